From an optimization exercise on the open Yosys and OpenROAD flow, aimed at small area and a short achievable clock period; shortcuts taken in it are not production practice. RTL that was checked went through simulation tests only; none was proved equivalent to the original. Runs are listed by start time; runs that overlapped did not see each other's results, and the first one shown may already differ from the original design. The series may have gaps, and a smaller design here may also do less where the tests do not look. Function not checked in runs 2 to 4: the RTL went through the layout flow alone. Power is estimated from default activity; no workload was simulated.

==> flow/design.v <==
`default_nettype none
  module risc16b
    (
     input wire 	 clk,
     input wire 	 rst,
     output logic [15:0] i_addr,
     output logic 	 i_oe,
     input wire [15:0] 	 i_din,
     output logic [15:0] d_addr,
     output logic 	 d_oe,
     input wire [15:0] 	 d_din,
     output logic [15:0] d_dout,
     output logic [1:0]  d_we
     );
   logic [15:0] 	 alu_ain, alu_bin, alu_dout;
   logic [3:0] 		 alu_op;
   logic [2:0] 		 reg_file_rnum1, reg_file_rnum2, reg_file_wnum;
   logic [15:0] 	 reg_file_dout1, reg_file_dout2, reg_file_din;
   logic 		 reg_file_we;
   logic [15:0] 	 ex_result_in;
   logic 		 ex_reg_file_we_in, ex_reg_file_we_reg;
   logic [15:0] 	 ex_result_reg;  
   logic [15:0] 	 ex_ir;          
   alu16 alu16_inst(.ain(alu_ain), .bin(alu_bin), .op(alu_op), .dout(alu_dout));
   reg_file reg_file_inst
     (.clk(clk), .rst(rst), .we(reg_file_we),
      .rnum1(reg_file_rnum1), .rnum2(reg_file_rnum2), .wnum(reg_file_wnum),
      .dout1(reg_file_dout1), .dout2(reg_file_dout2), .din(reg_file_din));
   logic [15:0] 	 if_pc;  
   logic [15:0] 	 if_ir;  
   logic [15:0] 	 if_pc_bta;
   logic 		 if_pc_we;
   always_ff @(posedge clk) begin
      if(rst)
	if_pc <= 16'd0;
      else if (if_pc_we == 1)
        if_pc <= if_pc_bta;
      else
        if_pc <= if_pc + 16'd2;
   end
   always_ff @(posedge clk) begin
      if (rst)
        if_ir <= 16'd0;
      else
        if_ir <= i_din;
   end
   assign i_oe = 1'b1;
   assign i_addr = if_pc;
   logic [15:0]   id_operand_reg1, id_operand_reg2;  
   logic [15:0]   id_ir;  
   logic [15:0]   id_imm_reg;  
   logic [15:0]   id_pc;
   logic [15:0]   id_operand_in1, id_imm_in;
   assign reg_file_rnum1 = if_ir[10:8];
   assign reg_file_rnum2 = if_ir[7:5];
   assign if_pc_bta = (id_imm_in + if_pc);
   always_ff @(posedge clk) begin
      if (rst)
        id_pc <= 16'd0;
      else 
        id_pc <= if_pc;
   end   
   always_comb begin
      if (rst)
        id_operand_in1 = 16'd0;
      else if(if_ir[10:8]== id_ir[10:8] & ex_reg_file_we_in == 1)
	id_operand_in1 = ex_result_in;
      else if(if_ir[10:8]==ex_ir[10:8] & reg_file_we == 1)
	id_operand_in1 = ex_result_reg;
      else 
        id_operand_in1 = reg_file_dout1;
   end
   always_ff @(posedge clk) begin
      if(rst)
	id_operand_reg1 <= 16'b0;
      else
	id_operand_reg1 <= id_operand_in1;
   end
   always_comb begin
      if(if_ir[15:11] == 5'b10000 && id_operand_in1 == 0)
	if_pc_we = 1'b1;
      else if(if_ir[15:11] == 5'b10001 && id_operand_in1 != 0)
	if_pc_we = 1'b1;
      else if(if_ir[15:11] == 5'b10010 && id_operand_in1[15] == 1)
	if_pc_we = 1'b1;
      else if(if_ir[15:11] == 5'b10011 && id_operand_in1[15] == 0)
	if_pc_we = 1'b1;
      else if(if_ir[15:11] == 5'b11000)
	if_pc_we = 1'b1;
      else
	if_pc_we = 1'b0;
   end  
   always_ff @(posedge clk) begin
      if (rst)
        id_imm_reg <= 16'd0;
      else
	id_imm_reg <= id_imm_in;
   end
   always_ff @(posedge clk) begin
      if (rst) 
        id_ir <= 16'd0;
      else
        id_ir <= if_ir;
   end
   always_ff @(posedge clk) begin
      if (rst)
        id_operand_reg2 <= 16'd0;
      else if(if_ir[7:5]== id_ir[10:8] & ex_reg_file_we_in == 1)
	id_operand_reg2 <= ex_result_in;
      else if(if_ir[7:5]== ex_ir[10:8] & reg_file_we == 1)
	id_operand_reg2 <= ex_result_reg;
      else 
        id_operand_reg2 <= reg_file_dout2;
   end
   always_comb begin
      if(if_ir[15:11] == 5'b00100 || if_ir[15] == 1'b1)
	id_imm_in = {{8{if_ir[7]}}, if_ir[7:0]};
      else
	id_imm_in = {8'b0, if_ir[7:0]};      
   end  
   logic [15:0]       ex_operand_reg1;
   assign ex_reg_file_we_in = (id_ir == 16'h0 ||  id_ir[15] == 1'h1 || (id_ir[15:11]==5'b0 && id_ir[4]==1'b1 && id_ir[0] == 1'b0)) ? 1'b0 : 1'b1;
   always_ff @(posedge clk) begin
      if (rst)
	ex_reg_file_we_reg <= 16'd0;
      else
	ex_reg_file_we_reg <= ex_reg_file_we_in;
   end
   assign d_addr = id_operand_reg2;
   always_comb begin
      if(id_ir[15:11]==5'b0 && (id_ir[4] == 1'b1 && id_ir[0] == 1'b1))
	d_oe = 1'd1;
      else
	d_oe = 1'd0;
   end
   always_comb begin
      if(id_ir[4:0] == 5'b10000 && id_ir[15:11] == 5'b0)
	d_dout = id_operand_reg1;
      else if(id_ir[4:0] == 5'b10010 && id_operand_reg2[0] == 1'b0) begin
	 d_dout[7:0] = 0;
	 d_dout[15:8] = id_operand_reg1[7:0];
      end
      else if(id_ir[4:0] == 5'b10010 && id_operand_reg2[0] == 1'b1) begin
	 d_dout[7:0] = id_operand_reg1[7:0];
	 d_dout[15:8] = 0;
      end
      else
	d_dout = 16'b0;
   end  
   always_comb begin
      if(id_ir[15:11]==5'b0 && id_ir[4:0] == 5'b10000)
	d_we = 2'b11;
      else if(id_ir[15:11]==5'b0 && id_ir[4:0] == 5'b10010)begin
	 if(id_operand_reg2[0] == 1'b0)
	   d_we = 2'b01;
	 else
	   d_we = 2'b10;
      end
      else
	d_we = 2'b00;
   end
   always_ff @(posedge clk) begin
      if(rst)
	ex_result_reg <= 16'd0;
      else
	ex_result_reg <= ex_result_in;
   end
   always_comb begin
      if( id_ir[15:11] == 5'b00000 && id_ir[4:0]== 5'b10011   )begin
	 if(id_operand_reg2[0]==1'b0)begin
	    ex_result_in[7:0] = d_din[15:8]  ;
	    ex_result_in[15:8] = 8'b0;
	 end
	 else begin
	    ex_result_in[15:8]= 8'b0;
	    ex_result_in[7:0]=d_din[7:0];
	 end
      end
      else if (id_ir[15:11]==5'd0 && id_ir[4:0]==5'b10001)begin
	 ex_result_in = d_din;
      end
      else
	ex_result_in = alu_dout;
   end  
   always_comb begin
      if(id_ir[15] == 1'b1)
	alu_ain = id_pc;
      else
	alu_ain = id_operand_reg1;
   end
   always_ff @(posedge clk) begin
      if (rst)
	ex_ir <= 16'd0;
      else
	ex_ir <= id_ir;
   end
   always_comb begin
      if(id_ir[15] == 1'b1)
	alu_op <= 4'b0100;
      else
	if (id_ir[14:11] == 4'b0000 )
	  alu_op <= id_ir[3:0];
	else
	  alu_op <= id_ir[14:11];
   end
   always_comb begin
      if (id_ir[15:11] == 5'b00000)
	alu_bin = id_operand_reg2;
      else
	alu_bin = id_imm_reg;
   end
   assign reg_file_wnum = ex_ir[10:8];
   assign reg_file_din = ex_result_reg;
   assign reg_file_we = ex_reg_file_we_reg;
endmodule
module reg_file
  (
   input wire 	       clk, rst,
   input wire [2:0]    rnum1, rnum2,
   output logic [15:0] dout1, dout2,
   input wire [2:0]    wnum,
   input wire [15:0]   din,
   input wire 	       we
   );
   logic [15:0]        registers[8];
   assign dout1 = registers[rnum1];
   assign dout2 = registers[rnum2];
   always_ff @(posedge clk) begin
      if (rst)
	for (int i = 0; i < 8; i++) registers[i] <= 16'h0000;
      else if (we)
	registers[wnum] <= din;
   end
endmodule
module alu16
  (
   input wire [15:0]   ain, bin,
   input wire [3:0]    op,
   output logic [15:0] dout
   );
   always_comb begin
      case(op)
	4'b0000 : dout = ain;
	4'b0001 : dout = bin;
	4'b0010 : dout = ~bin;
	4'b0011 : dout = ain ^ bin;
	4'b0100 : dout = ain + bin;
	4'b0101 : dout = ain - bin;
	4'b0110 : dout = bin << 8;
	4'b0111 : dout = bin >> 8;
	4'b1000 : dout = bin << 1;
	4'b1001 : dout = bin >> 1;
	4'b1010 : dout = ain & bin;
	4'b1011 : dout = ain|bin;
	4'b1100 : begin
	   if(ain - bin > 0)
	     dout = 255 - ain + bin;
	   else
	     dout = 255 - bin + ain;
	end
	default : dout = 16'h0000;
      endcase  
   end
endmodule
`default_nettype wire
==> flow/run.sh <==
#!/bin/bash
# synth_recipe.tcl (not shown) runs the flow's synth.tcl, then flattens the netlist and writes it again
# the make line also repeats each setting of config.mk as NAME=value (left out here)
make -C /OpenROAD-flow-scripts/flow DESIGN_CONFIG=/design/flow/config.mk WORK_HOME=/design/flow/orfs CLKGATE_MAP_FILE= SYNTH_SCRIPT=/design/flow/synth_recipe.tcl finish
==> flow/config.mk <==
export PLATFORM = sky130hd
export DESIGN_NAME = risc16b
export DESIGN_NICKNAME = risc16b
export VERILOG_FILES = /design/flow/design.v
export SDC_FILE = /design/flow/constraint.sdc
export NUM_CORES = 4
export LEC_CHECK = 0
export CAP_MARGIN = 20
export CORE_MARGIN = 2
export CORE_UTILIZATION = 40
export PLACE_DENSITY = 0.6
export SLEW_MARGIN = 20
==> flow/constraint.sdc <==
create_clock -name core_clock -period 7.0 [get_ports {clk}]
set_input_delay 1.4000 -clock core_clock [delete_from_list [all_inputs] [get_ports {clk}]]
set_output_delay 1.4000 -clock core_clock [all_outputs]
set_load 0.01 [all_outputs]
==> run summary, run 1 <==
run status=no timing/DRC/antenna violations; post-placement setup slack=-0.335 ns; number of buffers on the longest clock path=3; remaining global-route overflow=0; root buffer cell=sky130_fd_sc_hd__clkbuf_16; vias in the first global route=approximately 16000; average wire length per cell after detail routing=between 20 and 30 um; routed via count divided by cell count=6.01; area added between synthesis and finish=19.5%; number of I/O pins=86; clock network latency to the later pin of the worst-skew pair=0.54 ns; count of filler cells inserted in the layout=4313; total number of nets in the final design=2211; highest ir drop seen on vdd=0.245 mV; number of enable-type register cells in the synthesized netlist=128; Min Hold Slack=0.466 ns; Synthesized Nets=2034; number of cells on the worst hold path=1; placed wire-length estimate after detailed placement=54600 um; final clock skew=between 0.02 and 0.025 ns; transition time at the pin with the least slew margin=1.10 ns; vias post-DR=16193; TritonCTS clock tree=built; area occupied by multi-input gates=roughly 0.011 mm^2; arrival time of the worst setup path=7.19 ns; global-route wire length before repair=104000 um; Die Area=~0.047 mm^2; largest area contributor in the synthesized netlist=sky130_fd_sc_hd__edfxtp_1; Initial Util=40.2%; largest reg by FF count=reg_file_inst.registers; list of cells traversed by the critical path=or4_4, nor2_8, mux2i_1, inv_1, buf_4, ha_1, ha_1, nor2b_1, o31a_1, o211ai_1, a21oi_1, nor4_1, o22ai_1, maj3_1, mux2i_1, nor4b_2, o41ai_2, o22ai_2, o21ba_1, a21oi_1, o311a_1, buf_4, o22a_1, a311oi_1; worst max-slew margin expressed relative to the limit=26.1%; DRT iter0 DRCs=1555; final setup violating endpoints=0; clock-pin slew on the worst setup and hold paths=0.07 ns; Max-Cap Viols=0; synthesized instance count=1902; antenna cells=0; register bit total from synthesis=245; critical path's slowest cell=sky130_fd_sc_hd__or4_4; Total Routing Usage GR=29.5%; final RePlAce weighted congestion=1.03; number of warnings issued by yosys=3; number of placement rows=78; sequential fraction of the synthesis area=34.1%; cell types with the largest area share after synthesis=sky130_fd_sc_hd__edfxtp_1 21%, sky130_fd_sc_hd__dfxtp_1 13%, sky130_fd_sc_hd__mux4_2 7.9%; clock sink total=245; number of detailed-routing iterations run before antenna repair=7; chip width=217 um; CP Max Fanout=8; category of the worst setup path launch point=flop; cells on worst reg2reg path=24; proportion of layout cells with a drive suffix above 1=roughly 18%; Core Box Area=0.0451 mm^2; Final Hold Vio Count=0; number of buffers created by CTS=24; slowest cell delay on critical path=0.62 ns; area share of the leading cell type in the synthesized netlist=21.2%; number of buffers inserted by port buffering=84; total leakage power=0.00845 uW; Largest register FFs=128; startpoint-to-endpoint class of the critical path=flop to flop; number of unique standard cell types used by synthesis=100; max-slew violation count=0; H-tree level count=1; Post-route DRC=0; Tmin final=6.75 ns; P per Cell Area=around 260 mW/mm^2; aggregate routed wire length=70500 um; final period utilization=between 90% and 100%; die height=217 um; antenna violations before repair=0; Main synth FF type=sky130_fd_sc_hd__edfxtp_1; area used by sequential logic in the layout=0.00619 mm^2; ys async rst share=0%; Synth Cell Area=0.0181 mm^2; Setup crit end kind=flop; mean instance size in the synthesized netlist=9.54 um^2; aggregate negative setup slack=0 ns; largest net degree at the start of global routing=89; required time of the worst setup path=7.44 ns; post-route ant nets=0; slack of the critical path=about 0.25 ns; Hold Crit Class=flop to flop; timing-limited maximum frequency=0.148 GHz
-- layout make-up --
cell class                      instances  share of cell area [%]
Timing Repair Buffer                  257                    9.93
Clock buffer                           33                    3.41
Clock inverter                         10                   0.606
Inverter                               75                    1.30
Tap cell                              600                    3.46
Sequential cell                       245                    28.5
Multi-Input combinational cell       1476                    52.8
-- per-layer routing --
metal	part of all wire, %	global-route usage, %	up-vias
li1	-	-	7387
met1	40	37.0	7934
met2	47	49.6	689
met3	6.4	3.83	183
met4	6.1	16.0	0
met5	0	0	-
-- Yosys cell counts, drive strengths merged (9+ instances only) --
library cell  instances
o21ai               101
nand3                37
a221oi               11
xnor2                67
inv                  75
or3                  14
nor2                152
a211oi               31
a21boi                9
o221ai               14
a31oi                17
nor2b                63
fa                    9
o211ai               24
dfxtp               117
o21a                 11
a21o                 10
or2                   9
mux2i                72
xor2                 22
mux2                 22
a2111oi              12
and2                146
nand2b               21
nor4                 15
o22ai                23
ha                   89
a21oi               101
a22o                  9
clkbuf               73
nand2               116
buf                  33
mux4                 64
edfxtp              128
nand4                12
nor3                 48
and3                 13
-- what timing repair did --
action / CTS / global route
hold buffers: 0 / 0
pin swaps: 2 / 6
setup buffers: 4 / 6
gates resized for setup: 6 / 35
endpoints found under the setup margin: 16 / 16
-- per-stage QoR --
step	power [uW]	cells	utilization, %	cell area (um^2)
2_1_floorplan	3210	1902	-	18100
3_3_place_gp	4180	2641	45.5	20500
3_5_place_dp	4170	2642	45.5	20500
4_1_cts	5610	2689	47.6	21500
5_1_grt	5970	2696	48.1	21700
6_report	5720	2696	48.1	21700
-- layout by cell type, fill, tap and decap left out, drive strengths merged, types with 67 or more instances in the layout --
cell type	n
nand2	116
clkdlybuf4s50	83
xnor2	67
ha	89
a21oi	101
dfxtp	117
and2	146
mux2i	72
o21ai	101
inv	76
edfxtp	128
nor2	152
buf	174
-- final timing paths --
check / from / to / slack (ns)
max: id_ir[11] / if_pc[13] / 0.25
max reg2reg: id_ir[11] / if_pc[13] / 0.25
min: if_ir[3] / id_ir[3] / 0.47
min reg2reg: if_ir[3] / id_ir[3] / 0.47
-- worst max-delay path: cells and delay by family (launching register included) --
family / cells / cell delay, ns
compound gates: 11 / 2.95
simple gates: 5 / 1.38
fa+ha+maj: 3 / 1.13
mux: 2 / 0.47
buf+inv: 3 / 0.40
flops: 1 / 0.31
-- power breakdown --
part | internal [uW] | total, uW | switching, uW
logic | 1060 | 2530 | 1470
clock network | 851 | 1420 | 566
registers | 1610 | 1770 | 160
total | 3520 | 5720 | 2200
-- cell families after synthesis --
kind of cell,synth area share [%]
buffers and inverters,4.06
other,0.0207
multiplexers,13.3
adder cells (fa/ha/maj),7.25
flip-flops,34.1
XOR/XNOR,4.30
AO/OA/AOI/OAI,17.4
AND/OR/NAND/NOR,19.6
==> run 2: changes to the inputs <==
==> flow/design.v (replaced) <==
`default_nettype none
module risc16b
  (
   input wire          clk,
   input wire          rst,
   output logic [15:0] i_addr,
   output logic        i_oe,
   input wire [15:0]   i_din,
   output logic [15:0] d_addr,
   output logic        d_oe,
   input wire [15:0]   d_din,
   output logic [15:0] d_dout,
   output logic [1:0]  d_we
   );
   logic [15:0] pc;         
   logic [15:0] ir1;        
   logic        v1;         
   logic [15:0] ir2;        
   logic        v2;         
   logic [7:0]  sa, sb;     
   logic [15:0] rf [8];     
   logic [7:0]  zf;         
   wire [4:0]  op2   = ir2[15:11];
   wire [4:0]  fn2   = ir2[4:0];
   wire        rform = (op2 == 5'b00000);
   wire [3:0]  aop   = rform ? fn2[3:0] : op2[3:0];
   wire        is_lw  = rform & (fn2 == 5'b10001);
   wire        is_lbu = rform & (fn2 == 5'b10011);
   wire        is_ld  = is_lw | is_lbu;
   logic [15:0] af;
   always_comb
     for (int i = 0; i < 16; i++)
       af[i] = ~is_ld & (aop == i);
   logic [15:0] ra, rb;
   always_comb begin
      ra = 16'd0;
      rb = 16'd0;
      for (int i = 0; i < 8; i++) begin
         ra = ra | (rf[i] & {16{sa[i]}});
         rb = rb | (rf[i] & {16{sb[i]}});
      end
   end
   wire [15:0] b = rform ? rb : {{8{ir2[7] & (op2 == 5'b00100)}}, ir2[7:0]};
   wire a_add = af[4];
   wire a_sub = af[5];
   wire a_rsb = af[12];           
   wire arith = a_add | a_sub | a_rsb;
   wire inv_b = a_sub | af[2];
   wire c_x   = af[0];                            
   wire c_y   = af[1] | af[2];            
   wire c_p   = arith | af[3] | af[11];   
   wire c_g   = af[10] | af[11];          
   wire s_l8  = af[6];
   wire s_r8  = af[7];
   wire s_l1  = af[8];
   wire s_r1  = af[9];
   logic [15:0] binc;                     
   always_comb begin
      logic t;
      binc[7:0] = b[7:0];
      t = a_rsb;
      for (int i = 8; i < 16; i++) begin
         binc[i] = b[i] ^ t;
         t = t & b[i];
      end
   end
   wire [15:0] x = ra ^ {16{a_rsb}};
   wire [15:0] y = binc ^ {16{inv_b}};
   wire        cin = a_sub;
   wire [15:0] p = x ^ y;
   wire [15:0] g = x & y;
   logic [15:0] cg, cp;    
   always_comb begin
      logic [15:0] gg, pp;
      gg = g;
      pp = p;
      gg[0] = g[0] | (p[0] & cin);
      for (int l = 0; l < 4; l++)
        for (int i = 0; i < 16; i++)
          if ((i >> l) & 1) begin
             gg[i] = gg[i] | (pp[i] & gg[((i >> l) << l) - 1]);
             pp[i] = pp[i] & pp[((i >> l) << l) - 1];
          end
      cg = gg;
      cp = pp;
   end
   wire [15:0] c = {cg[14:0], cin};       
   wire [15:0] lu = (p & {16{c_p}}) | (g & {16{c_g}}) | (x & {16{c_x}}) | (y & {16{c_y}});
   wire [15:0] sh = ({b[7:0], 8'd0} & {16{s_l8}}) | ({8'd0, b[15:8]} & {16{s_r8}}) |
                    ({b[14:0], 1'b0} & {16{s_l1}}) | ({1'b0, b[15:1]} & {16{s_r1}});
   wire [7:0]  lbyte = rb[0] ? d_din[7:0] : d_din[15:8];
   wire [15:0] ld = is_lw ? d_din : {8'd0, lbyte & {8{is_lbu}}};
   wire [15:0] res = (lu ^ (c & {16{arith}})) | sh | ld;
   wire [15:0] kz = {x[14:0] | y[14:0], cin};
   wire        z_arith = ((p ^ kz) == 16'd0);
   wire        z_ls    = ((lu | sh) == 16'd0);
   wire        zlo     = (d_din[7:0] == 8'd0);
   wire        zhi     = (d_din[15:8] == 8'd0);
   wire        z_ld    = is_lw ? (zlo & zhi) : (rb[0] ? zlo : zhi);
   wire        res_zero = arith ? z_arith : is_ld ? z_ld : z_ls;
   wire we = v2 & ~ir2[15] & ~(rform & fn2[4] & ~fn2[0]);
   assign d_addr = rb;
   assign d_oe   = v2 & rform & fn2[4] & fn2[0];
   assign d_dout = {fn2[1] ? ra[7:0] : ra[15:8], ra[7:0]};
   wire   st_w   = v2 & rform & (fn2 == 5'b10000);
   wire   st_b   = v2 & rform & (fn2 == 5'b10010);
   assign d_we   = {st_w | (st_b & rb[0]), st_w | (st_b & ~rb[0])};
   wire [15:0] wdata = res & {16{~rst}};
   wire        wzero = res_zero | rst;
   always_ff @(posedge clk)
     for (int i = 0; i < 8; i++)
       if (rst | (we & sa[i])) begin
          rf[i] <= wdata;
          zf[i] <= wzero;
       end
   wire [4:0] op1 = ir1[15:11];
   logic [7:0] da, db;
   always_comb
     for (int i = 0; i < 8; i++) begin
        da[i] = (ir1[10:8] == i);
        db[i] = (ir1[7:5] == i);
     end
   logic z_rd, n_rd;
   always_comb begin
      z_rd = 1'b0;
      n_rd = 1'b0;
      for (int i = 0; i < 8; i++) begin
         z_rd = z_rd | (da[i] & zf[i]);
         n_rd = n_rd | (da[i] & rf[i][15]);
      end
   end
   wire fwd = we & ((da & sa) != 8'd0);
   wire z   = fwd ? res_zero : z_rd;
   wire n   = fwd ? res[15] : n_rd;
   wire taken = v1 & ((op1 == 5'b10000 &  z) | (op1 == 5'b10001 & ~z) |
                      (op1 == 5'b10010 &  n) | (op1 == 5'b10011 & ~n) |
                      (op1 == 5'b11000));
   wire [7:0]  lo_t;
   wire        c8;
   assign {c8, lo_t} = {1'b0, pc[7:0]} + {1'b0, ir1[7:0]};
   wire [7:0]  hi_inc = pc[15:8] + 8'd1;
   wire [7:0]  hi_dec = pc[15:8] - 8'd1;
   wire [6:0]  lo_inc;
   wire        c8i;
   assign {c8i, lo_inc} = {1'b0, pc[7:1]} + 8'd1;
   wire        s8 = ir1[7];
   wire [15:0] target = {(c8 & ~s8) ? hi_inc : (~c8 & s8) ? hi_dec : pc[15:8], lo_t};
   wire [15:0] pc2    = {c8i ? hi_inc : pc[15:8], lo_inc, pc[0]};
   always_ff @(posedge clk) begin
      pc  <= (taken ? target : pc2) & {16{~rst}};
      v1  <= ~rst;
      v2  <= v1 & ~rst;
      ir1 <= i_din;
      ir2 <= ir1;
      sa  <= da;
      sb  <= db;
   end
   assign i_addr = pc;
   assign i_oe   = 1'b1;
endmodule
`default_nettype wire
--- a/flow/config.mk
+++ b/flow/config.mk
@@ -10,3 +10,4 @@
 export CORE_UTILIZATION = 40
 export PLACE_DENSITY = 0.6
+export SETUP_SLACK_MARGIN = 4
 export SLEW_MARGIN = 20
==> run 2 against run 1 <==
Against the previous run: synthesized cell count decreased by 43%; sequential cell count decreased by 46; first-iteration DRC count decreased by 0.90%; via count is 34% lower; clock-buffer cell count decreased by 15; combinational power shrank about 60%; sequential share of layout area increased by 5.5 points; synthesized area shrank 38%; power fell by 39%; sequential power decreased by 17%; cell count decreased by 37%.
==> run summary, run 2 <==
Tmin final=5.19 ns; Setup crit end kind=flop; Initial Util=40.6%; transition time at the pin with the least slew margin=1.18 ns; category of the worst setup path launch point=flop; max-slew violation count=0; reg-to-reg critical path endpoint=pc[9]; Final Hold Vio Count=0; number of hold-repair buffers added at the cts stage=0; Max-Cap Viols=0; total power draw=approximately 3500 uW; final core utilization=57.3%; area added between synthesis and finish=41.2%; TritonCTS clock tree=built; Die Area=0.0296 mm^2; highest ir drop seen on vdd=0.179 mV; register bit total from synthesis=between 150 and 200; slowest cell delay on critical path=approximately 0.55 ns; clock network latency to the later pin of the worst-skew pair=0.44 ns; fraction of met2 tracks used by global routing=between 40% and 50%; Post-route DRC=0; critical path's slowest cell=sky130_fd_sc_hd__a2111oi_1; synthesized instance count=1081; highest-count cells in the layout ignoring fill and taps=136 x sky130_fd_sc_hd__edfxtp_1, 97 x sky130_fd_sc_hd__buf_4, 92 x sky130_fd_sc_hd__buf_6; number of cells on the worst hold path=0; routed via count divided by cell count=6.27; worst max-slew margin expressed relative to the limit=20.9%; timing-limited maximum frequency=0.193 GHz; Worst Path Buf+Inv=1; aggregate routed wire length=43500 um; chip width=172 um; most common cell in the netlist=sky130_fd_sc_hd__a22oi_1; Hold Crit Class=flop to flop; final period utilization=between 70% and 80%; startpoint-to-endpoint class of the critical path=flop to flop; Synth Cell Area=0.0113 mm^2; largest net degree at the start of global routing=39; post-route ant nets=0; number of placement rows=about 60; number of I/O pins=86; number of enable-type register cells in the synthesized netlist=136; Core Box Area=roughly 0.028 mm^2; worst hold endpoint=ir2[13]; cells on worst reg2reg path=19; arrival time of the worst setup path=5.56 ns; Worst R2R Setup Slack=approximately 1.8 ns; vias post-DR=roughly 11000; met3 Resource Use GR=~5.0%; antenna violations before repair=1; sequential fraction of the synthesis area=47.4%; final clock skew=~0.018 ns; CP Max Fanout=7; cell types with the largest area share after synthesis=sky130_fd_sc_hd__edfxtp_1 36%, sky130_fd_sc_hd__dfxtp_1 11%, sky130_fd_sc_hd__a22oi_1 9.7%; area share of the leading cell type in the synthesized netlist=36.2%; remaining global-route overflow=0; root buffer cell=sky130_fd_sc_hd__clkbuf_16; Largest register FFs=128; required time of the worst setup path=7.37 ns; fraction of the mapped netlist area in compound gates=21.9%; area occupied by multi-input gates=0.00664 mm^2; number of detailed-routing iterations run before antenna repair=9; final setup violating endpoints=0; number of buffers on the longest clock path=2; P per Cell Area=218 mW/mm^2; list of cells traversed by the critical path=buf_6, nor4_2, o21ai_1, o21ba_2, ha_4, ha_4, ha_4, xor2_2, ha_1, a2111oi_1, nor3_2, a21oi_2, xnor2_2, or3_1, a31o_1, a22o_4, or3_4, o311a_1, a211oi_2; cell type group with the largest total delay on the critical path=compound AO/OA/AOI/OAI gates; Regs by FF count=rf (128), ir1 (16), pc (16); Main synth FF type=sky130_fd_sc_hd__edfxtp_1; DRT iter0 DRCs=1541; proportion of layout cells with a drive suffix above 1=36.2%; cell seen most often among critical-path stages=sky130_fd_sc_hd__ha_4; aggregate negative setup slack=0 ns; setup repair after global routing missed its margin=yes; total number of nets in the final design=1387; die height=~170 um; Min Hold Slack=0.368 ns; multiplexer fraction of the synthesized cell area=approximately 2.4%; met1 layer usage reported by global route=between 30% and 40%; H-tree level count=4; post-route insts no fill=1693; cell count after placement=1504; final RePlAce weighted congestion=0.923; R2R Path Start=ir2[15]; number of buffers inserted by port buffering=between 80 and 90; largest area contributor in the synthesized netlist=sky130_fd_sc_hd__edfxtp_1; xor and xnor area share after synthesis=5.28%; number of buffers created by CTS=17; run status=no timing/DRC/antenna violations; main combinational cell family by area after synthesis=compound AO/OA/AOI/OAI gates; largest reg by FF count=rf; GRT Max-Usage Layer=met2; global-route wire length before repair=62600 um; mean instance size in the synthesized netlist=between 10 and 15 um^2; placed wire-length estimate after detailed placement=27900 um; clock-pin slew on the worst setup and hold paths=0.08 ns; number of unique standard cell types used by synthesis=67; total leakage power=0.00613 uW; number of warnings issued by yosys=2; basic-gate share of the synthesized area counting and, or, nand and nor cells=13.2%; top post-synthesis cells by count=145 x sky130_fd_sc_hd__a22oi_1, 136 x sky130_fd_sc_hd__edfxtp_1, 64 x sky130_fd_sc_hd__nand2_1; Synthesized Nets=about 1200; count of filler cells inserted in the layout=about 2300; clock sink total=199; Adder-Cell Fraction of Synth Area=5.79%; antenna cells=0; hold path startpoint=ir1[13]; average wire length per cell after detail routing=25.7 um; ys async rst share=0%; Total Routing Usage GR=28.8%; most common cell after layout, fill and taps aside=sky130_fd_sc_hd__edfxtp_1; area used by sequential logic in the layout=about 0.0054 mm^2; vias in the first global route=10103
[run 2: changes by cell type after synthesis, sizes merged, moves of 62 or more]
cell,delta
and2,-143
mux4,-64
mux2i,-62
nor2,-91
a21oi,-63
a22oi,+139
[run 2: area by class of cell]
type                            count  area share (%)
Tap cell                          378            2.97
Sequential cell                   199            34.1
Inverter                           49            1.18
Timing Repair Buffer              267            16.3
Clock buffer                       18            2.83
Multi-Input combinational cell    768            41.7
Clock inverter                     14           0.927
[run 2: stage by stage]
step,cell area (um^2),setup WS [ns]
3_3_place_gp,12800,1.01
3_5_place_dp,12800,0.913
5_1_grt,15900,1.50
6_report,15900,1.81
4_1_cts,15000,1.76
2_1_floorplan,11600,1.73
[run 2: logic make-up (layout without fill, tap and decap cells)]
| group | after synthesis | in the layout |
|---|---|---|
| AO/OA/AOI/OAI | 334 | 334 |
| XOR/XNOR | 68 | 68 |
| adder cells (fa/ha/maj) | 51 | 51 |
| buffers and inverters | 115 | 348 |
| flip-flops | 199 | 199 |
| multiplexers | 25 | 25 |
| other | 1 | 1 |
| AND/OR/NAND/NOR | 288 | 289 |
[run 2: timing repair]
action                                  4_1_cts  5_1_grt
gates resized for setup                     344      137
endpoints found under the setup margin      323      273
pin swaps                                    67       67
cloned                                        1        0
buffers inserted                            114       41
[run 2: where the power goes]
group | switching, uW | internal (uW) | leakage (uW)
Combinational | 544 | 463 | 0.00390
Clock | 487 | 498 | 0.000296
Sequential | 93.7 | 1380 | 0.00193
[run 2: worst register-to-register path: stages, from the launching register on]
cell,delay (ns)
sky130_fd_sc_hd__dfxtp_4,0.37
sky130_fd_sc_hd__buf_6,0.12
sky130_fd_sc_hd__nor4_2,0.36
sky130_fd_sc_hd__o21ai_1,0.28
sky130_fd_sc_hd__o21ba_2,0.40
sky130_fd_sc_hd__ha_4,0.16
sky130_fd_sc_hd__ha_4,0.13
sky130_fd_sc_hd__ha_4,0.20
sky130_fd_sc_hd__xor2_2,0.25
sky130_fd_sc_hd__ha_1,0.36
sky130_fd_sc_hd__a2111oi_1,0.55
sky130_fd_sc_hd__nor3_2,0.09
sky130_fd_sc_hd__a21oi_2,0.23
sky130_fd_sc_hd__xnor2_2,0.15
sky130_fd_sc_hd__or3_1,0.33
sky130_fd_sc_hd__a31o_1,0.19
sky130_fd_sc_hd__a22o_4,0.28
sky130_fd_sc_hd__or3_4,0.42
sky130_fd_sc_hd__o311a_1,0.15
sky130_fd_sc_hd__a211oi_2,0.13
[run 2: layer usage]
layer | wire [um] | part of all wire, %
met1 | 17700 | 41
met2 | 20000 | 46
met3 | 4100 | 9.4
met4 | 1680 | 3.9
met5 | 0 | 0
[run 2: worst max path at each step]
| stage | end | slack, ns | startpoint | cells after the start |
|---|---|---|---|---|
| after floorplan | pc[13] | 1.73 | ir2[14] | 28 |
| after global placement | pc[11] | 1.01 | ir2[15] | 18 |
| after detailed placement | pc[11] | 0.91 | ir2[15] | 18 |
| after CTS | pc[9] | 1.76 | ir2[15] | 24 |
| after global routing | pc[9] | 1.50 | ir2[14] | 20 |
| final | pc[9] | 1.81 | ir2[15] | 19 |
==> run 3: changes to the inputs <==
==> flow/design.v (replaced) <==
`default_nettype none
module risc16b
  (
   input wire          clk,
   input wire          rst,
   output logic [15:0] i_addr,
   output logic        i_oe,
   input wire [15:0]   i_din,
   output logic [15:0] d_addr,
   output logic        d_oe,
   input wire [15:0]   d_din,
   output logic [15:0] d_dout,
   output logic [1:0]  d_we
   );
   logic [15:0] pc;         
   logic [15:0] ir1;        
   logic        v1;         
   logic [15:0] rf [8];     
   logic [7:0]  zf;         
   logic [7:0]  sa, sb;     
   logic [7:0]  imm;        
   logic        imm_sx;     
   logic        a_rsb;      
   logic        inv_b;      
   logic        a_sub;      
   logic        arith;      
   logic        c_p, c_g, c_x, c_y;         
   logic        s_l8, s_r8, s_l1, s_r1;     
   logic        is_lw, is_lbu;
   logic        we;         
   logic        st_w, st_b, ld_oe;
   logic        dsel;       
   logic [15:0] ra, rb;
   always_comb begin
      ra = 16'd0;
      rb = 16'd0;
      for (int i = 0; i < 8; i++) begin
         ra = ra | (rf[i] & {16{sa[i]}});
         rb = rb | (rf[i] & {16{sb[i]}});
      end
   end
   wire [15:0] b = rb | {{8{imm_sx}}, imm};
   logic [15:0] y;
   always_comb begin
      y[7:0] = b[7:0] ^ {8{inv_b}};
      for (int i = 8; i < 16; i++)
        y[i] = b[i] ^ (inv_b | (a_rsb & (&(b[15:8] | (8'hff << (i - 8))))));
   end
   wire [15:0] x = ra ^ {16{a_rsb}};
   wire        cin = a_sub;
   wire [15:0] p = x ^ y;
   wire [16:0] s17 = {x, 1'b1} + {y, cin};
   wire [15:0] sum = s17[16:1];
   wire        nr = ~rst;
   wire [15:0] g  = x & y;
   wire [15:0] lu = (p & {16{c_p & nr}}) | (g & {16{c_g & nr}}) |
                    (x & {16{c_x & nr}}) | (y & {16{c_y & nr}});
   wire [15:0] sh = ({b[7:0], 8'd0} & {16{s_l8 & nr}}) | ({8'd0, b[15:8]} & {16{s_r8 & nr}}) |
                    ({b[14:0], 1'b0} & {16{s_l1 & nr}}) | ({1'b0, b[15:1]} & {16{s_r1 & nr}});
   wire [7:0]  lbyte = rb[0] ? d_din[7:0] : d_din[15:8];
   wire [15:0] ld = ({16{is_lw & nr}} & d_din) | {8'd0, lbyte & {8{is_lbu & nr}}};
   wire [15:0] res = lu | sh | ld | (sum & {16{arith & nr}});
   wire [15:0] kz = {x[14:0] | y[14:0], cin};
   wire        z_arith = ((p ^ kz) == 16'd0);
   wire        z_ls    = ((lu | sh) == 16'd0);   
   wire        zlo     = (d_din[7:0] == 8'd0);
   wire        zhi     = (d_din[15:8] == 8'd0);
   wire        z_ld    = is_lw ? (zlo & zhi) : (rb[0] ? zlo : zhi);
   wire        res_zero = arith ? z_arith : (is_lw | is_lbu) ? z_ld : z_ls;
   assign d_addr = rb;
   assign d_oe   = ld_oe;
   assign d_dout = {dsel ? ra[7:0] : ra[15:8], ra[7:0]};
   assign d_we   = {st_w | (st_b & rb[0]), st_w | (st_b & ~rb[0])};
   wire [15:0] wdata = res;
   wire        wzero = res_zero | rst;
   always_ff @(posedge clk)
     for (int i = 0; i < 8; i++)
       if (rst | (we & sa[i])) begin
          rf[i] <= wdata;
          zf[i] <= wzero;
       end
   wire [4:0] op1 = ir1[15:11];
   wire [4:0] fn1 = ir1[4:0];
   logic [7:0] da, db;
   always_comb
     for (int i = 0; i < 8; i++) begin
        da[i] = (ir1[10:8] == i);
        db[i] = (ir1[7:5] == i);
     end
   logic z_rd, n_rd;
   always_comb begin
      z_rd = 1'b0;
      n_rd = 1'b0;
      for (int i = 0; i < 8; i++) begin
         z_rd = z_rd | (da[i] & zf[i]);
         n_rd = n_rd | (da[i] & rf[i][15]);
      end
   end
   wire fwd = we & ((da & sa) != 8'd0);
   wire z   = fwd ? res_zero : z_rd;
   wire n   = fwd ? res[15] : n_rd;
   wire taken = v1 & ((op1 == 5'b10000 &  z) | (op1 == 5'b10001 & ~z) |
                      (op1 == 5'b10010 &  n) | (op1 == 5'b10011 & ~n) |
                      (op1 == 5'b11000));
   wire [7:0]  lo_t;
   wire        c8;
   assign {c8, lo_t} = {1'b0, pc[7:0]} + {1'b0, ir1[7:0]};
   wire [7:0]  hi_inc = pc[15:8] + 8'd1;
   wire [7:0]  hi_dec = pc[15:8] - 8'd1;
   wire [6:0]  lo_inc;
   wire        c8i;
   assign {c8i, lo_inc} = {1'b0, pc[7:1]} + 8'd1;
   wire        s8 = ir1[7];
   wire [15:0] target = {(c8 & ~s8) ? hi_inc : (~c8 & s8) ? hi_dec : pc[15:8], lo_t};
   wire [15:0] pc2    = {c8i ? hi_inc : pc[15:8], lo_inc, pc[0]};
   wire        rform1 = (op1 == 5'b00000);
   wire [3:0]  aop1   = rform1 ? fn1[3:0] : op1[3:0];
   wire        ld1    = rform1 & fn1[4] & fn1[0];           
   wire        lw1    = rform1 & (fn1 == 5'b10001);
   wire        lbu1   = rform1 & (fn1 == 5'b10011);
   logic [15:0] af;                        
   always_comb
     for (int i = 0; i < 16; i++)
       af[i] = ~op1[4] & ~lw1 & ~lbu1 & (aop1 == i);
   wire        ok1    = v1 & ~rst;
   always_ff @(posedge clk) begin
      pc     <= (taken ? target : pc2) & {16{~rst}};
      v1     <= ~rst;
      ir1    <= i_din;
      sa     <= da;
      sb     <= db & {8{rform1}};
      imm    <= ir1[7:0] & {8{~rform1}};
      imm_sx <= (op1 == 5'b00100) & ir1[7];
      a_rsb  <= af[12];
      inv_b  <= af[5] | af[2];
      a_sub  <= af[5];
      arith  <= af[4] | af[5] | af[12];
      c_p    <= af[3] | af[11];
      c_g    <= af[10] | af[11];
      c_x    <= af[0];
      c_y    <= af[1] | af[2];
      s_l8   <= af[6];
      s_r8   <= af[7];
      s_l1   <= af[8];
      s_r1   <= af[9];
      is_lw  <= lw1;
      is_lbu <= lbu1;
      we     <= ok1 & ~op1[4] & ~(rform1 & fn1[4] & ~fn1[0]);
      st_w   <= ok1 & rform1 & (fn1 == 5'b10000);
      st_b   <= ok1 & rform1 & (fn1 == 5'b10010);
      ld_oe  <= ok1 & ld1;
      dsel   <= fn1[1];
   end
   assign i_addr = pc;
   assign i_oe   = 1'b1;
endmodule
`default_nettype wire
--- a/flow/config.mk
+++ b/flow/config.mk
@@ -6,8 +6,10 @@
 export NUM_CORES = 4
 export LEC_CHECK = 0
+export ABC_AREA = 1
 export CAP_MARGIN = 20
 export CORE_MARGIN = 2
 export CORE_UTILIZATION = 40
 export PLACE_DENSITY = 0.6
-export SETUP_SLACK_MARGIN = 4
+export SETUP_SLACK_MARGIN = 3.8
 export SLEW_MARGIN = 20
+export TNS_END_PERCENT = 0
==> run 3 against run 2 <==
Against the previous run: highest routed layer unchanged; critical path type unchanged; utilization is 4.4 points lower; cell count is 36% higher; synthesized cell count is 56% higher; sequential share of layout area is 0.38 points lower; worst setup slack better by 1.3 ns; global-route usage is 0.95 points lower.
==> run summary, run 3 <==
number of warnings issued by yosys=2; clock-pin slew on the worst setup and hold paths=roughly 0.060 ns; Synth Cell Area=between 0.01 and 0.015 mm^2; worst max-slew margin expressed relative to the limit=roughly 22%; required time of the worst setup path=7.48 ns; area share of the leading cell type in the synthesized netlist=between 30% and 40%; routed via count divided by cell count=5.43; CP Max Fanout=8; Regs by FF count=rf (128), ir1 (16), pc (16); global-route wire length before repair=70100 um; final setup violating endpoints=0; GRT Max-Usage Layer=met2; final period utilization=~56%; number of hold-repair buffers added at the cts stage=0; number of unique standard cell types used by synthesis=56; antenna cells=0; transition time at the pin with the least slew margin=roughly 1.2 ns; Max-Cap Viols=0; cell types with the largest area share after synthesis=sky130_fd_sc_hd__edfxtp_1 31%, sky130_fd_sc_hd__nand2_1 18%, sky130_fd_sc_hd__dfxtp_1 12%; count of filler cells inserted in the layout=slightly below 3000; area added between synthesis and finish=29.4%; Die Area=0.0339 mm^2; largest area contributor in the synthesized netlist=sky130_fd_sc_hd__edfxtp_1; DRT iter0 DRCs=1425; sequential fraction of the synthesis area=43.3%; post-detailed-placement cell area=0.0143 mm^2; Initial Util=40.9%; number of enable-type register cells in the synthesized netlist=roughly 140; final clock skew=0.0312 ns; register bit total from synthesis=213; chip width=184 um; setup repair after global routing missed its margin=yes; critical path's slowest cell=sky130_fd_sc_hd__dfxtp_4; aggregate negative setup slack=0 ns; Final Hold Vio Count=0; largest net degree at the start of global routing=34; slowest cell delay on critical path=roughly 0.41 ns; R2R Path Start=sb[3]; Total Routing Usage GR=27.8%; H-tree level count=1; worst setup path start=sb[3]; post-route insts no fill=between 2000 and 2500; highest ir drop seen on vdd=0.224 mV; max-slew violation count=0; number of I/O pins=between 80 and 90; met1 layer usage reported by global route=36.6%; Synthesized Nets=1766; total number of nets in the final design=about 1900; antenna violations before repair=0; total non-filler cell area in the finished layout=0.0168 mm^2; die height=184 um; Main synth FF type=sky130_fd_sc_hd__edfxtp_1; aggregate routed wire length=roughly 48000 um; Worst Path Buf+Inv=6; vias post-DR=12525; P per Cell Area=between 200 and 250 mW/mm^2; total leakage power=0.00771 uW; Largest register FFs=128; number of buffers inserted by port buffering=84; TritonCTS clock tree=built; most common cell after layout, fill and taps aside=sky130_fd_sc_hd__nand2_1; run status=no timing/DRC/antenna violations; Hold Crit Class=flop to flop; remaining global-route overflow=0; Tmin final=3.93 ns; met3 Resource Use GR=4.21%; placed wire-length estimate after detailed placement=approximately 33000 um; number of buffers created by CTS=25; Min Hold Slack=0.497 ns; Setup crit end kind=flop; clock sink total=213; most common cell in the netlist=sky130_fd_sc_hd__nand2_1; hold path startpoint=ir1[6]; final RePlAce weighted congestion=0.962; clock network latency to the later pin of the worst-skew pair=approximately 0.54 ns; highest-count cells in the layout ignoring fill and taps=560 x sky130_fd_sc_hd__nand2_1, 137 x sky130_fd_sc_hd__inv_1, 136 x sky130_fd_sc_hd__edfxtp_1; cell count after placement=2175; Core Box Area=~0.032 mm^2; ys async rst share=0%; number of placement rows=between 60 and 70; root buffer cell=sky130_fd_sc_hd__clkbuf_16; synthesized instance count=1688; proportion of layout cells with a drive suffix above 1=20.8%; vias in the first global route=11839; arrival time of the worst setup path=4.41 ns; fraction of met2 tracks used by global routing=46.7%; cell type group with the largest total delay on the critical path=simple AND/OR/NAND/NOR gates; post-route ant nets=0; number of detailed-routing iterations run before antenna repair=5; timing-limited maximum frequency=0.254 GHz; Post-route DRC=0; mean instance size in the synthesized netlist=7.70 um^2; largest reg by FF count=rf; cell seen most often among critical-path stages=sky130_fd_sc_hd__nand2_1; category of the worst setup path launch point=flop; average wire length per cell after detail routing=around 21 um; number of buffers on the longest clock path=3; top post-synthesis cells by count=613 x sky130_fd_sc_hd__nand2_1, 153 x sky130_fd_sc_hd__inv_1, 136 x sky130_fd_sc_hd__edfxtp_1; startpoint-to-endpoint class of the critical path=flop to flop
## run 3: cell count changes after synthesis, moves of 41 or more
cell                       change
sky130_fd_sc_hd__nand3_1      +88
sky130_fd_sc_hd__a22oi_1     -144
sky130_fd_sc_hd__clkbuf_1     -41
sky130_fd_sc_hd__inv_1       +104
sky130_fd_sc_hd__nand2_1     +549
sky130_fd_sc_hd__nor2_1       +74
## run 3: per-stage QoR
step | utilization [%] | total power (uW) | setup WS [ns]
floorplan | - | 1840 | 3.62
global placement | 44.7 | 2050 | 1.52
detailed placement | 44.8 | 2050 | 1.46
CTS | 51.5 | 3400 | 3.24
global route | 52.9 | 3560 | 2.85
finish | 52.9 | 3430 | 3.07
## run 3: what timing repair did
item                                    CTS  global route
endpoints found under the setup margin  230           178
pin swaps                                51            46
buffers inserted                         63            19
gates cloned                              2             2
resized for setup                       192            70
## run 3: final cells by class
class / instances / area (um^2) / share of cell area (%)
multi-input cells: 1250 / 7120 / 42.3
flip-flops and latches: 213 / 5660 / 33.7
repair buffers: 193 / 1990 / 11.9
inverters: 170 / 673 / 4.00
clock buffers: 30 / 666 / 3.96
well taps: 435 / 544 / 3.24
clock inverters: 16 / 158 / 0.938
## run 3: path summary, 6_finish.rpt
kind / cells past startpoint / slack (ns) / to
worst max-delay path: 30 / 3.07 / pc[0]
worst min-delay path: 2 / 0.50 / imm[6]
worst max register to register: 30 / 3.07 / pc[0]
worst min register to register: 2 / 0.50 / imm[6]
## run 3: power breakdown
| part | switching, uW | internal, uW |
|---|---|---|
| clock | 546 | 734 |
| combinational | 404 | 261 |
| sequential | 61.5 | 1420 |
## run 3: worst min-delay path: stages (launching register included)
cell and delay (ns):
sky130_fd_sc_hd__dfxtp_1 0.34, sky130_fd_sc_hd__nand2_1 0.08, sky130_fd_sc_hd__inv_1 0.03
## run 3: cells by family after synthesis
kind of cell             Yosys count  share of synthesized area (%)
other                              1                         0.0289
AND/OR/NAND/NOR                  976                           32.8
buffers and inverters            226                           8.28
AO/OA/AOI/OAI                    191                           8.70
adder cells (fa/ha/maj)           44                           4.35
flip-flops                       213                           43.3
XOR/XNOR                          37                           2.49
## run 3: per-layer routing
metal / share of wire, % / wire [um] / vias to the layer above
met5: 0 / 0 / -
met4: 4.2 / 1990 / 0
met3: 8.1 / 3870 / 126
met2: 46 / 21900 / 611
met1: 42 / 19800 / 5926
li1: - / - / 5862
==> run 4: changes to the inputs <==
--- a/flow/config.mk
+++ b/flow/config.mk
@@ -6,5 +6,4 @@
 export NUM_CORES = 4
 export LEC_CHECK = 0
-export ABC_AREA = 1
 export CAP_MARGIN = 20
 export CORE_MARGIN = 2
==> run 4 against run 3 <==
Against the previous run: still clean; sequential share of layout area up 3.0 points; first-iteration DRC count up 6.7%; fmax down 21%; global-route usage up 0.26 points; combinational power down 4.5%; sequential cell count unchanged; clock skew down 0.014 ns; register-to-register slack worse by 1.0 ns; power up 0.28%; utilization down 0.35 points; highest routed layer unchanged.
==> run summary, run 4 <==
clock sink total=213; Largest register FFs=128; final core utilization=52.5%; largest net degree at the start of global routing=20; aggregate routed wire length=44400 um; antenna violations before repair=0; vias in the first global route=10404; uppermost signal routing layer after detailed routing=met4; startpoint-to-endpoint class of the critical path=flop to flop; required time of the worst setup path=7.42 ns; Post-route DRC=0; number of I/O pins=86; placed wire-length estimate after detailed placement=28900 um; Initial Util=40.4%; mean instance size in the synthesized netlist=around 10 um^2; chip width=roughly 180 um; root buffer cell=sky130_fd_sc_hd__clkbuf_16; number of unique standard cell types used by synthesis=roughly 80; post-route ant nets=0; Min Hold Slack=0.526 ns; wire length on met1=17900 um; vias post-DR=10663; Regs by FF count=rf (128), ir1 (16), pc (16); cell count after placement=approximately 1600; cell type group with the largest total delay on the critical path=compound AO/OA/AOI/OAI gates; largest area contributor in the synthesized netlist=sky130_fd_sc_hd__edfxtp_1; number of detailed-routing iterations run before antenna repair=9; Core Box Area=around 0.029 mm^2; most common cell in the netlist=sky130_fd_sc_hd__edfxtp_1; antenna cells=0; average wire length per cell after detail routing=25.8 um; Synth Cell Area=0.0119 mm^2; number of buffers created by CTS=24; Synthesized Nets=1214; largest reg by FF count=rf; met3 WL=3980 um; number of hold-repair buffers added at the cts stage=0; Main synth FF type=sky130_fd_sc_hd__edfxtp_1; number of buffers inserted by port buffering=84; WL met2=a little over 20000 um; proportion of layout cells with a drive suffix above 1=around a quarter; arrival time of the worst setup path=5.36 ns; number of buffers on the longest clock path=3; CP Max Fanout=7; cell seen most often among critical-path stages=sky130_fd_sc_hd__buf_4; list of cells traversed by the critical path=buf_6, buf_4, a22oi_1, nand4_1, buf_4, nor2_4, nor4b_2, or2_4, xnor2_2, ha_4, buf_4, a222oi_1, o221ai_1, nand3b_1, o211a_1, a211oi_4, mux2i_2, a41oi_2, mux2_4; Hold Crit Class=flop to flop; final clock skew=approximately 0.017 ns; die height=about 180 um; P per Cell Area=roughly 220 mW/mm^2; TritonCTS clock tree=built; routed via count divided by cell count=about 6.2; post-detailed-placement cell area=around 0.013 mm^2; total number of nets in the final design=1392; global-route wire length before repair=around 65000 um; remaining global-route overflow=0; number of warnings issued by yosys=2; worst max-slew margin expressed relative to the limit=22.1%; DRT iter0 DRCs=1521; critical path's slowest cell=sky130_fd_sc_hd__dfxtp_4; H-tree level count=1; highest-count cells in the layout ignoring fill and taps=136 x sky130_fd_sc_hd__edfxtp_1, 115 x sky130_fd_sc_hd__buf_4, 108 x sky130_fd_sc_hd__a22oi_1; slowest cell delay on critical path=0.40 ns; Total Routing Usage GR=28.1%; final period utilization=between 70 and 80%; Die Area=0.0311 mm^2; setup repair after global routing missed its margin=yes; total leakage power=roughly 0.006 uW; final RePlAce weighted congestion=1.00; highest ir drop seen on vdd=0.166 mV; Final Hold Vio Count=0; clock network latency to the later pin of the worst-skew pair=0.53 ns; most common cell after layout, fill and taps aside=sky130_fd_sc_hd__edfxtp_1; ys async rst share=0%; number of placement rows=63; final setup violating endpoints=0; synthesized instance count=1136; run status=no timing/DRC/antenna violations; category of the worst setup path launch point=flop; top post-synthesis cells by count=136 x sky130_fd_sc_hd__edfxtp_1, 131 x sky130_fd_sc_hd__a22oi_1, 105 x sky130_fd_sc_hd__nor2_1; total non-filler cell area in the finished layout=0.0154 mm^2; aggregate negative setup slack=0 ns; cell types with the largest area share after synthesis=sky130_fd_sc_hd__edfxtp_1 34%, sky130_fd_sc_hd__dfxtp_1 13%, sky130_fd_sc_hd__a22oi_1 8.3%; Max-Cap Viols=0; clock-pin slew on the worst setup and hold paths=0.06 ns; number of enable-type register cells in the synthesized netlist=136; Worst Path Buf+Inv=4; register bit total from synthesis=213; timing-limited maximum frequency=slightly above 0.2 GHz; area added between synthesis and finish=30.1%; transition time at the pin with the least slew margin=1.16 ns; Tmin final=around 4.9 ns; sequential fraction of the synthesis area=47.4%; max-slew violation count=0; post-route insts no fill=1722; area share of the leading cell type in the synthesized netlist=about a third; Setup crit end kind=flop
## run 4: cell count changes in the layout (fill, tap and decap cells not counted), sizes merged, moves of 20 or more
cell   change
a21oi     -20
a22oi    +140
buf       +25
inv      -114
nand2    -565
nand3    -107
nor2      -51
o21ai     -27
xnor2     +34
## run 4: cell families after synthesis
family          after synthesis  share of synthesized area (%)
compound gates              337                           21.3
xor+xnor                     75                           5.60
fa+ha+maj                    44                           4.76
buf+inv                     119                           4.91
flops                       213                           47.4
mux                          21                           1.83
other cells                   1                         0.0316
simple gates                326                           14.2
## run 4: area by class of cell
| type | instances | area, um^2 |
|---|---|---|
| inverter | 54 | 210 |
| timing repair buffer | 217 | 1970 |
| clock buffer | 35 | 662 |
| clock inverter | 9 | 158 |
| fill | 2593 | 14000 |
| sequential | 213 | 5670 |
| tap | 390 | 488 |
| multi-input combinational | 804 | 6290 |
## run 4: report_power, final
group / internal, uW / switching (uW) / leakage (uW)
Sequential: 1420 / 74.8 / 0.00204
Clock: 804 / 503 / 0.000394
Combinational: 273 / 362 / 0.00352
Total: 2500 / 939 / 0.00595
## run 4: worst paths after layout
| kind | start | slack (ns) | depth (start not counted) | to |
|---|---|---|---|---|
| hold / removal | pc[15] | 0.53 | 2 | pc[15] |
| setup / recovery | sb[0] | 2.05 | 19 | pc[14] |
| setup reg to reg | sb[0] | 2.05 | 19 | pc[14] |
| hold reg to reg | pc[15] | 0.53 | 2 | pc[15] |
## run 4: tightest hold or removal path, cell delays in order (launching register included)
cell                      delay, ns
sky130_fd_sc_hd__dfxtp_1       0.34
sky130_fd_sc_hd__xor2_1        0.07
sky130_fd_sc_hd__nor2_1        0.08
## run 4: metrics by stage
stage / setup WS, ns / power (uW)
finish: 2.05 / 3440
floorplan: 2.32 / 1830
detailed placement: 0.878 / 2040
global placement: 0.937 / 2040
global route: 1.89 / 3550
CTS: 2.10 / 3420
## run 4: repair_timing
action | in CTS | in global routing
setup endpoints to repair | 322 | 322
gates cloned | 0 | 0
buffers inserted | 103 | 15
resized for setup | 121 | 34
pin swaps | 60 | 34
## run 4: routing by layer
metal  up-vias  global-route usage [%]
met5         -                       0
met3       154                    4.80
met2       692                    45.0
met4         0                    12.1
met1      5120                    37.5
li1       4697                       -
==> run 5: changes to the inputs <==
==> flow/design.v (replaced) <==
`default_nettype none
module risc16b
  (
   input wire          clk,
   input wire          rst,
   output logic [15:0] i_addr,
   output logic        i_oe,
   input wire [15:0]   i_din,
   output logic [15:0] d_addr,
   output logic        d_oe,
   input wire [15:0]   d_din,
   output logic [15:0] d_dout,
   output logic [1:0]  d_we
   );
   logic [15:0] pc;         
   logic [15:0] ir1;        
   logic        v1;         
   logic [15:0] rf [8];     
   logic [15:0] opa;        
   logic [15:0] opb;        
   logic [2:0]  dst;        
   logic        inv_r;      
   logic        a_rsb;      
   logic        arith;      
   logic        c_p, c_g, c_x, c_y, c_ny;   
   logic        s_l8, s_r8, s_l1, s_r1;     
   logic        is_lw, is_lbu;
   logic        we;         
   logic        st_w, st_b, ld_oe;
   logic        dsel;       
   wire [15:0] x = opa;
   wire [15:0] y = opb;
   wire [15:0] p   = x ^ y;
   wire [15:0] g   = x & y;
   wire [15:0] u   = {p[15:9], p[8] ^ a_rsb, x[7:0]};
   wire [15:0] v   = {g[14:9], (x[8] & y[8]) | (a_rsb & p[8]), 1'b0, y[7:0]};
   wire [15:0] sum = u + v;
   wire [15:0] lu = (p & {16{c_p}}) | (g & {16{c_g}}) |
                    (x & {16{c_x}}) | (y & {16{c_y}}) | (~y & {16{c_ny}});
   wire [15:0] sh = ({y[7:0], 8'd0} & {16{s_l8}}) | ({8'd0, y[15:8]} & {16{s_r8}}) |
                    ({y[14:0], 1'b0} & {16{s_l1}}) | ({1'b0, y[15:1]} & {16{s_r1}});
   wire [7:0]  lbyte = y[0] ? d_din[7:0] : d_din[15:8];
   wire [15:0] ld = ({16{is_lw}} & d_din) | {8'd0, lbyte & {8{is_lbu}}};
   wire [15:0] res = lu | sh | ld | ((sum ^ {16{inv_r}}) & {16{arith}});
   wire [15:0] kz = inv_r ? {u[14:0] & v[14:0], 1'b0} : {u[14:0] | v[14:0], 1'b0};
   wire        z_arith = ((u ^ v ^ {16{inv_r}} ^ kz) == 16'd0);
   wire        z_ls    = ((lu | sh) == 16'd0);
   wire        zlo     = (d_din[7:0] == 8'd0);
   wire        zhi     = (d_din[15:8] == 8'd0);
   wire        z_ld    = is_lw ? (zlo & zhi) : (y[0] ? zlo : zhi);
   wire        res_zero = arith ? z_arith : (is_lw | is_lbu) ? z_ld : z_ls;
   assign d_addr = y;
   assign d_oe   = ld_oe;
   assign d_dout = {dsel ? x[7:0] : x[15:8], x[7:0]};
   assign d_we   = {st_w | (st_b & y[0]), st_w | (st_b & ~y[0])};
   wire [15:0] wdata = res & {16{~rst}};
   always_ff @(posedge clk)
     for (int i = 0; i < 8; i++)
       if (rst | (we & (dst == i)))
         rf[i] <= wdata;
   wire [4:0] op1 = ir1[15:11];
   wire [4:0] fn1 = ir1[4:0];
   wire [2:0] d1  = ir1[10:8];
   wire [2:0] s1  = ir1[7:5];
   wire [15:0] rfa = rf[d1];
   wire [15:0] rfb = rf[s1];
   wire        fwd_a = we & (d1 == dst);
   wire        fwd_b = we & (s1 == dst);
   wire z = fwd_a ? res_zero : (rfa == 16'd0);
   wire n = fwd_a ? res[15] : rfa[15];
   wire taken = v1 & ((op1 == 5'b10000 &  z) | (op1 == 5'b10001 & ~z) |
                      (op1 == 5'b10010 &  n) | (op1 == 5'b10011 & ~n) |
                      (op1 == 5'b11000));
   wire [7:0]  lo_t;
   wire        c8;
   assign {c8, lo_t} = {1'b0, pc[7:0]} + {1'b0, ir1[7:0]};
   wire [7:0]  hi_inc = pc[15:8] + 8'd1;
   wire [7:0]  hi_dec = pc[15:8] - 8'd1;
   wire [6:0]  lo_inc;
   wire        c8i;
   assign {c8i, lo_inc} = {1'b0, pc[7:1]} + 8'd1;
   wire        s8 = ir1[7];
   wire [15:0] target = {(c8 & ~s8) ? hi_inc : (~c8 & s8) ? hi_dec : pc[15:8], lo_t};
   wire [15:0] pc2    = {c8i ? hi_inc : pc[15:8], lo_inc, pc[0]};
   wire        rform1 = (op1 == 5'b00000);
   wire [3:0]  aop1   = rform1 ? fn1[3:0] : op1[3:0];
   wire        lw1    = rform1 & (fn1 == 5'b10001);
   wire        lbu1   = rform1 & (fn1 == 5'b10011);
   wire        wr1    = ~op1[4] & ~(rform1 & fn1[4] & ~fn1[0]);
   logic [15:0] af;                        
   always_comb
     for (int i = 0; i < 16; i++)
       af[i] = wr1 & ~lw1 & ~lbu1 & (aop1 == i);
   wire        ok1    = v1 & ~rst;
   wire [15:0] imm1   = {{8{(op1 == 5'b00100) & ir1[7]}}, ir1[7:0]};
   wire [15:0] asel1  = fwd_a ? res : rfa;
   wire [15:0] bsel1  = ~rform1 ? imm1 : fwd_b ? res : rfb;
   always_ff @(posedge clk) begin
      pc     <= (taken ? target : pc2) & {16{~rst}};
      v1     <= ~rst;
      ir1    <= i_din;
      opa    <= asel1 ^ {16{af[5] | af[12]}};
      opb    <= bsel1;
      a_rsb  <= af[12];
      dst    <= d1;
      inv_r  <= af[5];
      arith  <= af[4] | af[5] | af[12];
      c_p    <= af[3] | af[11];
      c_g    <= af[10] | af[11];
      c_x    <= af[0];
      c_y    <= af[1];
      c_ny   <= af[2];
      s_l8   <= af[6];
      s_r8   <= af[7];
      s_l1   <= af[8];
      s_r1   <= af[9];
      is_lw  <= lw1;
      is_lbu <= lbu1;
      we     <= ok1 & wr1;
      st_w   <= ok1 & rform1 & (fn1 == 5'b10000);
      st_b   <= ok1 & rform1 & (fn1 == 5'b10010);
      ld_oe  <= ok1 & rform1 & fn1[4] & fn1[0];
      dsel   <= fn1[1];
   end
   assign i_addr = pc;
   assign i_oe   = 1'b1;
endmodule
`default_nettype wire
--- a/flow/config.mk
+++ b/flow/config.mk
@@ -6,9 +6,10 @@
 export NUM_CORES = 4
 export LEC_CHECK = 0
+export ABC_AREA = 1
 export CAP_MARGIN = 20
 export CORE_MARGIN = 2
-export CORE_UTILIZATION = 40
-export PLACE_DENSITY = 0.6
-export SETUP_SLACK_MARGIN = 3.8
+export CORE_UTILIZATION = 65
+export PLACE_DENSITY = 0.75
+export SETUP_SLACK_MARGIN = 4.5
 export SLEW_MARGIN = 20
 export TNS_END_PERCENT = 0
==> run 5 against run 4 <==
Against the previous run: power rose by 0.97%; die area fell by 31%; still clean on timing, DRC and antenna; sequential power rose by 3%; largest power group unchanged; worst hold slack got worse by 0.060 ns; global-route usage rose by 12 points.
==> run summary, run 5 <==
clock network latency to the later pin of the worst-skew pair=around 0.5 ns; Die Area=0.0213 mm^2; area occupied by multi-input gates=0.00686 mm^2; R2R Path Start=s_l1; area added between synthesis and finish=19.6%; top post-synthesis cells by count=411 x sky130_fd_sc_hd__nand2_1, 199 x sky130_fd_sc_hd__inv_1, 194 x sky130_fd_sc_hd__nor2_1; total power draw=3470 uW; met1 layer usage reported by global route=around 51%; Post-route DRC=0; mean instance size in the synthesized netlist=7.81 um^2; final period utilization=between 40% and 50%; synthesized instance count=1679; number of detailed-routing iterations run before antenna repair=6; number of warnings issued by yosys=2; clock sink total=approximately 220; Min Hold Slack=0.466 ns; routed via count divided by cell count=6.19; startpoint-to-endpoint class of the critical path=flop to flop; CP Max Fanout=13; number of unique standard cell types used by synthesis=62; fraction of met2 tracks used by global routing=about two thirds; area share of the leading cell type in the synthesized netlist=29.3%; reg-to-reg critical path endpoint=pc[4]; hold path startpoint=ir1[8]; timing-limited maximum frequency=0.331 GHz; Core Box Area=just under 0.02 mm^2; final clock skew=0.0151 ns; Setup crit end kind=flop; most common cell after layout, fill and taps aside=sky130_fd_sc_hd__nand2_1; category of the worst setup path launch point=flop; number of placement rows=51; number of buffers created by CTS=22; clock-pin slew on the worst setup and hold paths=0.07 ns; Initial Util=66.7%; vias post-DR=around 13000; highest-count cells in the layout ignoring fill and taps=400 x sky130_fd_sc_hd__nand2_1, 193 x sky130_fd_sc_hd__inv_1, 185 x sky130_fd_sc_hd__nor2_1; Main synth FF type=sky130_fd_sc_hd__edfxtp_1; Tmin final=3.02 ns; final setup violating endpoints=0; transition time at the pin with the least slew margin=approximately 1.0 ns; proportion of layout cells with a drive suffix above 1=15.5%; setup repair after global routing missed its margin=yes; post-route ant nets=0; total leakage power=0.00672 uW; vias in the first global route=~12000; run status=no timing/DRC/antenna violations; P per Cell Area=roughly 220 mW/mm^2; highest ir drop seen on vdd=0.212 mV; ys async rst share=0%; aggregate routed wire length=44500 um; area used by sequential logic in the layout=0.00568 mm^2; sequential fraction of the synthesis area=42.6%; root buffer cell=sky130_fd_sc_hd__clkbuf_16; global-route wire length before repair=66600 um; TritonCTS clock tree=built; Max-Cap Viols=0; arrival time of the worst setup path=roughly 3.4 ns; number of buffers inserted by port buffering=84; number of buffers on the longest clock path=3; largest area contributor in the synthesized netlist=sky130_fd_sc_hd__edfxtp_1; GRT Max-Usage Layer=met2; cells on worst reg2reg path=19; chip width=146 um; remaining global-route overflow=0; DRT iter0 DRCs=1616; largest reg by FF count=rf; required time of the worst setup path=7.37 ns; aggregate negative setup slack=0 ns; number of cells on the worst hold path=0; largest net degree at the start of global routing=40; most common cell in the netlist=sky130_fd_sc_hd__nand2_1; number of enable-type register cells in the synthesized netlist=128; H-tree level count=1; max-slew violation count=0; worst max-slew margin expressed relative to the limit=between 30% and 40%; average wire length per cell after detail routing=around 22 um; worst hold endpoint=dst[0]; Total Routing Usage GR=40.0%; Worst R2R Setup Slack=3.98 ns; antenna violations before repair=0; met3 Resource Use GR=7.63%; Hold Crit Class=flop to flop; register bit total from synthesis=215; die height=146 um; Largest register FFs=128; antenna cells=0; Synth Cell Area=0.0131 mm^2; total number of nets in the final design=1868; Synthesized Nets=approximately 1800; cell types with the largest area share after synthesis=sky130_fd_sc_hd__edfxtp_1 29%, sky130_fd_sc_hd__dfxtp_1 13%, sky130_fd_sc_hd__nand2_1 12%; Final Hold Vio Count=0; count of filler cells inserted in the layout=~1300; final RePlAce weighted congestion=1.00; number of I/O pins=86; placed wire-length estimate after detailed placement=31000 um
[run 5: cell count changes in the layout (fill, tap and decap cells not counted), sizes merged, moves of 75 or more]
cell	delta
inv	+155
nand2	+352
nor2	+88
a22oi	-139
buf	-75
o21ai	+78
[run 5: how the worst max path moves through the flow]
stage                     startpoint   endpoint  slack (ns)  cells past startpoint
after floorplan            d_din[10]      pc[4]        4.26                     17
after global placement           rst  rf[5][10]        3.06                      4
after detailed placement         rst  rf[5][14]        2.98                      4
after CTS                     opa[8]      pc[7]        4.14                     16
after global routing            s_l1      pc[4]        3.91                     19
final                           s_l1      pc[4]        3.98                     19
[run 5: cell type report]
cell class              instances  share of cell area [%]
clock buffers                  24                    3.69
clock inverters                15                   0.901
inverters                     213                    5.26
multi-input cells            1191                    43.7
flip-flops and latches        215                    36.2
well taps                     265                    2.11
repair buffers                139                    8.09
repair inverters                1                  0.0319
[run 5: power breakdown]
part | switching [uW] | total [uW] | internal, uW
combinational | 471 | 766 | 295
sequential | 95.9 | 1540 | 1440
clock | 497 | 1170 | 674
total | 1060 | 3470 | 2410
[run 5: critical path, cell delays in order (launching register included)]
cell,delay [ns]
sky130_fd_sc_hd__dfxtp_1,0.74
sky130_fd_sc_hd__inv_1,0.29
sky130_fd_sc_hd__o21ai_0,0.29
sky130_fd_sc_hd__nor2_1,0.06
sky130_fd_sc_hd__nand2_1,0.12
sky130_fd_sc_hd__nor2_1,0.06
sky130_fd_sc_hd__nand2_1,0.06
sky130_fd_sc_hd__nor2_1,0.04
sky130_fd_sc_hd__nand2_1,0.05
sky130_fd_sc_hd__nand2_1,0.06
sky130_fd_sc_hd__nand2_1,0.07
sky130_fd_sc_hd__nand2_2,0.08
sky130_fd_sc_hd__nand2_4,0.09
sky130_fd_sc_hd__nand2_2,0.09
sky130_fd_sc_hd__a21oi_4,0.21
sky130_fd_sc_hd__nand3_4,0.19
sky130_fd_sc_hd__nand2_4,0.16
sky130_fd_sc_hd__nand2_2,0.08
sky130_fd_sc_hd__nand2_2,0.08
sky130_fd_sc_hd__nor2_1,0.04
[run 5: cell families after synthesis]
group / synth area share, %
compound gates: 12.9
simple gates: 25.9
buf+inv: 9.30
mux: 0.0858
fa+ha+maj: 5.04
flops: 42.6
xor+xnor: 4.20
other cells: 0.0286
[run 5: timing repair]
action	CTS	global route
hold buffers	0	0
resized for setup	183	56
setup endpoints to repair	359	354
endpoints found under the hold margin	0	0
gates cloned	5	0
pin swaps	26	18
buffers inserted	18	20
[run 5: layer usage]
| metal | up-vias | wire (um) |
|---|---|---|
| li1 | 5770 | - |
| met1 | 5821 | 15700 |
| met2 | 991 | 20600 |
| met3 | 194 | 5360 |
| met4 | 0 | 2820 |
| met5 | - | 0 |
[run 5: per-stage QoR]
| stage | setup WS (ns) | util [%] | std cells | instance area, um^2 |
|---|---|---|---|---|
| floorplan | 4.26 | - | 1679 | 13200 |
| finish | 3.98 | 79.8 | 2063 | 15700 |
| detailed placement | 2.98 | 71.4 | 1981 | 14000 |
| CTS | 4.14 | 77.9 | 2043 | 15300 |
| global placement | 3.06 | 71.4 | 1981 | 14000 |
| global route | 3.91 | 79.8 | 2063 | 15700 |
==> run 6: changes to the inputs <==
--- a/flow/config.mk
+++ b/flow/config.mk
@@ -9,6 +9,6 @@
 export CAP_MARGIN = 20
 export CORE_MARGIN = 2
-export CORE_UTILIZATION = 65
-export PLACE_DENSITY = 0.75
+export CORE_UTILIZATION = 80
+export PLACE_DENSITY = 0.85
 export SETUP_SLACK_MARGIN = 4.5
 export SLEW_MARGIN = 20
==> run 6 against run 5 <==
Against the previous run: the flow now stops in 5_1_grt; synthesized area unchanged; synthesized cell count is the same.
==> run summary, run 6 <==
run status=stopped before the end; step where the flow halted=5_1_grt; Stop Error=[ERROR GRT-0116] Global routing finished with congestion. Check the congestion regions in the DRC Viewer.; root buffer cell=sky130_fd_sc_hd__clkbuf_16; ys async rst share=0%; register bit total from synthesis=215; number of hold-repair buffers added at the cts stage=0; top post-synthesis cells by count=411 x sky130_fd_sc_hd__nand2_1, 199 x sky130_fd_sc_hd__inv_1, 194 x sky130_fd_sc_hd__nor2_1; most common cell in the netlist=sky130_fd_sc_hd__nand2_1; sequential fraction of the synthesis area=42.6%; final RePlAce weighted congestion=~1.1; vias in the first global route=18132; number of buffers on the longest clock path=3; placed wire-length estimate after detailed placement=31100 um; clock sink total=215; synthesized instance count=1679; area share of the leading cell type in the synthesized netlist=29.3%; H-tree level count=1; number of buffers created by CTS=22; number of buffers inserted by port buffering=84; number of enable-type register cells in the synthesized netlist=around 130; number of unique standard cell types used by synthesis=62; mean instance size in the synthesized netlist=7.81 um^2; die height=132 um; cell count after placement=1928; Total Routing Usage GR=89.9%; chip width=132 um; number of placement rows=46; number of I/O pins=86; Synth Cell Area=0.0131 mm^2; largest net degree at the start of global routing=40; largest area contributor in the synthesized netlist=sky130_fd_sc_hd__edfxtp_1; Synthesized Nets=around 1800; cell types with the largest area share after synthesis=sky130_fd_sc_hd__edfxtp_1 29%, sky130_fd_sc_hd__dfxtp_1 13%, sky130_fd_sc_hd__nand2_1 12%; post-detailed-placement cell area=approximately 0.014 mm^2; Main synth FF type=sky130_fd_sc_hd__edfxtp_1; number of warnings issued by yosys=2; remaining global-route overflow=956; global-route wire length before repair=~120000 um; Initial Util=between 80 and 90%
run 6: cell counts after synthesis:
Identical to the previous run, type by type.
run 6: repair_timing:
action | CTS
setup endpoints to repair | 371
gates cloned | 3
pin swaps | 28
resized for setup | 208
setup buffers | 29
run 6: routing by layer:
metal  GRT usage [%]  GRT overflow
met5            57.5            11
met4            86.9           279
met3            78.0            89
met2             104           447
met1            89.5           130
run 6: worst min-delay path by stage:
stage / endpoint / cells past startpoint
after CTS: dst[1] / 0
after floorplan: dst[2] / 0
after detailed placement: dsel / 0
after global placement: dsel / 0
run 6: power by group through the flow:
stage / clock network [uW] / logic (uW) / registers (uW)
after CTS: 1260 / 742 / 1540
after detailed placement: 0 / 639 / 1560
after global placement: 0 / 611 / 1550
after floorplan: 0 / 445 / 1510
run 6: stage by stage:
stage,setup WS (ns),utilization (%)
2_1_floorplan,4.26,-
3_3_place_gp,2.81,87.4
3_5_place_dp,2.84,87.5
4_1_cts,4.13,96.9
run 6: logic make-up after synthesis:
| logic type | Yosys count | share of synthesized area [%] |
|---|---|---|
| simple gates | 779 | 25.9 |
| compound gates | 293 | 12.9 |
| buf+inv | 277 | 9.30 |
| flops | 215 | 42.6 |
| xor+xnor | 62 | 4.20 |
| fa+ha+maj | 51 | 5.04 |
| other cells | 1 | 0.0286 |
| mux | 1 | 0.0858 |
==> run 7: changes to the inputs <==
--- a/flow/design.v
+++ b/flow/design.v
@@ -63,6 +63,13 @@
    wire [2:0] d1  = ir1[10:8];
    wire [2:0] s1  = ir1[7:5];
-   wire [15:0] rfa = rf[d1];
-   wire [15:0] rfb = rf[s1];
+   logic [15:0] rfa, rfb;
+   always_comb begin
+      rfa = 16'd0;
+      rfb = 16'd0;
+      for (int i = 0; i < 8; i++) begin
+         rfa = rfa | (rf[i] & {16{d1 == i}});
+         rfb = rfb | (rf[i] & {16{s1 == i}});
+      end
+   end
    wire        fwd_a = we & (d1 == dst);
    wire        fwd_b = we & (s1 == dst);
@@ -75,9 +82,24 @@
    wire        c8;
    assign {c8, lo_t} = {1'b0, pc[7:0]} + {1'b0, ir1[7:0]};
-   wire [7:0]  hi_inc = pc[15:8] + 8'd1;
-   wire [7:0]  hi_dec = pc[15:8] - 8'd1;
-   wire [6:0]  lo_inc;
-   wire        c8i;
-   assign {c8i, lo_inc} = {1'b0, pc[7:1]} + 8'd1;
+   logic [7:0] hi_inc, hi_dec;            
+   logic [6:0] lo_inc;                    
+   logic       c8i;
+   always_comb begin
+      logic ci, cd;
+      ci = 1'b1;
+      cd = 1'b1;
+      for (int i = 0; i < 8; i++) begin
+         hi_inc[i] = pc[8+i] ^ ci;
+         hi_dec[i] = pc[8+i] ^ cd;
+         ci = ci & pc[8+i];
+         cd = cd & ~pc[8+i];
+      end
+      ci = 1'b1;
+      for (int i = 0; i < 7; i++) begin
+         lo_inc[i] = pc[1+i] ^ ci;
+         ci = ci & pc[1+i];
+      end
+      c8i = ci;
+   end
    wire        s8 = ir1[7];
    wire [15:0] target = {(c8 & ~s8) ? hi_inc : (~c8 & s8) ? hi_dec : pc[15:8], lo_t};
--- a/flow/config.mk
+++ b/flow/config.mk
@@ -9,7 +9,7 @@
 export CAP_MARGIN = 20
 export CORE_MARGIN = 2
-export CORE_UTILIZATION = 80
-export PLACE_DENSITY = 0.85
-export SETUP_SLACK_MARGIN = 4.5
+export CORE_UTILIZATION = 65
+export PLACE_DENSITY = 0.75
+export SETUP_SLACK_MARGIN = 4.0
 export SLEW_MARGIN = 20
 export TNS_END_PERCENT = 0
==> run 7 against run 6 <==
Against the previous run: the run now finishes clean; synthesized area is 1.7% lower; synthesized cell count down 1.8%.
==> run summary, run 7 <==
run status=no timing/DRC/antenna violations; number of cells on the worst hold path=0; final RePlAce weighted congestion=1.01; number of unique standard cell types used by synthesis=between 50 and 60; mean instance size in the synthesized netlist=7.82 um^2; global-route wire length before repair=63900 um; vias in the first global route=11427; total power draw=between 3000 and 4000 uW; Post-route DRC=0; H-tree level count=1; antenna cells=0; Hold Crit Class=flop to flop; Final Hold Vio Count=0; worst max-slew margin expressed relative to the limit=41.3%; number of warnings issued by yosys=2; startpoint-to-endpoint class of the critical path=flop to primary output; top post-synthesis cells by count=446 x sky130_fd_sc_hd__nand2_1, 196 x sky130_fd_sc_hd__inv_1, 171 x sky130_fd_sc_hd__nor2_1; final clock skew=0.0153 ns; CP Max Fanout=4; cell count after placement=1949; Die Area=0.0210 mm^2; Synth Cell Area=0.0129 mm^2; timing-limited maximum frequency=0.308 GHz; post-route insts no fill=between 1500 and 2000; number of hold-repair buffers added at the cts stage=0; root buffer cell=sky130_fd_sc_hd__clkbuf_16; vias post-DR=approximately 12000; number of placement rows=51; transition time at the pin with the least slew margin=0.877 ns; Initial Util=about two thirds; P per Cell Area=between 200 and 250 mW/mm^2; number of buffers created by CTS=23; Tmin final=around 3.2 ns; required time of the worst setup path=5.60 ns; average wire length per cell after detail routing=21.0 um; largest net degree at the start of global routing=43; area share of the leading cell type in the synthesized netlist=29.8%; Adder-Cell Fraction of Synth Area=between 6 and 7%; proportion of layout cells with a drive suffix above 1=7.11%; die height=145 um; xor and xnor area share after synthesis=3.33%; chip width=145 um; register bit total from synthesis=215; total number of nets in the final design=1814; most common cell in the netlist=sky130_fd_sc_hd__nand2_1; final setup violating endpoints=0; aggregate negative setup slack=0 ns; most common cell after layout, fill and taps aside=sky130_fd_sc_hd__nand2_1; Synthesized Nets=1748; cell types with the largest area share after synthesis=sky130_fd_sc_hd__edfxtp_1 30%, sky130_fd_sc_hd__dfxtp_1 14%, sky130_fd_sc_hd__nand2_1 13%; largest area contributor in the synthesized netlist=sky130_fd_sc_hd__edfxtp_1; number of buffers inserted by port buffering=84; sequential fraction of the synthesis area=43.3%; highest ir drop seen on vdd=roughly 0.25 mV; placed wire-length estimate after detailed placement=~30000 um; clock sink total=215; post-route ant nets=0; number of enable-type register cells in the synthesized netlist=128; aggregate routed wire length=41900 um; area added between synthesis and finish=15.0%; Total Routing Usage GR=40.1%; clock network latency to the later pin of the worst-skew pair=about 0.52 ns; clock-pin slew on the worst setup and hold paths=0.06 ns; highest-count cells in the layout ignoring fill and taps=445 x sky130_fd_sc_hd__nand2_1, 196 x sky130_fd_sc_hd__inv_1, 167 x sky130_fd_sc_hd__nor2_1; TritonCTS clock tree=built; synthesized instance count=approximately 1600; remaining global-route overflow=0; ys async rst share=0%; Setup crit end kind=primary output; multiplexer fraction of the synthesized cell area=less than 1%; cells on worst reg2reg path=13; post-detailed-placement cell area=0.0138 mm^2; arrival time of the worst setup path=1.85 ns; number of I/O pins=86; routed via count divided by cell count=~6.2; final period utilization=46.4%; max-slew violation count=0; count of filler cells inserted in the layout=approximately 1400; post-placement setup slack=3.13 ns; total non-filler cell area in the finished layout=roughly 0.015 mm^2; category of the worst setup path launch point=flop; Main synth FF type=sky130_fd_sc_hd__edfxtp_1; main combinational cell family by area after synthesis=simple AND/OR/NAND/NOR gates; DRT iter0 DRCs=1523; Max-Cap Viols=0; fraction of the mapped netlist area in compound gates=14.0%; setup repair after global routing missed its margin=yes; slack of the critical path=3.75 ns; number of buffers on the longest clock path=3; antenna violations before repair=0; Core Box Area=0.0195 mm^2; number of detailed-routing iterations run before antenna repair=8; basic-gate share of the synthesized area counting and, or, nand and nor cells=23.8%; total leakage power=0.00643 uW; Largest register FFs=between 100 and 150; largest reg by FF count=rf
[run 7: changes by cell type after synthesis, sizes merged, moves of 13 or more]
cell,before,now
a21oi,89,76
nor3,31,15
ha,48,63
nand2,415,447
nor2,200,174
[run 7: power by group]
| group | switching (uW) | internal, uW | leakage, uW |
|---|---|---|---|
| clock network | 506 | 781 | 0.000401 |
| registers | 94.6 | 1440 | 0.00205 |
| logic | 422 | 252 | 0.00398 |
[run 7: per-stage QoR]
step / util [%] / hold slack (ns)
after CTS: 75.7 / 0.488
after global placement: 71.1 / 0.466
after global routing: 76.2 / 0.498
after floorplan: - / 0.332
after detailed placement: 71.1 / 0.487
final: 76.2 / 0.498
[run 7: cells by family (layout without fill, tap and decap cells)]
family / count (synthesis) / after routing
AND/OR/NAND/NOR: 742 / 742
XOR/XNOR: 49 / 49
other: 1 / 1
multiplexers: 1 / 1
buffers and inverters: 275 / 358
adder cells (fa/ha/maj): 66 / 66
flip-flops: 215 / 215
AO/OA/AOI/OAI: 299 / 299
[run 7: area by class of cell]
cell class / count / area [um^2] / share of cell area [%]
clock buffers: 32 / 704 / 4.75
clock inverters: 10 / 109 / 0.734
inverters: 213 / 805 / 5.43
multi-input cells: 1158 / 6260 / 42.2
flip-flops and latches: 215 / 5610 / 37.8
well taps: 265 / 332 / 2.24
repair buffers: 103 / 1010 / 6.84
[run 7: per-layer routing]
metal  routed length (um)  track usage [%]
met2                18400             61.4
met5                    0                0
met4                 2280             19.5
met1                15800             53.7
met3                 5400             9.74
[run 7: path summary, 6_finish.rpt]
path | start | endpoint | slack (ns)
max reg2reg | opb[4] | rf[1][13] | 3.80
max | opa[3] | d_dout[11] | 3.75
min reg2reg | ir1[1] | dsel | 0.50
min | ir1[1] | dsel | 0.50
[run 7: timing repair]
item | 4_1_cts | 5_1_grt
endpoints found under the setup margin | 222 | 283
buffers inserted | 3 | 2
pin swaps | 3 | 2
resized for setup | 27 | 17
[run 7: worst max-delay path: stages (launching register included)]
cell                              delay (ns)
sky130_fd_sc_hd__dfxtp_1                0.49
sky130_fd_sc_hd__inv_1                  0.10
sky130_fd_sc_hd__a21oi_1                0.15
sky130_fd_sc_hd__clkdlybuf4s50_1        0.59
==> run 8: changes to the inputs <==
--- a/flow/config.mk
+++ b/flow/config.mk
@@ -9,7 +9,7 @@
 export CAP_MARGIN = 20
 export CORE_MARGIN = 2
-export CORE_UTILIZATION = 65
-export PLACE_DENSITY = 0.75
-export SETUP_SLACK_MARGIN = 4.0
+export CORE_UTILIZATION = 70
+export PLACE_DENSITY = 0.8
+export SETUP_SLACK_MARGIN = 5
 export SLEW_MARGIN = 20
 export TNS_END_PERCENT = 0
==> run 8 against run 7 <==
Against the previous run: clock skew is 0.017 ns higher; die area down 6.9%; combinational power is 9.2% higher; sequential share of layout area decreased by 0.47 points; register-to-register slack gained 0.22 ns; clock power down 6%; via count up 5.1%; critical path depth is 17 higher; synthesized area did not move; power is 0.48% lower; sequential cell count is the same; synthesized cell count did not move; critical endpoint is now pc[3]; largest cell class unchanged; highest routed layer unchanged.
==> run summary, run 8 <==
post-route ant nets=0; number of placement rows=49; Synthesized Nets=approximately 1700; required time of the worst setup path=roughly 7.4 ns; multiplexer fraction of the synthesized cell area=0.0776%; root buffer cell=sky130_fd_sc_hd__clkbuf_16; final period utilization=42.5%; GRT Max-Usage Layer=met2; final clock skew=roughly 0.033 ns; cells on worst reg2reg path=20; TritonCTS clock tree=built; number of hold-repair buffers added at the cts stage=0; top post-synthesis cells by count=446 x sky130_fd_sc_hd__nand2_1, 196 x sky130_fd_sc_hd__inv_1, 171 x sky130_fd_sc_hd__nor2_1; reg-to-reg critical path endpoint=pc[3]; arrival time of the worst setup path=3.41 ns; final setup violating endpoints=0; ys async rst share=0%; total number of nets in the final design=1818; clock-pin slew on the worst setup and hold paths=0.07 ns; Synth Cell Area=~0.013 mm^2; total non-filler cell area in the finished layout=0.0152 mm^2; Final Hold Vio Count=0; number of cells on the worst hold path=0; aggregate negative setup slack=0 ns; Adder-Cell Fraction of Synth Area=~6.6%; fraction of the mapped netlist area in compound gates=14.0%; Setup crit end kind=flop; highest ir drop seen on vdd=0.295 mV; total leakage power=between 0.006 and 0.007 uW; cell types with the largest area share after synthesis=sky130_fd_sc_hd__edfxtp_1 30%, sky130_fd_sc_hd__dfxtp_1 14%, sky130_fd_sc_hd__nand2_1 13%; startpoint-to-endpoint class of the critical path=flop to flop; clock network latency to the later pin of the worst-skew pair=0.54 ns; Min Hold Slack=0.442 ns; global-route wire length before repair=67800 um; antenna cells=0; number of detailed-routing iterations run before antenna repair=6; R2R Path Start=a_rsb; die height=140 um; number of buffers inserted by port buffering=84; category of the worst setup path launch point=flop; vias in the first global route=12311; H-tree level count=1; number of unique standard cell types used by synthesis=56; largest net degree at the start of global routing=43; transition time at the pin with the least slew margin=0.938 ns; antenna violations before repair=0; hold path startpoint=ir1[10]; aggregate routed wire length=44700 um; largest reg by FF count=rf; worst max-slew margin expressed relative to the limit=37.4%; most common cell in the netlist=sky130_fd_sc_hd__nand2_1; number of warnings issued by yosys=2; vias post-DR=12974; basic-gate share of the synthesized area counting and, or, nand and nor cells=about a quarter; largest area contributor in the synthesized netlist=sky130_fd_sc_hd__edfxtp_1; most common cell after layout, fill and taps aside=sky130_fd_sc_hd__nand2_1; area share of the leading cell type in the synthesized netlist=between 20% and 30%; run status=no timing/DRC/antenna violations; DRT iter0 DRCs=1939; number of enable-type register cells in the synthesized netlist=128; Initial Util=71.5%; mean instance size in the synthesized netlist=7.82 um^2; clock sink total=215; fraction of met2 tracks used by global routing=71.1%; Largest register FFs=128; average wire length per cell after detail routing=approximately 23 um; register bit total from synthesis=215; main combinational cell family by area after synthesis=simple AND/OR/NAND/NOR gates; worst hold endpoint=dst[2]; max-slew violation count=0; timing-limited maximum frequency=roughly 0.34 GHz; sequential fraction of the synthesis area=43.3%; met3 Resource Use GR=11.1%; number of buffers on the longest clock path=3; remaining global-route overflow=0; Main synth FF type=sky130_fd_sc_hd__edfxtp_1; area added between synthesis and finish=17.8%; synthesized instance count=1648; placed wire-length estimate after detailed placement=30700 um; Total Routing Usage GR=44.4%; proportion of layout cells with a drive suffix above 1=11.9%; Die Area=0.0195 mm^2; post-detailed-placement cell area=0.0138 mm^2; P per Cell Area=229 mW/mm^2; met1 layer usage reported by global route=55.6%; Hold Crit Class=flop to flop; number of buffers created by CTS=22; setup repair after global routing missed its margin=yes; Core Box Area=between 0.015 and 0.02 mm^2; CP Max Fanout=8; xor and xnor area share after synthesis=3.33%; Worst R2R Setup Slack=4.02 ns; final RePlAce weighted congestion=1.02; chip width=140 um; Max-Cap Viols=0; number of I/O pins=86; highest-count cells in the layout ignoring fill and taps=432 x sky130_fd_sc_hd__nand2_1, 193 x sky130_fd_sc_hd__inv_1, 164 x sky130_fd_sc_hd__nor2_1; routed via count divided by cell count=6.61; Post-route DRC=0; Tmin final=a little under 3 ns
## run 8: cell counts after synthesis
Identical to the previous run, type by type.
## run 8: logic make-up (layout without fill, tap and decap cells)
logic type	Yosys count	in the layout
buf+inv	275	359
flops	215	215
xor+xnor	49	49
mux	1	1
compound gates	299	299
fa+ha+maj	66	66
other cells	1	1
simple gates	742	744
## run 8: area by class of cell
cell class | instances | area (um^2)
Multi-Input combinational cell | 1160 | 6620
Sequential cell | 215 | 5670
Fill cell | 1069 | 2830
Timing Repair Buffer | 106 | 1070
Inverter | 213 | 805
Clock buffer | 28 | 593
Tap cell | 229 | 287
Clock inverter | 12 | 151
## run 8: worst max path at each step
stage                 to     start
6_report           pc[3]     a_rsb
5_1_grt            pc[3]  d_din[9]
4_1_cts        rf[7][13]    opb[1]
3_5_place_dp   rf[0][12]    opb[0]
3_3_place_gp    rf[4][9]       rst
2_1_floorplan      pc[5]  d_din[3]
## run 8: power breakdown
part	internal [uW]	switching (uW)	total, uW
Sequential	1440	96.2	1540
Clock	685	522	1210
Combinational	275	461	736
## run 8: timing repair
action | 4_1_cts | 5_1_grt
resized for setup | 118 | 61
cloned | 2 | 1
setup buffers | 11 | 5
pin swaps | 14 | 20
endpoints found under the setup margin | 374 | 374
## run 8: per-stage QoR
step	instances	total power (uW)	setup slack [ns]	utilization (%)
after floorplan	1648	1950	4.23	-
after global placement	1904	2170	3.41	76.4
after detailed placement	1904	2190	3.35	76.4
after CTS	1957	3400	4.07	83.1
after global routing	1963	3560	3.95	84.3
final	1963	3480	4.02	84.3
## run 8: metal layers
| layer | routed length [um] | up-vias |
|---|---|---|
| met1 | 15600 | 5857 |
| met4 | 3010 | 0 |
| met3 | 6100 | 265 |
| met5 | 0 | - |
| met2 | 20000 | 1237 |
| li1 | - | 5615 |
## run 8: critical path: stages (launching register included)
cell and delay (ns):
sky130_fd_sc_hd__dfxtp_4 0.38, sky130_fd_sc_hd__fa_2 0.49, sky130_fd_sc_hd__ha_4 0.29, sky130_fd_sc_hd__inv_2 0.03, sky130_fd_sc_hd__o211ai_1 0.08, sky130_fd_sc_hd__nand3_1 0.11
sky130_fd_sc_hd__nor2_1 0.12, sky130_fd_sc_hd__nand3_1 0.11, sky130_fd_sc_hd__nor2_2 0.19, sky130_fd_sc_hd__nand3_2 0.11, sky130_fd_sc_hd__nand2_2 0.10, sky130_fd_sc_hd__nand2_2 0.07
sky130_fd_sc_hd__nand3_2 0.08, sky130_fd_sc_hd__nand2_2 0.05, sky130_fd_sc_hd__inv_2 0.07, sky130_fd_sc_hd__nand3_4 0.14, sky130_fd_sc_hd__buf_6 0.18, sky130_fd_sc_hd__nand2_8 0.09
sky130_fd_sc_hd__nand2_1 0.08, sky130_fd_sc_hd__nand2_1 0.08, sky130_fd_sc_hd__nor2_1 0.05
==> run 9: changes to the inputs <==
--- a/flow/config.mk
+++ b/flow/config.mk
@@ -10,6 +10,7 @@
 export CORE_MARGIN = 2
 export CORE_UTILIZATION = 70
+export CTS_BUF_LIST = sky130_fd_sc_hd__clkbuf_4 sky130_fd_sc_hd__clkbuf_8
 export PLACE_DENSITY = 0.8
-export SETUP_SLACK_MARGIN = 5
+export SETUP_SLACK_MARGIN = 4.5
 export SLEW_MARGIN = 20
 export TNS_END_PERCENT = 0
==> run 9 against run 8 <==
Against the previous run: via count grew 0.78%; worst setup slack lost 0.018 ns; cell count grew 1.1%; sequential cell count is the same; first-iteration DRC count shrank 1.5%; non-clock buffer count is the same; worst hold slack gained 0.024 ns; critical path type is now flop to primary output; largest cell class unchanged; highest routed layer unchanged.
==> run summary, run 9 <==
highest ir drop seen on vdd=0.284 mV; Core Box Area=0.0180 mm^2; worst max-slew margin expressed relative to the limit=36.5%; sequential fraction of the synthesis area=roughly 43%; Largest register FFs=approximately 130; aggregate negative setup slack=0 ns; area added between synthesis and finish=17.2%; category of the worst setup path launch point=flop; number of warnings issued by yosys=2; number of detailed-routing iterations run before antenna repair=7; fraction of the mapped netlist area in compound gates=14.0%; total leakage power=approximately 0.0065 uW; Setup crit end kind=primary output; vias post-DR=13075; run status=no timing/DRC/antenna violations; main combinational cell family by area after synthesis=simple AND/OR/NAND/NOR gates; most common cell in the netlist=sky130_fd_sc_hd__nand2_1; cell type group with the largest total delay on the critical path=buffers and inverters; required time of the worst setup path=5.60 ns; max-slew violation count=0; mean instance size in the synthesized netlist=7.82 um^2; placed wire-length estimate after detailed placement=30700 um; area share of the leading cell type in the synthesized netlist=between 20% and 30%; final setup violating endpoints=0; Max-Cap Viols=0; multiplexer fraction of the synthesized cell area=0.0776%; global-route wire length before repair=68400 um; Synth Cell Area=0.0129 mm^2; ys async rst share=0%; vias in the first global route=between 10000 and 15000; most common cell after layout, fill and taps aside=sky130_fd_sc_hd__nand2_1; list of cells traversed by the critical path=buf_4, a21oi_1, clkdlybuf4s15_2; transition time at the pin with the least slew margin=between 0.9 and 1 ns; post-placement setup slack=3.35 ns; aggregate routed wire length=44800 um; largest reg by FF count=rf; routed via count divided by cell count=between 6 and 7; critical path's slowest cell=sky130_fd_sc_hd__dfxtp_4; Die Area=0.0195 mm^2; die height=around 140 um; setup repair after global routing missed its margin=yes; DRT iter0 DRCs=1909; Final Hold Vio Count=0; Total Routing Usage GR=44.9%; average wire length per cell after detail routing=22.6 um; clock network latency to the later pin of the worst-skew pair=0.55 ns; chip width=140 um; largest area contributor in the synthesized netlist=sky130_fd_sc_hd__edfxtp_1; H-tree level count=2; highest-count cells in the layout ignoring fill and taps=439 x sky130_fd_sc_hd__nand2_1, 195 x sky130_fd_sc_hd__inv_1, 165 x sky130_fd_sc_hd__nor2_1; Initial Util=71.5%; number of I/O pins=86; P per Cell Area=227 mW/mm^2; xor and xnor area share after synthesis=under 10%; number of buffers created by CTS=36; number of unique standard cell types used by synthesis=56; Post-route DRC=0; total number of nets in the final design=1831; startpoint-to-endpoint class of the critical path=flop to primary output; arrival time of the worst setup path=1.59 ns; final core utilization=83.8%; final RePlAce weighted congestion=1.02; Synthesized Nets=1748; number of enable-type register cells in the synthesized netlist=128; antenna violations before repair=0; synthesized instance count=1648; timing-limited maximum frequency=0.334 GHz; register bit total from synthesis=215; Adder-Cell Fraction of Synth Area=6.58%; number of placement rows=49; proportion of layout cells with a drive suffix above 1=12.2%; root buffer cell=sky130_fd_sc_hd__clkbuf_8; Tmin final=about 3.0 ns; Worst Path Buf+Inv=2; slowest cell delay on critical path=0.39 ns; number of buffers on the longest clock path=3; Hold Crit Class=flop to flop; Main synth FF type=sky130_fd_sc_hd__edfxtp_1; final period utilization=42.8%; antenna cells=0; largest net degree at the start of global routing=43; CP Max Fanout=9; cell types with the largest area share after synthesis=sky130_fd_sc_hd__edfxtp_1 30%, sky130_fd_sc_hd__dfxtp_1 14%, sky130_fd_sc_hd__nand2_1 13%; number of buffers inserted by port buffering=84; top post-synthesis cells by count=446 x sky130_fd_sc_hd__nand2_1, 196 x sky130_fd_sc_hd__inv_1, 171 x sky130_fd_sc_hd__nor2_1; post-route ant nets=0; remaining global-route overflow=0; basic-gate share of the synthesized area counting and, or, nand and nor cells=23.8%; final clock skew=0.0502 ns; clock-pin slew on the worst setup and hold paths=0.06 ns; clock sink total=215; TritonCTS clock tree=built; slack of the critical path=4.01 ns
## run 9: cell counts after synthesis
No cell type changed its count.
## run 9: report_power, final
group / switching, uW / internal (uW)
Combinational: 460 / 274
Clock: 545 / 610
Sequential: 95.5 / 1440
Total: 1100 / 2320
## run 9: timing repair
action                     in CTS  in global routing
pin swaps                      12                  9
buffers inserted               12                  4
setup endpoints to repair     371                364
hold buffers                    0                  0
gates cloned                    2                  0
gates resized for setup       111                 43
## run 9: cell type report
type,count,area [um^2]
clock buffers,44,562
clock inverters,19,156
fillers,1095,2910
inverters,213,807
multi-input cells,1159,6550
flip-flops and latches,215,5660
well taps,229,287
repair buffers,106,1100
## run 9: worst reg2reg max path, delay by kind of cell (launching register included)
family	cells	cell delay, ns
and+or+nand+nor	9	1.45
DFF	1	0.42
adders and majority gates	1	0.39
buffers and inverters	2	0.20
AOI/OAI and AO/OA	1	0.18
## run 9: path summary, 6_finish.rpt
check                           depth (start not counted)          to  startpoint  slack (ns)
worst max-delay path                                    3  d_dout[15]        dsel        4.01
worst min-delay path                                    0      dst[1]      ir1[9]        0.47
worst max register to register                         13    rf[7][9]      opb[1]        4.01
worst min register to register                          0      dst[1]      ir1[9]        0.47
## run 9: per-layer routing
metal / vias to the layer above / GRT usage [%] / part of all wire [%]
met5: - / 0 / 0
met4: 0 / 21.6 / 5.9
met3: 271 / 10.8 / 14
met1: 5911 / 57.2 / 35
li1: 5651 / - / -
met2: 1242 / 72.3 / 45
## run 9: cell families (layout without fill, tap and decap cells)
logic type | after synthesis | count (layout)
xor+xnor | 49 | 49
buf+inv | 275 | 382
other cells | 1 | 1
simple gates | 742 | 743
compound gates | 299 | 299
fa+ha+maj | 66 | 66
mux | 1 | 1
flops | 215 | 215
## run 9: through the flow
step	hold slack (ns)	power (uW)	instances	instance area [um^2]
after CTS	0.468	3360	1981	14900
final	0.466	3420	1985	15100
after global placement	0.455	2170	1904	13800
after global routing	0.471	3520	1985	15100
after detailed placement	0.465	2190	1904	13800
after floorplan	0.332	1950	1648	12900
==> run 10: changes to the inputs <==
--- a/flow/config.mk
+++ b/flow/config.mk
@@ -10,5 +10,4 @@
 export CORE_MARGIN = 2
 export CORE_UTILIZATION = 70
-export CTS_BUF_LIST = sky130_fd_sc_hd__clkbuf_4 sky130_fd_sc_hd__clkbuf_8
 export PLACE_DENSITY = 0.8
 export SETUP_SLACK_MARGIN = 4.5
==> run 10 against run 9 <==
Against the previous run: combinational power about the same; via count shrank 0.77%; fmax grew 0.60%; synthesized cell count unchanged; sequential power barely moved; still clean on timing, DRC and antenna; critical endpoint is now pc[3].
==> run summary, run 10 <==
routed via count divided by cell count=between 6 and 7; final setup violating endpoints=0; met3 Resource Use GR=between 10% and 20%; largest net degree at the start of global routing=43; most common cell after layout, fill and taps aside=sky130_fd_sc_hd__nand2_1; placed wire-length estimate after detailed placement=30700 um; number of buffers created by CTS=22; highest-count cells in the layout ignoring fill and taps=432 x sky130_fd_sc_hd__nand2_1, 193 x sky130_fd_sc_hd__inv_1, 164 x sky130_fd_sc_hd__nor2_1; final period utilization=between 40% and 50%; root buffer cell=sky130_fd_sc_hd__clkbuf_16; vias post-DR=12974; Final Hold Vio Count=0; Total Routing Usage GR=44.4%; Worst R2R Setup Slack=a little over 4 ns; synthesized instance count=1648; clock-pin slew on the worst setup and hold paths=0.07 ns; final clock skew=0.0328 ns; required time of the worst setup path=7.44 ns; worst max-slew margin expressed relative to the limit=37.4%; sequential fraction of the synthesis area=a little over two fifths; post-detailed-placement cell area=0.0138 mm^2; Die Area=0.0195 mm^2; Synth Cell Area=0.0129 mm^2; number of warnings issued by yosys=2; Max-Cap Viols=0; Initial Util=slightly above 70%; met1 layer usage reported by global route=a little under three fifths; TritonCTS clock tree=built; run status=no timing/DRC/antenna violations; highest ir drop seen on vdd=about 0.3 mV; number of hold-repair buffers added at the cts stage=0; area share of the leading cell type in the synthesized netlist=between 20% and 30%; CP Max Fanout=8; number of unique standard cell types used by synthesis=56; max-slew violation count=0; number of enable-type register cells in the synthesized netlist=128; largest area contributor in the synthesized netlist=sky130_fd_sc_hd__edfxtp_1; final RePlAce weighted congestion=1.02; global-route wire length before repair=67800 um; antenna cells=0; total number of nets in the final design=1818; mean instance size in the synthesized netlist=7.82 um^2; Synthesized Nets=approximately 1700; Core Box Area=0.0180 mm^2; category of the worst setup path launch point=flop; number of buffers inserted by port buffering=84; area added between synthesis and finish=17.8%; average wire length per cell after detail routing=22.8 um; P per Cell Area=229 mW/mm^2; clock network latency to the later pin of the worst-skew pair=between 0.5 and 0.6 ns; Min Hold Slack=approximately 0.44 ns; number of detailed-routing iterations run before antenna repair=6; final core utilization=between 80 and 90%; top post-synthesis cells by count=446 x sky130_fd_sc_hd__nand2_1, 196 x sky130_fd_sc_hd__inv_1, 171 x sky130_fd_sc_hd__nor2_1; remaining global-route overflow=0; proportion of layout cells with a drive suffix above 1=approximately an eighth; largest reg by FF count=rf; total leakage power=0.00652 uW; post-route ant nets=0; fraction of met2 tracks used by global routing=71.1%; cells on worst reg2reg path=20; cell types with the largest area share after synthesis=sky130_fd_sc_hd__edfxtp_1 30%, sky130_fd_sc_hd__dfxtp_1 14%, sky130_fd_sc_hd__nand2_1 13%; most common cell in the netlist=sky130_fd_sc_hd__nand2_1; transition time at the pin with the least slew margin=0.938 ns; startpoint-to-endpoint class of the critical path=flop to flop; number of placement rows=49; Main synth FF type=sky130_fd_sc_hd__edfxtp_1; ys async rst share=0%; antenna violations before repair=0; clock sink total=215; Largest register FFs=~130; total non-filler cell area in the finished layout=0.0152 mm^2; die height=140 um; vias in the first global route=12311; setup repair after global routing missed its margin=yes; slack of the critical path=4.02 ns; timing-limited maximum frequency=0.336 GHz; aggregate negative setup slack=0 ns; number of buffers on the longest clock path=3; number of I/O pins=86; Hold Crit Class=flop to flop; register bit total from synthesis=about 220; DRT iter0 DRCs=1939; number of cells on the worst hold path=0; Post-route DRC=0; GRT Max-Usage Layer=met2; Setup crit end kind=flop; aggregate routed wire length=44700 um; Tmin final=2.98 ns; arrival time of the worst setup path=3.41 ns; H-tree level count=1; chip width=140 um; post-placement setup slack=roughly 3.4 ns
==> run 10: cell counts after synthesis <==
Identical to the previous run, type by type.
==> run 10: layout make-up <==
type	count	area [um^2]
Sequential cell	215	5670
Tap cell	229	287
Inverter	213	805
Clock inverter	12	151
Timing Repair Buffer	106	1070
Fill cell	1069	2830
Clock buffer	28	593
Multi-Input combinational cell	1160	6620
==> run 10: cells by family after synthesis <==
kind of cell,synth area share (%)
flip-flops,43.3
AO/OA/AOI/OAI,14.0
XOR/XNOR,3.33
other,0.0291
buffers and inverters,8.89
AND/OR/NAND/NOR,23.8
multiplexers,0.0776
adder cells (fa/ha/maj),6.58
==> run 10: per-layer routing <==
layer | up-vias | routed length [um]
li1 | 5615 | -
met1 | 5857 | 15600
met5 | - | 0
met2 | 1237 | 20000
met4 | 0 | 3010
met3 | 265 | 6100
==> run 10: final timing paths <==
path                               from  endpoint
worst max-delay path              a_rsb     pc[3]
worst min-delay path            ir1[10]    dst[2]
worst max register to register    a_rsb     pc[3]
worst min register to register  ir1[10]    dst[2]
==> run 10: through the flow <==
step	power [uW]	std cells
global placement	2170	1904
CTS	3400	1957
global route	3560	1963
finish	3480	1963
detailed placement	2190	1904
floorplan	1950	1648
==> run 10: critical path, stage by stage (launching register included) <==
cell and delay [ns]:
sky130_fd_sc_hd__dfxtp_4 0.38, sky130_fd_sc_hd__fa_2 0.49, sky130_fd_sc_hd__ha_4 0.29, sky130_fd_sc_hd__inv_2 0.03, sky130_fd_sc_hd__o211ai_1 0.08, sky130_fd_sc_hd__nand3_1 0.11, sky130_fd_sc_hd__nor2_1 0.12, sky130_fd_sc_hd__nand3_1 0.11
sky130_fd_sc_hd__nor2_2 0.19, sky130_fd_sc_hd__nand3_2 0.11, sky130_fd_sc_hd__nand2_2 0.10, sky130_fd_sc_hd__nand2_2 0.07, sky130_fd_sc_hd__nand3_2 0.08, sky130_fd_sc_hd__nand2_2 0.05, sky130_fd_sc_hd__inv_2 0.07, sky130_fd_sc_hd__nand3_4 0.14
sky130_fd_sc_hd__buf_6 0.18, sky130_fd_sc_hd__nand2_8 0.09, sky130_fd_sc_hd__nand2_1 0.08, sky130_fd_sc_hd__nand2_1 0.08, sky130_fd_sc_hd__nor2_1 0.05
==> run 10: what timing repair did <==
action,in CTS,in global routing
gates cloned,2,1
setup endpoints to repair,372,371
setup buffers,11,5
pin swaps,14,20
resized for setup,118,61
==> run 10: power breakdown <==
part	internal [uW]	switching, uW	leakage (uW)
combinational	275	461	0.00410
clock	685	522	0.000360
sequential	1440	96.2	0.00205
total	2400	1080	0.00652

-- re-timing with driven ports --
The flow's constraints put no driver on any port. The routed layouts listed below were extracted and timed again, unchanged, in two steps. Step 1 assumes that a clkbuf_16 drives the clock port and a buf_2 every other input. Step 2 moves the port delays by t, midway between the first and last clock arrival at a register: inputs arrive t later, outputs are due t later. That takes back most of the time a late clock gives input paths. Slacks: ideal / step 1 / step 2; pairs: ideal / step 1.
| run | t (ns) | setup slack, ns | worst hold slack (ns) | worst slew at a driven data input, ns | pins driven straight from the clock port |
|---|---|---|---|---|---|
| run 1 | 0.579 | 0.248 / 0.248 / 0.248 | 0.466 / 0.466 / 0.466 | 0.04 | 1 |
| run 2 | 0.485 | 1.810 / 1.810 / 1.810 | 0.368 / 0.368 / 0.368 | 0.05 | 1 |
| run 3 | 0.579 | 3.070 / 3.070 / 2.697 | 0.497 / 0.497 / 0.497 | 0.05 | 1 |
| run 4 | 0.573 | 2.055 / 2.055 / 1.580 | 0.526 / 0.526 / 0.526 | 0.04 | 1 |
| run 5 | 0.550 | 3.981 / 3.981 / 3.547 | 0.466 / 0.466 / 0.466 | 0.05 | 1 |
| run 7 | 0.558 | 3.750 / 3.703 / 3.312 | 0.498 / 0.498 / 0.498 | 0.06 | 1 |
| run 8 | 0.573 | 4.024 / 3.977 / 3.509 | 0.442 / 0.442 / 0.442 | 0.05 | 1 |
| run 9 | 0.571 | 4.006 / 3.960 / 3.466 | 0.466 / 0.466 / 0.466 | 0.06 | 1 |
| run 10 | 0.573 | 4.024 / 3.977 / 3.509 | 0.442 / 0.442 / 0.442 | 0.05 | 1 |
After both steps setup and hold are still met in every run listed. For run 9, which loses most, drivers alone change the setup slack by -0.046 ns; drivers and shift together by -0.540 ns.
